Source: an optimization exercise on an open RTL-to-GDS flow (aim: small area, a short achievable clock period and few clock cycles per item). Production flows keep margins and buffers that such runs may drop.
RTL that was checked went through simulation tests only; none was proved equivalent to the original.
Runs are listed by start time; runs that overlapped did not see each other's results, and the first one shown may already differ from the original design.
The series may have gaps, and a smaller design here may also do less where the tests do not look.
Only the layout flow was run in runs 2 and 4; the RTL was not checked for function there.
Power figures rest on the tool's default switching activity, not on a simulated workload.

===== design/flow/design.v =====
module fullAdder (a,b,c_in,s,c_out);
  input a;
  input b;
  input c_in;
  output s;
  output c_out;
  assign s=a^b^c_in;
  assign c_out=(a & b)|(c_in & (a^b));
endmodule  
module carrySaveAdder (addendA,addendB,addendC,sum,carry);
  parameter width = 32;
  input [width-1:0] addendA;
  input [width-1:0] addendB;
  input [width-1:0] addendC;
  output [width-1:0] sum;
  output [width-1:0] carry;
  genvar i;
  generate
    for (i=0; i < width; i++) begin
      fullAdder fx(.a(addendA[i]),.b(addendB[i]),.c_in(addendC[i]),.s(sum[i]),.c_out(carry[i]));
    end
  endgenerate
endmodule  
module adder (add1,add0,carry_in,sum);
 parameter parallelism=32;
 input unsigned [parallelism-1:0] add1;
 input unsigned [parallelism-1:0] add0;
 input carry_in;
 output unsigned [parallelism-1:0] sum;
 logic unsigned [parallelism-1:0] temp_sum;
 assign sum = temp_sum;
 always_comb begin
   if (carry_in) begin
     temp_sum=add1+add0+1;
   end else begin
     temp_sum=add1+add0;
   end
 end
endmodule  
module comparator (inA,inB,isEqual);
  parameter width = 32;
  input [width-1:0] inA;
  input [width-1:0] inB;
  output isEqual;
  assign isEqual = (inA==inB) ? 1'b1 : 1'b0;
endmodule  
module mux2to1 (inA,inB,sel,out);
  parameter width = 32;
  input [width-1:0] inA;
  input [width-1:0] inB;
  input sel;
  output [width-1:0] out;
  logic [width-1:0] temp;
  assign out = (temp);
  always_comb begin
    if (sel) begin
      temp=inB;
    end else begin
      temp=inA;
    end
  end
endmodule  
module mux4to1 (inA,inB,inC,inD,sel,out);
  parameter width = 32;
  input [width-1:0] inA;
  input [width-1:0] inB;
  input [width-1:0] inC;
  input [width-1:0] inD;
  input [1:0] sel;
  output [width-1:0] out;
  logic [width-1:0] temp;
  assign out = (temp);
  always_comb begin
    if (sel==2'b00) begin
      temp=inA;
    end else if (sel==2'b01) begin
      temp=inB;
    end else if (sel==2'b10) begin
      temp=inC;
    end else begin
      temp=inD;
    end
  end
endmodule  
module register (parallelIn,parallelOut,clk,rst_n,clear,sample_en);
  parameter width = 32;
  input [width-1:0] parallelIn;      
  output [width-1:0] parallelOut;    
  input clk;
  input rst_n;                       
  input clear;                       
  input sample_en;                   
  logic [width-1:0] temp;
  assign parallelOut = temp;
  always_ff @ (posedge clk, negedge rst_n) begin
    if (~rst_n) begin
      temp<={width{1'b0}};
    end else begin
      if (clear) begin
        temp<={width{1'b0}};
      end else begin
        if (sample_en) begin
          temp<=parallelIn;
        end else begin
          temp<=temp;
        end
      end
    end
  end
endmodule  
module shiftRegister (parallelIn,parallelOut,clk,rst_n,clear,sample_en,shiftLeft,shiftRight,newBit);
  parameter width = 32;
  input [width-1:0] parallelIn;      
  output [width-1:0] parallelOut;    
  input clk;
  input rst_n;                       
  input clear;                       
  input sample_en;                   
  input shiftLeft;                   
  input shiftRight;                  
  input newBit;                      
  logic [width-1:0] temp;
  assign parallelOut = temp;
  always_ff @ (posedge clk, negedge rst_n) begin
    if (~rst_n) begin
      temp<={width{1'b0}};
    end else begin
      if (clear) begin
        temp<={width{1'b0}};
      end else begin
        if      (sample_en) begin
          temp<=parallelIn;
        end else if (shiftLeft) begin
          temp<={temp[width-2:0],newBit};
        end else if (shiftRight) begin
          temp<={newBit,temp[width-1:1]};
        end else begin
          temp<=temp;
        end
      end
    end
  end
endmodule  
module syncCounter (clk,rst_n,clear,parallelLoad,threashold,upDown_n,load_en,cnt_en,terminalCount,parallelOutput);
  parameter WIDTH=16;
  input clk;                             
  input rst_n;                           
  input clear;                           
  input [WIDTH-1:0] parallelLoad;        
  input [WIDTH-1:0] threashold;          
  input upDown_n;                        
  input load_en;                         
  input cnt_en;                          
  output terminalCount;                  
  output [WIDTH-1:0] parallelOutput;     
  logic unsigned [WIDTH-1:0] counter;
  logic tc;
  assign parallelOutput = counter;
  assign terminalCount  = tc;
  always_ff @(posedge clk, negedge rst_n) begin
    if (~rst_n) begin
      counter<={WIDTH{1'b0}};
    end else begin
      if (clear) begin
        counter<={WIDTH{1'b0}};
      end else begin
        if (load_en) begin
          counter<=parallelLoad;
        end else begin
          if (cnt_en) begin
            if (upDown_n) begin
              counter<=counter+1;
            end else begin
              counter<=counter-1;
            end
          end
        end
      end
    end
  end
  always_comb begin
    if (threashold==counter) begin
      tc=1'b1;
    end else begin
      tc=1'b0;
    end
  end
endmodule
module kernelLogic (data,notData,saveReminder,opCode,sumMSBs,carryMSBs,multDecisionBits,SignSel,Non0,outData,d_MSB);
  parameter parallelism=32;
  parameter csaBits=5;
  input [parallelism:0] data;
  input [parallelism:0] notData;
  input saveReminder;
  input [2:0] opCode;
  input [csaBits-1:0] sumMSBs;
  input [csaBits-1:0] carryMSBs;
  input [1:0] multDecisionBits;
  input d_MSB;
  output SignSel;
  output Non0;
  output [parallelism:0] outData;
  logic [1:0] divisionControl;
  logic signD;
  logic unsigned [csaBits-1:0] tempU;
  logic signed [csaBits-1:0] temp;
  always_comb begin
    tempU=($unsigned(sumMSBs))+($unsigned(carryMSBs));
    temp=($signed(tempU));
    if (temp<-2) begin
      divisionControl=2'b00;
    end else if (temp>=0) begin
      divisionControl=2'b01;
    end else begin
      divisionControl=2'b11;
    end
  end
  always_comb begin
    if(opCode[0]) begin                  
      signD=0;
    end else begin
      signD=d_MSB;
    end
  end
  logic SS,N0;
  logic signed [parallelism:0] oData;
  assign SignSel=SS;
  assign Non0=N0;
  assign outData=oData;
  always_comb begin
    if (saveReminder) begin               
      SS=1'b0;
      N0=1'b0;
      oData={parallelism{1'b0}};
    end else begin
      if (opCode[2]==1'b1) begin         
        if (!signD) begin     
          case (divisionControl)
            2'b00: begin
              oData=data;
              SS=1'b1;
              N0=1'b1;
            end
            2'b01: begin
              oData=notData;
              SS=1'b0;
              N0=1'b1;
            end
            default: begin
              oData={parallelism{1'b0}};
              SS=1'b0;
              N0=1'b0;
            end
          endcase
        end else begin                 
          case (divisionControl)
            2'b00: begin
              oData=notData;
              SS=1'b1;
              N0=1'b1;
            end
            2'b01: begin
              oData=data;
              SS=1'b0;
              N0=1'b1;
            end
            default: begin
              oData={parallelism{1'b0}};
              SS=1'b0;
              N0=1'b0;
            end
          endcase
        end
      end else begin                     
        SS=1'b0;
        N0=1'b0;
        case (multDecisionBits)
          2'b10: oData=notData;  
          2'b01: oData=data;  
          default: oData={parallelism{1'b0}};
        endcase
      end
    end
  end
endmodule 
module MultDivUnitDP (clk,rst_n,opCode,lOp,rOp,result,res_ready,div_by_zero,div_overflow,lOp_en,divisor_lShift,notLOp_en,saveReminder,sumMux_sel,carryMux_sel,sum_en,carry_en,leftAddMux_sel,rightAddMux_sel,QCorrectBitMux_sel,rightAddMode,lRes_en,rRes_en,reminder_rShift,counterMux_sel,thrMux_sel,count_upDown,count_load,count_en,counterReg_en,prevReg_en,tc,signS,magnitudeD,csa_clear);
  parameter parallelism=32;
  input clk;
  input rst_n;
  input [2:0] opCode;
  input [parallelism-1:0] lOp;
  input [parallelism-1:0] rOp;
  output [parallelism-1:0] result;
  output res_ready;
  output div_by_zero;
  output div_overflow;
  input lOp_en;
  input divisor_lShift;
  input notLOp_en;
  input saveReminder;
  input [1:0] sumMux_sel;
  input carryMux_sel;
  input sum_en;
  input carry_en;
  input [1:0] leftAddMux_sel;
  input [1:0] rightAddMux_sel;
  input QCorrectBitMux_sel;
  input rightAddMode;
  input lRes_en;
  input rRes_en;
  input reminder_rShift;
  input counterMux_sel;
  input thrMux_sel;
  input count_upDown;
  input count_load;
  input count_en;
  input counterReg_en;
  input prevReg_en;
  input csa_clear;
  output tc;
  output signS;
  output [1:0] magnitudeD;
  logic usignedL,usignedR;
  logic [parallelism:0] signCorrection_to_lOpReg;
  logic [parallelism:0] signCorrection_to_rOpReg;
  logic [parallelism:0] lOp_to_kernelLogic;
  logic [parallelism+2:0] sumHMux_to_sumHReg;
  logic [parallelism+1:0] sumLMux_to_sumLReg;
  logic [parallelism+2:0] carryHMux_to_carryHReg;
  logic [parallelism:0] notLOp_to_kernelLogic;
  logic [parallelism:0] leftAdder_to_outReg;
  logic [parallelism:0] firstPP;
  logic [parallelism+2:0] sumH;
  logic [parallelism+1:0] sumL;
  logic [parallelism+2:0] carryH;
  logic [parallelism-1:0] carryL;
  logic [parallelism-1:0] quotientCorrectBit;
  logic SignSel;
  logic Non0;
  logic newNQ;
  logic newQ;
  logic [parallelism:0] kl_to_csa;
  logic [parallelism+1:0] csaSum_to_outReg;
  logic [parallelism+1:0] csaCarry_to_outReg;
  logic [parallelism:0] leftOpleftAdd;
  logic [parallelism:0] rightOpleftAdd;
  logic [parallelism-1:0] leftOprightAdd;
  logic [parallelism-1:0] rightOprightAdd;
  logic [parallelism:0] sum_to_outAdders;
  logic [parallelism:0] carry_to_outAdders;
  logic [parallelism-1:0] rightAdder_to_outReg;
  logic [parallelism-1:0] rResOutReg;
  logic [parallelism+1:0] lResOutReg;
  logic [parallelism-1:0] res;
  logic [5:0] counterMux_to_counter;
  logic [5:0] thrMux_to_thr;
  logic [5:0] counterOut_to_counterReg;
  logic [5:0] counterRegOut;
  logic [2:0] prevOpCode;
  logic [parallelism-1:0] prevLOp;
  logic [parallelism-1:0] prevROp;
  logic lEquality;
  logic rEquality;
  logic opEquality;
  logic divZero;
  logic min;
  logic maxPos;
  always_comb begin
    case (opCode)
      3'b010:begin
        usignedL=1;
        usignedR=0;
      end
      3'b011:begin
        usignedL=1;
        usignedR=1;
      end
      3'b101:begin
        usignedL=1;
        usignedR=1;
      end
      3'b111:begin
        usignedL=1;
        usignedR=1;
      end
      default: begin
        usignedL=0;
        usignedR=0;
      end
    endcase
  end
  assign signCorrection_to_lOpReg = (usignedL) ? {1'b0,lOp[parallelism-1:0]} : {lOp[parallelism-1],lOp[parallelism-1:0]};
  assign signCorrection_to_rOpReg = (usignedR) ? {1'b0,rOp[parallelism-1:0]} : {rOp[parallelism-1],rOp[parallelism-1:0]};
  shiftRegister #(parallelism+1) lOpRegister (  .parallelIn(signCorrection_to_lOpReg),
                                                .parallelOut(lOp_to_kernelLogic),
                                                .clk(clk),
                                                .rst_n(rst_n),
                                                .clear(csa_clear),
                                                .sample_en(lOp_en),
                                                .shiftLeft(divisor_lShift),
                                                .shiftRight(1'b0),
                                                .newBit(1'b0));
  assign magnitudeD = lOp_to_kernelLogic[parallelism-1:parallelism-2];
  register #(parallelism+1) notLOpRegister (  .parallelIn(leftAdder_to_outReg),
                                              .parallelOut(notLOp_to_kernelLogic),
                                              .clk(clk),
                                              .rst_n(rst_n),
                                              .clear(csa_clear),
                                              .sample_en(notLOp_en));
  kernelLogic #(.parallelism(parallelism)) KL ( .data(lOp_to_kernelLogic),
                                                .notData(notLOp_to_kernelLogic),
                                                .saveReminder(saveReminder),
                                                .opCode(opCode),
                                                .sumMSBs(sumH[parallelism+2:parallelism-2]),  
                                                .carryMSBs(carryH[parallelism+2:parallelism-2]),
                                                .multDecisionBits(sumL[1:0]),
                                                .SignSel(SignSel),
                                                .Non0(Non0),
                                                .outData(kl_to_csa),
                                                .d_MSB(signCorrection_to_lOpReg[parallelism]));
  assign firstPP = (signCorrection_to_rOpReg[0]) ? leftAdder_to_outReg : {parallelism+1{1'b0}};
  mux4to1 #(parallelism+3) sumHMux ( .inA({signCorrection_to_rOpReg[parallelism],signCorrection_to_rOpReg[parallelism],signCorrection_to_rOpReg}),  
                                    .inB({csaSum_to_outReg[parallelism+1:0],1'b0}),
                                    .inC({{2{csaSum_to_outReg[parallelism+1]}},csaSum_to_outReg[parallelism+1:1]}),
                                    .inD({{3{firstPP[parallelism]}},firstPP[parallelism:1]}),
                                    .out(sumHMux_to_sumHReg),
                                    .sel(sumMux_sel));
  register #(parallelism+3) sumHReg (  .parallelIn(sumHMux_to_sumHReg),
                                    .parallelOut(sumH),
                                    .clk(clk),
                                    .rst_n(rst_n),
                                    .clear(csa_clear),
                                    .sample_en(sum_en));
  assign newQ = (Non0 & ~SignSel);
  mux4to1 #(parallelism+2) sumLMux ( .inA({parallelism+2{1'b0}}),
                                    .inB({sumL[parallelism:0],newQ}),
                                    .inC({csaSum_to_outReg[0],sumL[parallelism+1:1]}),
                                    .inD({firstPP[0],signCorrection_to_rOpReg}),
                                    .out(sumLMux_to_sumLReg),
                                    .sel(sumMux_sel));
  register #(parallelism+2) sumLReg (  .parallelIn(sumLMux_to_sumLReg),
                                  .parallelOut(sumL),
                                  .clk(clk),
                                  .rst_n(rst_n),
                                  .clear(csa_clear),
                                  .sample_en(sum_en));
  mux2to1 #(parallelism+3) carryHMux ( .inA({csaCarry_to_outReg[parallelism:0],2'b0}),
                                    .inB({{2{csaCarry_to_outReg[parallelism+1]}},csaCarry_to_outReg[parallelism:0]}),
                                    .out(carryHMux_to_carryHReg),
                                    .sel(carryMux_sel));
  register #(parallelism+3) carryHReg (  .parallelIn(carryHMux_to_carryHReg),
                                    .parallelOut(carryH),
                                    .clk(clk),
                                    .rst_n(rst_n),
                                    .clear(csa_clear),
                                    .sample_en(carry_en));
  assign newNQ = (Non0 & SignSel);
  register #(parallelism) carryLReg (  .parallelIn({carryL[parallelism-2:0],newNQ}),
                                  .parallelOut(carryL),
                                  .clk(clk),
                                  .rst_n(rst_n),
                                  .clear(csa_clear),
                                  .sample_en(carry_en));
  carrySaveAdder #(parallelism+2) csa ( .addendA({kl_to_csa[parallelism],kl_to_csa[parallelism:0]}),
                                      .addendB(sumH[parallelism+1:0]),
                                      .addendC(carryH[parallelism+1:0]),
                                      .sum(csaSum_to_outReg),
                                      .carry(csaCarry_to_outReg));
  assign sum_to_outAdders = (saveReminder) ? {sumH[parallelism+1:1]} : {1'b0,sumH[parallelism-2:0],sumL[parallelism+1]};
  assign carry_to_outAdders = (saveReminder) ? {carryH[parallelism+1:1]} : {1'b0,carryH[parallelism-2:0],1'b0};
  mux4to1 #(parallelism+1) leftOpleftAdd_mux (  .inA(sum_to_outAdders),
                                              .inB(~lOp_to_kernelLogic),
                                              .inC(lOp_to_kernelLogic),
                                              .inD(notLOp_to_kernelLogic),
                                              .out(leftOpleftAdd),
                                              .sel(leftAddMux_sel));
  mux4to1 #(parallelism+1) rightOpleftAdd_mux (  .inA(carry_to_outAdders),
                                              .inB({{parallelism{1'b0}},1'b1}),
                                              .inC(lResOutReg[parallelism+1:1]),
                                              .inD(lResOutReg[parallelism+1:1]),
                                              .out(rightOpleftAdd),
                                              .sel(leftAddMux_sel));
  mux4to1 #(parallelism) leftOprightAdd_mux (  .inA(sumL[parallelism-1:0]),
                                              .inB(rResOutReg),
                                              .inC(~rResOutReg),
                                              .inD(sumL[parallelism:1]),
                                              .sel(rightAddMux_sel),
                                              .out(leftOprightAdd));
  mux2to1 #(parallelism) QCorrectBit_mux (    .inA({{parallelism-1{1'b0}},1'b1}),
                                              .inB({{parallelism{1'b1}}}),
                                              .out(quotientCorrectBit),
                                              .sel(QCorrectBitMux_sel));
  mux4to1 #(parallelism) rightOprightAdd_mux (  .inA(~carryL[parallelism-1:0]),
                                              .inB(quotientCorrectBit),
                                              .inC({parallelism{1'b0}}),
                                              .inD({parallelism{1'b0}}),
                                              .sel(rightAddMux_sel),
                                              .out(rightOprightAdd));
  adder #(parallelism+1) leftAdder (  .add1(leftOpleftAdd),
                                    .add0(rightOpleftAdd),
                                    .carry_in(1'b0),
                                    .sum(leftAdder_to_outReg));
  adder #(parallelism) rightAdder (  .add1(leftOprightAdd),
                                    .add0(rightOprightAdd),
                                    .carry_in(rightAddMode),
                                    .sum(rightAdder_to_outReg));
  shiftRegister #(parallelism+2) remProdHRegister (  .parallelIn({leftAdder_to_outReg,1'b0}),
                                                    .parallelOut(lResOutReg),
                                                    .clk(clk),
                                                    .rst_n(rst_n),
                                                    .clear(1'b0),
                                                    .sample_en(lRes_en),
                                                    .shiftLeft(1'b0),
                                                    .shiftRight(reminder_rShift),
                                                    .newBit(lResOutReg[parallelism+1]));
  assign signS = (lResOutReg[parallelism+1]);
  register #(parallelism) quoProdLReg (  .parallelIn(rightAdder_to_outReg),
                                        .parallelOut(rResOutReg),
                                        .clk(clk),
                                        .rst_n(rst_n),
                                        .clear(1'b0),
                                        .sample_en(rRes_en));
  assign result = res;
  always_comb begin
    case (opCode)
      3'b000: res=rResOutReg;
      3'b001: res=lResOutReg[parallelism:1];
      3'b010: res=lResOutReg[parallelism:1];
      3'b011: res=lResOutReg[parallelism:1];
      3'b100: res=rResOutReg;
      3'b101: res=rResOutReg;
      3'b110: res=lResOutReg[parallelism-1:0];
      3'b111: res=lResOutReg[parallelism-1:0];
      default: res={parallelism{1'b0}};
    endcase
  end
  mux2to1 #(6) counterMux (  .inA(6'b000001),
                              .inB(counterRegOut),  
                              .out(counterMux_to_counter),
                              .sel(counterMux_sel));
  mux2to1 #(6) threasholdMux (  .inA(6'b000001),
                              .inB(6'b011111),  
                              .out(thrMux_to_thr),
                              .sel(thrMux_sel));
  syncCounter #(6) counter ( .clk(clk),
                            .rst_n(rst_n),
                            .clear(csa_clear),
                            .parallelLoad(counterMux_to_counter),
                            .threashold(thrMux_to_thr),
                            .upDown_n(count_upDown),
                            .load_en(count_load),
                            .cnt_en(count_en),
                            .terminalCount(tc),
                            .parallelOutput(counterOut_to_counterReg));
  register #(6) counterReg (  .parallelIn(counterOut_to_counterReg),
                              .parallelOut(counterRegOut),
                              .clk(clk),
                              .rst_n(rst_n),
                              .clear(csa_clear),
                              .sample_en(counterReg_en));
  register #(parallelism) prevLopReg (  .parallelIn(lOp),
                                        .parallelOut(prevLOp),
                                        .clk(clk),
                                        .rst_n(rst_n),
                                        .clear(1'b0),
                                        .sample_en(prevReg_en));
  register #(parallelism) prevRopReg (  .parallelIn(rOp),
                                        .parallelOut(prevROp),
                                        .clk(clk),
                                        .rst_n(rst_n),
                                        .clear(1'b0),
                                        .sample_en(prevReg_en));
  register #(3) prevOpReg (  .parallelIn(opCode),
                              .parallelOut(prevOpCode),
                              .clk(clk),
                              .rst_n(rst_n),
                              .clear(1'b0),
                              .sample_en(prevReg_en));
  comparator #(parallelism) left_comparator ( .inA(lOp),
                                            .inB(prevLOp),
                                            .isEqual(lEquality));
  comparator #(parallelism) right_comparator ( .inA(rOp),
                                            .inB(prevROp),
                                            .isEqual(rEquality));
  always_comb begin
    if ((((prevOpCode==3'b001) || (prevOpCode==3'b010) || (prevOpCode==3'b011)) && (opCode==3'b000)) || (((opCode==3'b100) || (opCode==3'b110)) && ((prevOpCode==3'b100) || (prevOpCode==3'b110))) || (((opCode==3'b101) || (opCode==3'b111)) && ((prevOpCode==3'b101) || (prevOpCode==3'b111))) || (opCode==prevOpCode)) begin
      opEquality=1'b1;
    end else begin
      opEquality=1'b0;
    end
  end
  assign res_ready = (lEquality & rEquality & opEquality);
  comparator #(parallelism) zero_comparator ( .inA(lOp),
                                            .inB({parallelism{1'b0}}),
                                            .isEqual(divZero));
  assign div_by_zero = (divZero & opCode[2]);
  comparator #(parallelism) min_comparator ( .inA(lOp),
                                            .inB({parallelism{1'b1}}),
                                            .isEqual(min));
  comparator #(parallelism) maxPos_comparator ( .inA(rOp),
                                            .inB({1'b0,{parallelism-1{1'b1}}}),
                                            .isEqual(maxPos));
  assign div_overflow = (min & maxPos & opCode[2]);
endmodule
module MultDivUnit (clk,rst_n,opCode,lOp,rOp,result,done,valid,divByZero,divOverflow);
  parameter parallelism=32;
  input clk;
  input rst_n;
  input [2:0] opCode;
  input valid;
  input [parallelism-1:0] lOp; 
  input [parallelism-1:0] rOp; 
  output [parallelism-1:0] result;
  output done;
  output divByZero;
  output divOverflow;
  logic res_ready;
  logic div_by_zero;
  logic div_overflow;
  logic lOp_en;
  logic divisor_lShift;
  logic notLOp_en;
  logic saveReminder;
  logic [1:0] sumMux_sel;
  logic carryMux_sel;
  logic sum_en;
  logic carry_en;
  logic [1:0] leftAddMux_sel;
  logic [1:0] rightAddMux_sel;
  logic QCorrectBitMux_sel;
  logic rightAddMode;
  logic lRes_en;
  logic rRes_en;
  logic reminder_rShift;
  logic counterMux_sel;
  logic thrMux_sel;
  logic count_upDown;
  logic count_load;
  logic count_en;
  logic counterReg_en;
  logic prevReg_en;
  logic csa_clear;
  logic d_o_n_e; 
  logic d_i_v_B_y_Z_e_r_o; 
  logic d_i_v_O_v_e_r_f_l_o_w; 
  logic tc;
  logic signS;
  logic [1:0] magnitudeD;
  logic signD;
  logic signZ;
  logic divisorReady;
  logic load1;
  logic sDiv;
  logic negRes;
  logic [2:0] opCode_eff;
  logic [parallelism-1:0] lOp_eff;
  logic [parallelism-1:0] rOp_eff;
  logic [parallelism-1:0] result_dp;
  logic div_overflow_dp;
  enum bit [4:0]{   idle            =5'b00000,
                    divByZeroState  =5'b00001,
                    divOverflowState=5'b00010,
                    loadData        =5'b00011,
                    divisorLShift   =5'b00100,
                    saveIterLoop    =5'b00101,
                    divKernelStep   =5'b00110,
                    computeQ        =5'b00111,
                    waitSignals     =5'b01000,
                    correctDown     =5'b01001,
                    correctUp       =5'b01010,
                    qInv            =5'b01011,
                    remCorrection   =5'b01100,
                    save_muliplicand=5'b01101,
                    save_mulitplier =5'b01110,
                    multKernelStep  =5'b01111,
                    save_product    =5'b10000,
                    opDone          =5'b10001} present_state, next_state;
  assign sDiv=opCode[2] & ~opCode[0];
  assign opCode_eff={opCode[2:1],opCode[0] | opCode[2]};
  assign lOp_eff=(sDiv & lOp[parallelism-1]) ? -lOp : lOp;
  assign rOp_eff=(sDiv & rOp[parallelism-1]) ? -rOp : rOp;
  assign negRes=sDiv & (opCode[1] ? rOp[parallelism-1] : (rOp[parallelism-1] ^ lOp[parallelism-1]));
  assign result=negRes ? -result_dp : result_dp;
  assign div_overflow=sDiv & (&lOp) & (rOp=={1'b1,{parallelism-1{1'b0}}});
  assign done=d_o_n_e;
  assign divByZero=d_i_v_B_y_Z_e_r_o;
  assign divOverflow=d_i_v_O_v_e_r_f_l_o_w;
  MultDivUnitDP #(parallelism) DP (.*,
                                   .opCode(opCode_eff),
                                   .lOp(lOp_eff),
                                   .rOp(rOp_eff),
                                   .result(result_dp),
                                   .div_overflow(div_overflow_dp));
  always_comb begin
    if (opCode_eff[0]) begin
      signZ=1'b0;
      signD=1'b0;
    end else begin
      signZ=rOp_eff[parallelism-1];
      signD=lOp_eff[parallelism-1];
    end
  end
  always_comb begin
    if (lOp_eff[parallelism-1] & opCode_eff[0]) begin
      load1=1'b1;
    end else begin
      load1=1'b0;
    end
  end
  always_comb begin
    if (magnitudeD[0] ^ magnitudeD[1]) begin
      divisorReady=1'b1;
    end else begin
      divisorReady=1'b0;
    end
  end
  always_ff @ (posedge clk) begin
    if (~rst_n)
      present_state<=idle; 
    else
      present_state<=next_state;
  end
  always_comb begin
    case (present_state)
      idle: if (valid) begin
              if (div_overflow) begin
                next_state=divOverflowState;
              end else if (res_ready) begin
                next_state=opDone;
              end else if (div_by_zero) begin
                next_state=divByZeroState;
              end else if (opCode[2]==1'b0) begin
                next_state=save_muliplicand;
              end else begin
                next_state=loadData;
              end
            end else begin
              next_state=idle;
            end
      divByZeroState: next_state=idle;
      divOverflowState: next_state=idle;
      loadData: if (load1) begin
                  next_state=saveIterLoop;
                end else begin
                  next_state=divisorLShift;
                end
      divisorLShift:  if (divisorReady) begin
                        next_state=saveIterLoop;
                      end else begin
                        next_state=divisorLShift;
                      end
      saveIterLoop: next_state=divKernelStep;
      divKernelStep:  if (tc) begin
                        next_state=computeQ;
                      end else begin
                        next_state=divKernelStep;
                      end
      computeQ: if (signD) begin
                  next_state=qInv;
                end else begin
                  next_state=waitSignals;
                end
      waitSignals:  if (signS ^ signZ) begin
                      if (signS ^ signD) begin
                        next_state=correctDown;
                      end else begin
                        next_state=correctUp;
                      end
                    end else begin
                      next_state=remCorrection;
                    end
      qInv: if (signS ^ signZ) begin
              if (signS ^ signD) begin
                next_state=correctDown;
              end else begin
                next_state=correctUp;
              end
            end else begin
              next_state=remCorrection;
            end
      correctDown: next_state=remCorrection;
      correctUp:  next_state=remCorrection;
      remCorrection: if (tc) begin
                        next_state=opDone;
                      end else begin
                        next_state=remCorrection;
                      end
      save_muliplicand: next_state=save_mulitplier;
      save_mulitplier:  next_state=multKernelStep;
      multKernelStep: if (tc) begin
                        next_state=save_product;
                      end else begin
                        next_state=multKernelStep;
                      end
      save_product: next_state=opDone;
      opDone: next_state=idle;
      default: next_state=idle;
    endcase
  end
  always_comb begin
    case (present_state)
      idle: begin
        lOp_en=1'b0;
        divisor_lShift=1'b0;
        notLOp_en=1'b0;
        saveReminder=1'b0;
        sumMux_sel=2'b0;
        carryMux_sel=1'b0;
        sum_en=1'b0;
        carry_en=1'b0;
        leftAddMux_sel=2'b0;
        rightAddMux_sel=2'b0;
        QCorrectBitMux_sel=1'b0;
        rightAddMode=1'b0;
        lRes_en=1'b0;
        rRes_en=1'b0;
        reminder_rShift=1'b0;
        counterMux_sel=1'b0;
        thrMux_sel=1'b0;
        count_upDown=1'b0;
        count_load=1'b0;
        count_en=1'b0;
        counterReg_en=1'b0;
        prevReg_en=1'b0;
        csa_clear=1'b1;
        d_o_n_e=1'b0;
        d_i_v_B_y_Z_e_r_o=1'b0;
        d_i_v_O_v_e_r_f_l_o_w=1'b0;
      end
      divByZeroState: begin
        lOp_en=1'b0;
        divisor_lShift=1'b0;
        notLOp_en=1'b0;
        saveReminder=1'b0;
        sumMux_sel=2'b0;
        carryMux_sel=1'b0;
        sum_en=1'b0;
        carry_en=1'b0;
        leftAddMux_sel=2'b0;
        rightAddMux_sel=2'b0;
        QCorrectBitMux_sel=1'b0;
        rightAddMode=1'b0;
        lRes_en=1'b0;
        rRes_en=1'b0;
        reminder_rShift=1'b0;
        counterMux_sel=1'b0;
        thrMux_sel=1'b0;
        count_upDown=1'b0;
        count_load=1'b0;
        count_en=1'b0;
        counterReg_en=1'b0;
        prevReg_en=1'b0;
        csa_clear=1'b0;
        d_o_n_e=1'b1;
        d_i_v_B_y_Z_e_r_o=1'b1;
        d_i_v_O_v_e_r_f_l_o_w=1'b0;
      end
      divOverflowState: begin
        lOp_en=1'b0;
        divisor_lShift=1'b0;
        notLOp_en=1'b0;
        saveReminder=1'b0;
        sumMux_sel=2'b0;
        carryMux_sel=1'b0;
        sum_en=1'b0;
        carry_en=1'b0;
        leftAddMux_sel=2'b0;
        rightAddMux_sel=2'b0;
        QCorrectBitMux_sel=1'b0;
        rightAddMode=1'b0;
        lRes_en=1'b0;
        rRes_en=1'b0;
        reminder_rShift=1'b0;
        counterMux_sel=1'b0;
        thrMux_sel=1'b0;
        count_upDown=1'b0;
        count_load=1'b0;
        count_en=1'b0;
        counterReg_en=1'b0;
        prevReg_en=1'b0;
        csa_clear=1'b0;
        d_o_n_e=1'b1;
        d_i_v_B_y_Z_e_r_o=1'b0;
        d_i_v_O_v_e_r_f_l_o_w=1'b1;
      end
      loadData: begin
        lOp_en=1'b1;
        divisor_lShift=1'b0;
        notLOp_en=1'b0;
        saveReminder=1'b0;
        sumMux_sel=2'b00;
        carryMux_sel=1'b0;
        sum_en=1'b1;
        carry_en=1'b0;
        leftAddMux_sel=2'b0;
        rightAddMux_sel=2'b0;
        QCorrectBitMux_sel=1'b0;
        rightAddMode=1'b0;
        lRes_en=1'b0;
        rRes_en=1'b0;
        reminder_rShift=1'b0;
        counterMux_sel=1'b0;
        thrMux_sel=1'b0;
        count_upDown=1'b0;
        count_load=1'b1;
        count_en=1'b0;
        counterReg_en=1'b0;
        prevReg_en=1'b1;
        csa_clear=1'b0;
        d_o_n_e=1'b0;
        d_i_v_B_y_Z_e_r_o=1'b0;
        d_i_v_O_v_e_r_f_l_o_w=1'b0;
      end
      divisorLShift: begin
        lOp_en=1'b0;
        divisor_lShift=1'b1;
        notLOp_en=1'b0;
        saveReminder=1'b0;
        sumMux_sel=2'b0;
        carryMux_sel=1'b0;
        sum_en=1'b0;
        carry_en=1'b0;
        leftAddMux_sel=2'b0;
        rightAddMux_sel=2'b0;
        QCorrectBitMux_sel=1'b0;
        rightAddMode=1'b0;
        lRes_en=1'b0;
        rRes_en=1'b0;
        reminder_rShift=1'b0;
        counterMux_sel=1'b0;
        thrMux_sel=1'b0;
        count_upDown=1'b1;
        count_load=1'b0;
        count_en=1'b1;
        counterReg_en=1'b0;
        prevReg_en=1'b0;
        csa_clear=1'b0;
        d_o_n_e=1'b0;
        d_i_v_B_y_Z_e_r_o=1'b0;
        d_i_v_O_v_e_r_f_l_o_w=1'b0;
      end
      saveIterLoop: begin
        lOp_en=1'b0;
        divisor_lShift=1'b0;
        notLOp_en=1'b1;
        saveReminder=1'b0;
        sumMux_sel=2'b0;
        carryMux_sel=1'b0;
        sum_en=1'b0;
        carry_en=1'b0;
        leftAddMux_sel=2'b01;
        rightAddMux_sel=2'b0;
        QCorrectBitMux_sel=1'b0;
        rightAddMode=1'b0;
        lRes_en=1'b0;
        rRes_en=1'b0;
        reminder_rShift=1'b0;
        counterMux_sel=1'b0;
        thrMux_sel=1'b0;
        count_upDown=1'b0;
        count_load=1'b0;
        count_en=1'b0;
        counterReg_en=1'b1;
        prevReg_en=1'b0;
        csa_clear=1'b0;
        d_o_n_e=1'b0;
        d_i_v_B_y_Z_e_r_o=1'b0;
        d_i_v_O_v_e_r_f_l_o_w=1'b0;
      end
      divKernelStep: begin
        lOp_en=1'b0;
        divisor_lShift=1'b0;
        notLOp_en=1'b0;
        saveReminder=1'b0;
        sumMux_sel=2'b01;
        carryMux_sel=1'b0;
        sum_en=1'b1;
        carry_en=1'b1;
        leftAddMux_sel=2'b0;
        rightAddMux_sel=2'b0;
        QCorrectBitMux_sel=1'b0;
        rightAddMode=1'b0;
        lRes_en=1'b0;
        rRes_en=1'b0;
        reminder_rShift=1'b0;
        counterMux_sel=1'b0;
        thrMux_sel=1'b0;
        count_upDown=1'b0;
        count_load=1'b0;
        count_en=1'b1;
        counterReg_en=1'b0;
        prevReg_en=1'b0;
        csa_clear=1'b0;
        d_o_n_e=1'b0;
        d_i_v_B_y_Z_e_r_o=1'b0;
        d_i_v_O_v_e_r_f_l_o_w=1'b0;
      end
      computeQ: begin
        lOp_en=1'b0;
        divisor_lShift=1'b0;
        notLOp_en=1'b0;
        saveReminder=1'b1;
        sumMux_sel=2'b0;
        carryMux_sel=1'b0;
        sum_en=1'b0;
        carry_en=1'b0;
        leftAddMux_sel=2'b0;
        rightAddMux_sel=2'b0;
        QCorrectBitMux_sel=1'b0;
        rightAddMode=1'b1;
        lRes_en=1'b1;
        rRes_en=1'b1;
        reminder_rShift=1'b0;
        counterMux_sel=1'b1;
        thrMux_sel=1'b0;
        count_upDown=1'b0;
        count_load=1'b1;
        count_en=1'b0;
        counterReg_en=1'b0;
        prevReg_en=1'b0;
        csa_clear=1'b0;
        d_o_n_e=1'b0;
        d_i_v_B_y_Z_e_r_o=1'b0;
        d_i_v_O_v_e_r_f_l_o_w=1'b0;
      end
      waitSignals: begin
        lOp_en=1'b0;
        divisor_lShift=1'b0;
        notLOp_en=1'b0;
        saveReminder=1'b0;
        sumMux_sel=2'b0;
        carryMux_sel=1'b0;
        sum_en=1'b0;
        carry_en=1'b0;
        leftAddMux_sel=2'b0;
        rightAddMux_sel=2'b0;
        QCorrectBitMux_sel=1'b0;
        rightAddMode=1'b0;
        lRes_en=1'b0;
        rRes_en=1'b0;
        reminder_rShift=1'b0;
        counterMux_sel=1'b0;
        thrMux_sel=1'b0;
        count_upDown=1'b0;
        count_load=1'b0;
        count_en=1'b0;
        counterReg_en=1'b0;
        prevReg_en=1'b0;
        csa_clear=1'b0;
        d_o_n_e=1'b0;
        d_i_v_B_y_Z_e_r_o=1'b0;
        d_i_v_O_v_e_r_f_l_o_w=1'b0;
      end
      correctDown: begin
        lOp_en=1'b0;
        divisor_lShift=1'b0;
        notLOp_en=1'b0;
        saveReminder=1'b0;
        sumMux_sel=2'b0;
        carryMux_sel=1'b0;
        sum_en=1'b0;
        carry_en=1'b0;
        leftAddMux_sel=2'b10;
        rightAddMux_sel=2'b01;
        QCorrectBitMux_sel=1'b1;
        rightAddMode=1'b0;
        lRes_en=1'b1;
        rRes_en=1'b1;
        reminder_rShift=1'b0;
        counterMux_sel=1'b0;
        thrMux_sel=1'b0;
        count_upDown=1'b0;
        count_load=1'b0;
        count_en=1'b0;
        counterReg_en=1'b0;
        prevReg_en=1'b0;
        csa_clear=1'b0;
        d_o_n_e=1'b0;
        d_i_v_B_y_Z_e_r_o=1'b0;
        d_i_v_O_v_e_r_f_l_o_w=1'b0;
      end
      correctUp: begin
        lOp_en=1'b0;
        divisor_lShift=1'b0;
        notLOp_en=1'b0;
        saveReminder=1'b0;
        sumMux_sel=2'b0;
        carryMux_sel=1'b0;
        sum_en=1'b0;
        carry_en=1'b0;
        leftAddMux_sel=2'b11;
        rightAddMux_sel=2'b01;
        QCorrectBitMux_sel=1'b0;
        rightAddMode=1'b0;
        lRes_en=1'b1;
        rRes_en=1'b1;
        reminder_rShift=1'b0;
        counterMux_sel=1'b0;
        thrMux_sel=1'b0;
        count_upDown=1'b0;
        count_load=1'b0;
        count_en=1'b0;
        counterReg_en=1'b0;
        prevReg_en=1'b0;
        csa_clear=1'b0;
        d_o_n_e=1'b0;
        d_i_v_B_y_Z_e_r_o=1'b0;
        d_i_v_O_v_e_r_f_l_o_w=1'b0;
      end
      qInv: begin
        lOp_en=1'b0;
        divisor_lShift=1'b0;
        notLOp_en=1'b0;
        saveReminder=1'b0;
        sumMux_sel=2'b0;
        carryMux_sel=1'b0;
        sum_en=1'b0;
        carry_en=1'b0;
        leftAddMux_sel=2'b0;
        rightAddMux_sel=2'b10;
        QCorrectBitMux_sel=1'b0;
        rightAddMode=1'b1;
        lRes_en=1'b0;
        rRes_en=1'b1;
        reminder_rShift=1'b0;
        counterMux_sel=1'b0;
        thrMux_sel=1'b0;
        count_upDown=1'b0;
        count_load=1'b0;
        count_en=1'b0;
        counterReg_en=1'b0;
        prevReg_en=1'b0;
        csa_clear=1'b0;
        d_o_n_e=1'b0;
        d_i_v_B_y_Z_e_r_o=1'b0;
        d_i_v_O_v_e_r_f_l_o_w=1'b0;
      end
      remCorrection: begin
        lOp_en=1'b0;
        divisor_lShift=1'b0;
        notLOp_en=1'b0;
        saveReminder=1'b0;
        sumMux_sel=2'b0;
        carryMux_sel=1'b0;
        sum_en=1'b0;
        carry_en=1'b0;
        leftAddMux_sel=2'b0;
        rightAddMux_sel=2'b0;
        QCorrectBitMux_sel=1'b0;
        rightAddMode=1'b0;
        lRes_en=1'b0;
        rRes_en=1'b0;
        reminder_rShift=1'b1;
        counterMux_sel=1'b0;
        thrMux_sel=1'b0;
        count_upDown=1'b0;
        count_load=1'b0;
        count_en=1'b1;
        counterReg_en=1'b0;
        prevReg_en=1'b0;
        csa_clear=1'b0;
        d_o_n_e=1'b0;
        d_i_v_B_y_Z_e_r_o=1'b0;
        d_i_v_O_v_e_r_f_l_o_w=1'b0;
      end
      save_muliplicand: begin
        lOp_en=1'b1;
        divisor_lShift=1'b0;
        notLOp_en=1'b0;
        saveReminder=1'b0;
        sumMux_sel=2'b0;
        carryMux_sel=1'b1;
        sum_en=1'b0;
        carry_en=1'b0;
        leftAddMux_sel=2'b0;
        rightAddMux_sel=2'b0;
        QCorrectBitMux_sel=1'b0;
        rightAddMode=1'b0;
        lRes_en=1'b0;
        rRes_en=1'b0;
        reminder_rShift=1'b0;
        counterMux_sel=1'b0;
        thrMux_sel=1'b0;
        count_upDown=1'b0;
        count_load=1'b0;
        count_en=1'b0;
        counterReg_en=1'b0;
        prevReg_en=1'b1;
        csa_clear=1'b0;
        d_o_n_e=1'b0;
        d_i_v_B_y_Z_e_r_o=1'b0;
        d_i_v_O_v_e_r_f_l_o_w=1'b0;
      end
      save_mulitplier: begin
        lOp_en=1'b0;
        divisor_lShift=1'b0;
        notLOp_en=1'b1;
        saveReminder=1'b0;
        sumMux_sel=2'b11;
        carryMux_sel=1'b1;
        sum_en=1'b1;
        carry_en=1'b0;
        leftAddMux_sel=2'b01;
        rightAddMux_sel=2'b0;
        QCorrectBitMux_sel=1'b0;
        rightAddMode=1'b0;
        lRes_en=1'b0;
        rRes_en=1'b0;
        reminder_rShift=1'b0;
        counterMux_sel=1'b0;
        thrMux_sel=1'b0;
        count_upDown=1'b0;
        count_load=1'b0;
        count_en=1'b0;
        counterReg_en=1'b0;
        prevReg_en=1'b0;
        csa_clear=1'b0;
        d_o_n_e=1'b0;
        d_i_v_B_y_Z_e_r_o=1'b0;
        d_i_v_O_v_e_r_f_l_o_w=1'b0;
      end
      multKernelStep: begin
        lOp_en=1'b0;
        divisor_lShift=1'b0;
        notLOp_en=1'b0;
        saveReminder=1'b0;
        sumMux_sel=2'b10;
        carryMux_sel=1'b1;
        sum_en=1'b1;
        carry_en=1'b1;
        leftAddMux_sel=2'b0;
        rightAddMux_sel=2'b0;
        QCorrectBitMux_sel=1'b0;
        rightAddMode=1'b0;
        lRes_en=1'b0;
        rRes_en=1'b0;
        reminder_rShift=1'b0;
        counterMux_sel=1'b0;
        thrMux_sel=1'b1;
        count_upDown=1'b1;
        count_load=1'b0;
        count_en=1'b1;
        counterReg_en=1'b0;
        prevReg_en=1'b0;
        csa_clear=1'b0;
        d_o_n_e=1'b0;
        d_i_v_B_y_Z_e_r_o=1'b0;
        d_i_v_O_v_e_r_f_l_o_w=1'b0;
      end
      save_product: begin
        lOp_en=1'b0;
        divisor_lShift=1'b0;
        notLOp_en=1'b0;
        saveReminder=1'b0;
        sumMux_sel=2'b0;
        carryMux_sel=1'b1;
        sum_en=1'b0;
        carry_en=1'b0;
        leftAddMux_sel=2'b0;
        rightAddMux_sel=2'b11;
        QCorrectBitMux_sel=1'b0;
        rightAddMode=1'b0;
        lRes_en=1'b1;
        rRes_en=1'b1;
        reminder_rShift=1'b0;
        counterMux_sel=1'b0;
        thrMux_sel=1'b0;
        count_upDown=1'b0;
        count_load=1'b0;
        count_en=1'b0;
        counterReg_en=1'b0;
        prevReg_en=1'b0;
        csa_clear=1'b0;
        d_o_n_e=1'b0;
        d_i_v_B_y_Z_e_r_o=1'b0;
        d_i_v_O_v_e_r_f_l_o_w=1'b0;
      end
      opDone: begin
        lOp_en=1'b0;
        divisor_lShift=1'b0;
        notLOp_en=1'b0;
        saveReminder=1'b0;
        sumMux_sel=2'b0;
        carryMux_sel=1'b0;
        sum_en=1'b0;
        carry_en=1'b0;
        leftAddMux_sel=2'b0;
        rightAddMux_sel=2'b0;
        QCorrectBitMux_sel=1'b0;
        rightAddMode=1'b0;
        lRes_en=1'b0;
        rRes_en=1'b0;
        reminder_rShift=1'b0;
        counterMux_sel=1'b0;
        thrMux_sel=1'b0;
        count_upDown=1'b0;
        count_load=1'b0;
        count_en=1'b0;
        counterReg_en=1'b0;
        prevReg_en=1'b0;
        csa_clear=1'b0;
        d_o_n_e=1'b1;
        d_i_v_B_y_Z_e_r_o=1'b0;
        d_i_v_O_v_e_r_f_l_o_w=1'b0;
      end
      default: begin
        lOp_en=1'b0;
        divisor_lShift=1'b0;
        notLOp_en=1'b0;
        saveReminder=1'b0;
        sumMux_sel=2'b0;
        carryMux_sel=1'b0;
        sum_en=1'b0;
        carry_en=1'b0;
        leftAddMux_sel=2'b0;
        rightAddMux_sel=2'b0;
        QCorrectBitMux_sel=1'b0;
        rightAddMode=1'b0;
        lRes_en=1'b0;
        rRes_en=1'b0;
        reminder_rShift=1'b0;
        counterMux_sel=1'b0;
        thrMux_sel=1'b0;
        count_upDown=1'b0;
        count_load=1'b0;
        count_en=1'b0;
        counterReg_en=1'b0;
        prevReg_en=1'b0;
        csa_clear=1'b0;
        d_o_n_e=1'b0;
        d_i_v_B_y_Z_e_r_o=1'b0;
        d_i_v_O_v_e_r_f_l_o_w=1'b0;
      end
    endcase
  end
endmodule

===== design/flow/run.sh =====
#!/bin/bash
# synth_recipe.tcl (not shown) runs the flow's synth.tcl, then flattens the netlist and writes it again
# the make line also repeats each setting of config.mk as NAME=value (left out here)
make -C /OpenROAD-flow-scripts/flow DESIGN_CONFIG=/design/flow/config.mk WORK_HOME=/design/flow/orfs CLKGATE_MAP_FILE= SYNTH_SCRIPT=/design/flow/synth_recipe.tcl finish

===== design/flow/config.mk =====
export PLATFORM = sky130hd
export DESIGN_NAME = MultDivUnit
export DESIGN_NICKNAME = MultDivUnit
export VERILOG_FILES = /design/flow/design.v
export SDC_FILE = /design/flow/constraint.sdc
export NUM_CORES = 4
export LEC_CHECK = 0
export CAP_MARGIN = 20
export CORE_MARGIN = 2
export CORE_UTILIZATION = 40
export SLEW_MARGIN = 20

===== design/flow/constraint.sdc =====
create_clock -name core_clock -period 9.5 [get_ports {clk}]
set_input_delay 1.9000 -clock core_clock [delete_from_list [all_inputs] [get_ports {clk}]]
set_output_delay 1.9000 -clock core_clock [all_outputs]
set_load 0.01 [all_outputs]

==> impl_metrics.ini, run 1 <==
[synthesis]
ys_types = 94
post_synth_inst_count = 3960
synth_edf_count = 0
synth-main-ff-cell = dfrtp_1
syn_nets = 4154
async_reset_ff_frac = 0.916
synthesis.area_sq_mm = 0.0320
ys_ff_latch = 379
yosysSeqAreaShare = 0.291
avgSynthCellArea_sq_um = 8.09
ys_warn_count = 21

[timing]
finalSetupViolCount = 0
period_share = 0.888
fmax_mhz = 119
fin_skew_ps = 26.0
setup_tns_ps = 0
hold_ws_ps = 523
tightestPinTransition_ps = 1180
period_minus_slack_ps = 8430
setup_ws_ps = 1070
slew_violations = 0
relSlewSlack = 0.203
finalHoldViolations = 0
rsz0062_at_grt = no

[setup_path]
path_delay_family = buffers and inverters
critical-path-slowest-cell = clkdlybuf4s50_1
cp.arrival_ps = 6530
critPathKind = input port to output pin
cp-start-kind = input port
cp.required_ps = 7600
worst_path_most_repeated_cell = nand2b_1
rr_worst_depth = 16
r2r_start = DP.leftOprightAdd_mux.sel[0]$_DFF_P_
path_buf_inv = 4
slowest_delay_ps = 680
worstPathMaxFanout = 33
r2r_end = DP.quoProdLReg.temp[31]$_DFFE_PN0P_
cp-end-kind = output pin
regToRegSetupSlack_ps = 2860
path_cells = clkdlybuf4s50_1, nand2b_1, buf_4, nand2b_1, buf_4, o221ai_1, nand3_1, nor3b_1, and3_1, nand2b_1, o21ai_0, o21ai_0, xor2_1, clkdlybuf4s50_1

[hold_path]
hp-class = flip-flop to flip-flop
min_path_cells = 2
hold_end = DP.counterReg.temp[4]$_DFFE_PN0P_
worstHoldStart = DP.counterReg.temp[4]$_DFFE_PN0P_

[final_layout]
nets = 4036
layout_commonest_cell = nor2_1
drive_gt1_frac = 0.0562
final_cell_mix = nor2_1 (472), dfrtp_1 (347), a21oi_1 (339)
synthToLayoutAreaGrowth_pct = 10.1

[global_route]
grt_overflow = 0
grt_pass1_vias = 29008
grt_first_pass_wirelength_um = 184000
grt_max_degree = 150
antenna_found_initial = 1
grt_usage = 0.288

[placed_design]
gp_congestion = 0.990
dp_hpwl_um = 87300
dp_slack_ps = 1170
numPortBuffers = 104

[power_and_ir_drop]
internal_power_uw = 4340
combPwrFrac = 0.440
p_switching_uw = 3450
clockPowerShare = 0.245
cellPowerDensity_mw_per_mm2 = 221
ir_drop_mv = 0.134
leakagePower_uw = 0.0136
p_sw_frac = 0.443
power_frac_seq = 0.316

[clock_tree]
cts-htree-levels = 2
post_cts_buffers = 0
cts-root-buf = clkbuf_16
cts_sinks = 379
cts_tree = built
clk_pin_slew_ps = 60
insertion_delay_ps = 610
cts_resized = 0
cts_buffers = 48
hold_buffers = 0
cts.path.max_buffers = 3

[floorplan]
die_w_um = 287
initial_core_util = 0.405
rows = 103
die_h_um = 287
coreArea_sq_mm = 0.0791
ioPinCount = 105
die-area_sq_mm = 0.0824

[route]
routed-via-count = 30952
antenna_left = 0
drtIter0Drc = 3292
vias_per_cell = 6.28
routedWlPerCell_um = 24.4
remaining_drc_errors = 0
first_pass_iters = 7
routed_wl_um = 121000

[outcome]
status = timing/DRC/antenna clean

[job]
cap_violations = 0
==> synthesized netlist by cell type (19+ instances only) <==
| cell type | n | area, sq um |
|---|---|---|
| nand3_1 | 63 | 315 |
| o22ai_1 | 19 | 119 |
| buf_1 | 43 | 161 |
| or3_1 | 19 | 119 |
| clkbuf_1 | 266 | 998 |
| and2_1 | 22 | 138 |
| and3_1 | 28 | 175 |
| mux2i_1 | 277 | 2770 |
| a21oi_1 | 339 | 1700 |
| dfrtp_1 | 347 | 8680 |
| nand4_1 | 37 | 231 |
| a211oi_1 | 194 | 1460 |
| nand2b_1 | 29 | 181 |
| o22a_1 | 34 | 298 |
| nor2b_1 | 91 | 569 |
| xor2_1 | 89 | 780 |
| nor3_1 | 62 | 310 |
| xnor2_1 | 136 | 1190 |
| ha_1 | 86 | 1080 |
| nor2_1 | 472 | 1770 |
| nor4_1 | 35 | 219 |
| o211ai_1 | 20 | 150 |
| dfxtp_1 | 32 | 641 |
| a221o_1 | 36 | 360 |
| fa_1 | 38 | 761 |
| a21o_1 | 41 | 308 |
| a22oi_1 | 102 | 766 |
| o21ai_0 | 258 | 1290 |
| inv_1 | 96 | 360 |
| a31oi_1 | 38 | 238 |
| nand2_1 | 306 | 1150 |
| o221ai_1 | 63 | 552 |
==> registers in the layout (all words and copies together) (netlist names), 3 cells and up <==
signal / count
DP.carryHReg.temp: 35
DP.sumHReg.temp: 35
DP.notLOpRegister.temp: 33
DP.carryLReg.temp: 32
DP.counterReg.temp: 6
DP.lOpRegister.temp: 33
DP.quoProdLReg.temp: 32
DP.prevOpReg.temp: 3
present_state: 5
DP.sumLReg.temp: 34
DP.counter.counter: 6
DP.prevLopReg.temp: 32
DP.prevRopReg.temp: 32
DP.remProdHRegister.temp: 34
==> worst max-delay path by stage <==
stage            endpoint  cells past startpoint      start  slack, ps
6_report       result[31]                     14  opCode[0]       1070
5_1_grt        result[31]                     14  opCode[0]        880
4_1_cts        result[31]                     14  opCode[0]       1170
3_5_place_dp   result[31]                     14  opCode[0]       1170
3_3_place_gp   result[31]                     14  opCode[0]       1220
2_1_floorplan  result[30]                     15  opCode[2]       2450
==> stage by stage <==
step,util,std cells,instance area [sq um],total power (uW)
floorplan,-,3960,32000,4670
global placement,0.425,4841,33600,5790
detailed placement,0.425,4841,33600,5810
CTS,0.445,4929,35200,7730
global route,0.446,4930,35300,8240
finish,0.446,4931,35300,7790
==> area by class of cell <==
class | instances | area (sq um)
well taps | 1050 | 1310
multi-input cells | 3159 | 21100
clock buffers | 65 | 1360
diodes | 1 | 2.50
clock inverters | 23 | 250
repair buffers | 157 | 1480
flip-flops and latches | 379 | 9360
fillers | 7953 | 43900
inverters | 97 | 364
==> power groups by stage <==
stage                     clock network (uW)  registers (uW)  logic, uW
after floorplan                            0            2160       2510
after global placement                     0            2480       3310
after detailed placement                   0            2470       3340
after CTS                               1930            2450       3360
after global routing                    2000            2500       3740
final                                   1910            2460       3420
==> per-layer routing <==
layer,vias to the layer above,global-route usage,share of wire
li1,14280,-,-
met1,15072,0.403,0.44
met2,1328,0.436,0.44
met3,272,0.0487,0.080
met4,0,0.122,0.046
met5,-,0,0
==> worst min-delay path, delay by kind of cell, from the launching register on <==
| family | cells | cell delay (ps) |
|---|---|---|
| flip-flops | 1 | 340 |
| AND/OR/NAND/NOR | 1 | 80 |
| multiplexers | 1 | 70 |
==> kinds of logic (layout without fill, tap and decap cells) <==
family,Yosys count,after routing,synth area share
multiplexers,288,288,0.0904
XOR/XNOR,229,229,0.0641
adder cells (fa/ha/maj),124,124,0.0573
buffers and inverters,422,342,0.0508
AND/OR/NAND/NOR,1244,1244,0.184
AO/OA/AOI/OAI,1274,1274,0.263
flip-flops,379,379,0.291
other,0,1,0
Testbench counts, summed over its fixed seeds: cycles 80,647, ops 3,200.
==> run 2, diff against run 1 <==
==> design/flow/design.v (replaced) <==
module MultDivUnit (clk,rst_n,opCode,lOp,rOp,result,done,valid,divByZero,divOverflow);
  input clk;
  input rst_n;
  input [2:0] opCode;
  input valid;
  input [31:0] lOp; 
  input [31:0] rOp; 
  output [31:0] result;
  output done;
  output divByZero;
  output divOverflow;
  localparam W = 35;
  localparam [2:0] S_IDLE   = 3'd0,
                   S_MUL    = 3'd1,
                   S_MFIX   = 3'd2,
                   S_DPREP  = 3'd3,
                   S_DSHIFT = 3'd4,
                   S_DITER  = 3'd5,
                   S_DFIX   = 3'd6,
                   S_DONE   = 3'd7;
  logic [2:0]   state;
  logic [2:0]   op;
  logic [5:0]   cnt;
  logic [W-1:0] X;      
  logic [32:0]  PH;     
  logic [31:0]  PL;     
  logic         bprev;  
  logic         negA;   
  logic         negB;   
  logic         dz;
  logic         ovf;
  logic         resPH;  
  function automatic [5:0] bitlen32(input [31:0] v);
    integer i;
    bitlen32 = 6'd0;
    for (i = 0; i < 32; i = i + 1)
      if (v[i]) bitlen32 = i + 1;
  endfunction
  wire in_signedA = (opCode == 3'b001) | (opCode == 3'b010) | (opCode == 3'b100) | (opCode == 3'b110);
  wire in_signedB = (opCode == 3'b001) | (opCode == 3'b100) | (opCode == 3'b110);
  wire in_dz  = opCode[2] & (lOp == 32'd0);
  wire in_ovf = opCode[2] & ~opCode[0] & (rOp == 32'h80000000) & (&lOp);
  logic         enA, invA, selX, sel2X, selPL, invB, cin;
  logic [W-1:0] opA, mag, sum;
  always_comb begin
    enA = 1'b1; invA = 1'b0; selX = 1'b0; sel2X = 1'b0; selPL = 1'b0; invB = 1'b0; cin = 1'b0;
    case (state)
      S_MUL: begin
        selX  = PL[0] ^ bprev;
        sel2X = (PL[1] & ~PL[0] & ~bprev) | (~PL[1] & PL[0] & bprev);
        invB  = PL[1] & ~(PL[0] & bprev);
        cin   = invB;
      end
      S_MFIX: begin
        selX = 1'b1;
      end
      S_DPREP: begin
        invA = negA; cin = negA;
      end
      S_DITER: begin
        selX = 1'b1; invB = ~X[W-1]; cin = ~X[W-1];
      end
      S_DFIX: begin
        if (op[1]) begin  
          invA = 1'b1; cin = 1'b1;
        end else begin    
          enA = 1'b0; selPL = 1'b1; invB = 1'b1; cin = 1'b1;
        end
      end
      default: ;
    endcase
  end
  assign opA = ({{(W-33){PH[32]}}, PH} & {W{enA}}) ^ {W{invA}};
  assign mag = ({W{selX}} & X) | ({W{sel2X}} & {X[W-2:0], 1'b0}) | ({W{selPL}} & {{(W-32){1'b0}}, PL});
  assign sum = opA + (mag ^ {W{invB}}) + {{(W-1){1'b0}}, cin};
  wire [5:0] nA = bitlen32(PH[31:0] ^ {32{PH[32]}}) + {5'd0, PH[32]};
  wire [5:0] nB = bitlen32(X[31:0] ^ {32{X[W-1]}});
  wire [6:0] dd = {1'b0, nA} - {1'b0, nB};
  wire       qbit = ~sum[W-1];
  always_ff @(posedge clk or negedge rst_n) begin
    if (~rst_n) state <= S_IDLE;
    else begin
      case (state)
        S_IDLE:   if (valid) state <= (in_dz | in_ovf) ? S_DONE : (opCode[2] ? S_DPREP : S_MUL);
        S_MUL:    if (cnt == 6'd0) state <= (op[1] & negB) ? S_MFIX : S_DONE;
        S_MFIX:   state <= S_DONE;
        S_DPREP:  state <= dd[6] ? S_DONE : S_DSHIFT;
        S_DSHIFT: state <= S_DITER;
        S_DITER:  if (cnt == 6'd0) state <= ((op[1] ? negA : (negA ^ negB)) & ~op[0]) ? S_DFIX : S_DONE;
        S_DFIX:   state <= S_DONE;
        default:  state <= S_IDLE;
      endcase
    end
  end
  always_ff @(posedge clk) begin
    case (state)
      S_IDLE: if (valid) begin
        op    <= opCode;
        dz    <= in_dz;
        ovf   <= in_ovf;
        resPH <= 1'b0;
        bprev <= 1'b0;
        cnt   <= 6'd15;
        if (opCode[2]) begin
          X    <= {{(W-32){in_signedB & lOp[31]}}, lOp};
          PH   <= {in_signedA & rOp[31], rOp};
          PL   <= 32'd0;
          negA <= in_signedA & rOp[31];
          negB <= in_signedB & lOp[31];
        end else begin
          X    <= {{(W-32){in_signedA & rOp[31]}}, rOp};
          PH   <= 33'd0;
          PL   <= lOp;
          negB <= lOp[31];
        end
      end
      S_MUL: begin
        PH    <= sum[W-1:2];
        PL    <= {sum[1:0], PL[31:2]};
        bprev <= PL[1];
        cnt   <= cnt - 6'd1;
      end
      S_MFIX: PH <= sum[32:0];
      S_DPREP: begin
        if (~dd[6]) begin
          PH  <= sum[32:0];
          cnt <= dd[5:0];
        end
      end
      S_DSHIFT: X <= X << cnt;
      S_DITER: begin
        if (qbit) PH <= sum[32:0];
        PL  <= {PL[30:0], qbit};
        X   <= {X[W-1], X[W-1:1]};
        cnt <= cnt - 6'd1;
      end
      S_DFIX: begin
        PH    <= sum[32:0];
        resPH <= 1'b1;
      end
      default: ;
    endcase
  end
  wire selLow = (op == 3'b000) | ((op[2:1] == 2'b10) & ~resPH);
  assign result      = selLow ? PL : PH[31:0];
  assign done        = (state == S_DONE);
  assign divByZero   = dz;
  assign divOverflow = ovf;
endmodule
==> impl_metrics.ini, run 2 <==
[floorplan]
ioPinCount = 105
coreArea_sq_mm = 0.0325
rows = 66
die_w_um = 186
initial_core_util = 0.407
die_h_um = 186
die-area_sq_mm = 0.0346

[setup_path]
path_cells = buf_4, inv_2, or2_1, inv_2, nand2_2, nand2_2, buf_4, xnor2_1, ha_1, nor2b_1, o31a_1, o21ai_1, a21oi_2, o31ai_1, a21oi_1, o21ai_1, a31oi_1, a221oi_4, buf_4
slowest_delay_ps = 620
cp-start-kind = flip-flop
critical-path-slowest-cell = nand2_2
worstPathMaxFanout = 45
path_buf_inv = 5
r2r_start = state[2]$_DFFE_PN0P_
cp-end-kind = flip-flop
cp.arrival_ps = 6760
critPathKind = flip-flop to flip-flop
crit_start = state[2]$_DFFE_PN0P_
cp.required_ps = 9570
worst_path_most_repeated_cell = buf_4
path_delay_family = compound AO/OA/AOI/OAI gates

[synthesis]
ys_ff_latch = 118
ys_types = 88
async_reset_ff_frac = 0.0254
synth_top_area_frac = 0.261
synthesis.area_sq_mm = 0.0132
synth-main-ff-cell = edfxtp_1
avgSynthCellArea_sq_um = 8.45
synth_edf_count = 115
syn_nets = 1683
yosysTopAreaCell = edfxtp_1
synthTopCellsByArea = edfxtp_1 (26%), mux2i_1 (7.3%), xnor2_1 (6.0%)
post_synth_inst_count = 1567
yosysSeqAreaShare = 0.266
yosysMostFrequentCell = nand2_1
synth_common_cells = nand2_1 (196), nor2_1 (126), edfxtp_1 (115), mux2i_1 (96), xnor2_1 (90)
ys_warn_count = 1

[outcome]
status = timing/DRC/antenna clean

[clock_tree]
cts.path.max_buffers = 2
clk_pin_slew_ps = 60
hold_buffers = 0
cts-root-buf = clkbuf_16
cts_sinks = 118
cts_buffers = 17
cts_resized = 0
cts-htree-levels = 4
cts_tree = built
insertion_delay_ps = 430
post_cts_buffers = 0

[route]
routed_wl_um = 52400
routedWlPerCell_um = 25.7
maxUsedRoutingLayer = met4
antenna_left = 0
drtIter0Drc = 1893
first_pass_iters = 10
route.met3.wl_um = 5010
remaining_drc_errors = 0
wl_met2_um = 23100
vias_per_cell = 6.53
wl_met1_um = 22400
routed-via-count = 13301

[placed_design]
gp_congestion = 0.947
dp_hpwl_um = 39000
numPortBuffers = 104

[timing]
period_minus_slack_ps = 6690
slew_violations = 0
finalHoldViolations = 0
tightestPinTransition_ps = 1150
period_share = 0.704
fin_skew_ps = 10.6
rsz0062_at_grt = no
setup_tns_ps = 0
relSlewSlack = 0.232
fmax_mhz = 150
finalSetupViolCount = 0

[final_layout]
drive_gt1_frac = 0.114
largest_register_ffs = 35
synthToLayoutAreaGrowth_pct = 14.0
top_register = X
antenna_cells = 0
final_cell_mix = nand2_1 (195), nor2_1 (122), edfxtp_1 (115)
nFillCells = 3180
layout_commonest_cell = nand2_1
multi_input_area_sq_mm = 0.00908
nets = 1697
seq_area_sq_mm = 0.00353
largestRegisters = X x35, PH x33, PL x32

[global_route]
antenna_found_initial = 0
grt_max_degree = 73
grt_usage = 0.301
grt_pass1_vias = 12245
grt_first_pass_wirelength_um = 77300
grt_overflow = 0

[hold_path]
worstHoldStart = negB$_DFFE_PP_
hp-class = flip-flop to flip-flop

[job]
cap_violations = 0
## run 2: cell count changes after synthesis, sizes merged, moves of 115 or more
cell / change
a211oi: -175
a21oi: -259
clkbuf: -175
edfxtp: +115
mux2i: -181
nor2: -345
o21ai: -195
dfrtp: -344
## run 2: final cells by class
class / count / share of cell area
inverter: 39 / 0.00970
tap: 442 / 0.0366
multi-input combinational: 1276 / 0.601
clock buffer: 19 / 0.0287
clock inverter: 13 / 0.00887
timing repair buffer: 129 / 0.0810
sequential: 118 / 0.234
## run 2: final timing paths
| check | endpoint | slack (ps) | cells past startpoint |
|---|---|---|---|
| setup / recovery | PH[26]$_DFFE_PP_ | 2810 | 19 |
| hold / removal | state[2]$_DFFE_PN0P_ | 730 | 3 |
| setup reg to reg | PH[26]$_DFFE_PP_ | 2810 | 19 |
| hold reg to reg | state[2]$_DFFE_PN0P_ | 730 | 3 |
| max in group asynchronous | state[2]$_DFFE_PN0P_ | 7700 | 1 |
| min in group asynchronous | state[2]$_DFFE_PN0P_ | 1650 | 1 |
## run 2: cells by family (layout without fill, tap and decap cells)
logic type / count (synthesis) / count (layout) / share of synthesized area
AOI/OAI and AO/OA: 424 / 424 / 0.235
muxes: 157 / 157 / 0.139
xor gates and xnor gates: 108 / 108 / 0.0714
and+or+nand+nor: 541 / 541 / 0.191
buffers and inverters: 173 / 200 / 0.0520
DFF: 118 / 118 / 0.266
adders and majority gates: 46 / 46 / 0.0452
## run 2: metrics by stage
stage,hold slack (ps),area [sq um],utilization,instances,worst slack (ps)
6_report,727,15100,0.464,2036,2810
5_1_grt,761,15100,0.464,2036,2470
4_1_cts,716,15100,0.464,2036,2960
3_5_place_dp,708,14500,0.447,2004,2990
3_3_place_gp,713,14500,0.447,2004,3090
2_1_floorplan,586,13200,-,1567,2690
## run 2: tightest hold or removal path, delay by kind of cell, from the launching register on
kind           cells  cell delay [ps]
flip-flops         1              380
AO/OA/AOI/OAI      3              300
## run 2: per-layer routing
metal,vias up,GRT usage
li1,5977,-
met1,6402,0.423
met2,814,0.467
met3,108,0.0524
met4,0,0.103
met5,-,0
Power of run 2 is left out: the tool's default activity adds up to more than one toggle a clock period on the data nets, which glitch-free logic cannot reach.
==> run 3, diff against run 2 <==
==> design/flow/design.v (replaced) <==
module MultDivUnit (clk,rst_n,opCode,lOp,rOp,result,done,valid,divByZero,divOverflow);
  input clk;
  input rst_n;
  input [2:0] opCode;
  input valid;
  input [31:0] lOp; 
  input [31:0] rOp; 
  output [31:0] result;
  output done;
  output divByZero;
  output divOverflow;
  localparam W = 34;
  localparam AW = 37;
  logic sIDLE, sMUL, sMFIX, sDPREP, sDNORM, sDITER, sDCORR, sDFIX, sDONE;
  logic [2:0]   op;
  logic [5:0]   cnt;
  logic [W-1:0] X;      
  logic [W-1:0] PH;     
  logic [31:0]  PL;     
  logic         negA;   
  logic         negB;   
  logic         mfix;   
  logic         dz;
  logic         ovf;
  logic         oselPL, oselPH;
  logic [31:0]  prevA;     
  logic         lastDone;  
  logic [1:0]   lastKind;  
  logic [1:0]   pk;        
  logic         remFinal;  
  logic         plFinal;   
  localparam [1:0] K_NONE = 2'd0, K_MUL = 2'd1, K_DIVS = 2'd2, K_DIVU = 2'd3;
  localparam [1:0] P_SU = 2'd0, P_SS = 2'd1, P_UU = 2'd2;
  logic         c_enA, c_invA, c_selX, c_sel2X, c_selPL, c_invB, c_cin;
  logic         c_selX1, c_sel2X1, c_neg1;  
  function automatic [2:0] booth(input hi, input mid, input lo);
    booth = {mid ^ lo, (hi & ~mid & ~lo) | (~hi & mid & lo), hi & ~(mid & lo)};
  endfunction
  function automatic [32:0] below_msb(input [32:0] v);
    integer i;
    below_msb[32] = v[32];
    for (i = 31; i >= 0; i = i - 1)
      below_msb[i] = below_msb[i+1] | v[i];
  endfunction
  wire [2:0] bd_in0 = booth(rOp[1], rOp[0], 1'b0);
  wire [2:0] bd_in1 = booth(rOp[3], rOp[2], rOp[1]);
  wire [2:0] bd_pl0 = booth(PL[5], PL[4], PL[3]);
  wire [2:0] bd_pl1 = booth(PL[7], PL[6], PL[5]);
  wire in_signedA = (opCode == 3'b001) | (opCode == 3'b010) | (opCode == 3'b100) | (opCode == 3'b110);
  wire in_signedB = (opCode == 3'b001) | (opCode == 3'b100) | (opCode == 3'b110);
  wire in_dz  = opCode[2] & (lOp == 32'd0);
  wire in_ovf = opCode[2] & ~opCode[0] & (rOp == 32'h80000000) & (&lOp);
  wire in_negA = in_signedA & rOp[31];
  wire in_negB = in_signedB & lOp[31];
  wire sameOps = lastDone & (rOp == prevA) & (lOp == X[31:0]);
  wire in_fixDiv = ~opCode[0] & (in_negA ^ in_negB);
  wire in_fixRem = ~opCode[0] & in_negA;
  wire mulOk = ~opCode[2] & (lastKind == K_MUL) &
               ((opCode == 3'b000) | ((opCode == 3'b001) & (pk == P_SS)) |
                ((opCode == 3'b010) & (pk == P_SU)) | ((opCode == 3'b011) & ((pk == P_UU) | (pk == P_SU))));
  wire divOk = opCode[2] & (lastKind == (opCode[0] ? K_DIVU : K_DIVS));
  wire reuse = sameOps & (mulOk | divOk);
  wire ruMFIX  = ~opCode[2] & (opCode[1:0] == 2'b11) & (pk == P_SU) & rOp[31];
  wire ruDCORR = opCode[2] & opCode[1] & ~remFinal & PH[W-1];
  wire ruDFIX  = opCode[2] & (opCode[1] ? (~remFinal & ~PH[W-1] & in_fixRem) : (~plFinal & in_fixDiv));
  wire [AW-1:0] Xe  = {{(AW-W){X[W-1]}}, X};
  wire [AW-1:0] opA = ({{(AW-W){PH[W-1]}}, PH} & {AW{c_enA}}) ^ {AW{c_invA}};
  wire [AW-1:0] mag = ({AW{c_selX}} & Xe) | ({AW{c_sel2X}} & {Xe[AW-2:0], 1'b0}) | ({AW{c_selPL}} & {{(AW-32){1'b0}}, PL});
  wire [AW-1:0] mag1 = ({AW{c_selX1}} & Xe) | ({AW{c_sel2X1}} & {Xe[AW-2:0], 1'b0});
  wire [AW-1:0] t1 = mag ^ {AW{c_invB}};
  wire [AW-1:0] t2 = {mag1[AW-3:0], 2'b00} ^ {AW{c_neg1}};
  wire [AW-1:0] cs_s = opA ^ t1 ^ t2;
  wire [AW-1:0] cs_c = {(opA[AW-2:0] & t1[AW-2:0]) | (opA[AW-2:0] & t2[AW-2:0]) | (t1[AW-2:0] & t2[AW-2:0]), c_neg1};
  wire [AW-1:0] sumf = cs_s + cs_c + {{(AW-1){1'b0}}, c_cin};
  wire [W-1:0]  sum = sumf[W-1:0];
  wire [32:0] Xm  = X[32:0] ^ {33{X[W-1]}};
  wire [32:0] Am  = PH[32:0] ^ {33{PH[W-1]}};
  wire [32:0] MA  = below_msb(Am);
  wire [32:0] MAp = PH[W-1] ? {MA[31:0], 1'b1} : MA;
  wire        qz  = |(Xm & ~MAp);                       
  wire        ok4 = ~|Xm[32:29] & ~|({Xm[28:0], 4'b0} & ~MA);         
  wire        ok1 = ~Xm[32] & ~|({Xm[31:0], 1'b0} & ~MA);
  wire        dIter = sDITER | (sDNORM & ~ok1);         
  wire cntz    = (cnt == 6'd0);
  wire isRem   = op[1];
  wire needFix = ~op[0] & (isRem ? negA : (negA ^ negB));
  logic nIDLE, nMUL, nMFIX, nDPREP, nDNORM, nDITER, nDCORR, nDFIX, nDONE;
  always_comb begin
    nIDLE = 1'b0; nMUL = 1'b0; nMFIX = 1'b0; nDPREP = 1'b0; nDNORM = 1'b0;
    nDITER = 1'b0; nDCORR = 1'b0; nDFIX = 1'b0; nDONE = 1'b0;
    if (sIDLE) begin
      if (valid) begin
        if (reuse) begin
          if (ruMFIX) nMFIX = 1'b1;
          else if (ruDCORR) nDCORR = 1'b1;
          else if (ruDFIX) nDFIX = 1'b1;
          else nDONE = 1'b1;
        end
        else if (opCode[2]) nDPREP = 1'b1; else nMUL = 1'b1;
      end else nIDLE = 1'b1;
    end
    if (sMUL) begin
      if (cntz) begin
        if (mfix) nMFIX = 1'b1; else nDONE = 1'b1;
      end else nMUL = 1'b1;
    end
    if (sMFIX) nDONE = 1'b1;
    if (sDPREP) begin
      if (dz | ovf | qz) nDONE = 1'b1; else nDNORM = 1'b1;
    end
    if (sDNORM & ok1) nDNORM = 1'b1;
    if (dIter) begin
      if (cntz) begin
        if (isRem & sum[W-1]) nDCORR = 1'b1;
        else if (needFix) nDFIX = 1'b1;
        else nDONE = 1'b1;
      end else nDITER = 1'b1;
    end
    if (sDCORR) begin
      if (needFix) nDFIX = 1'b1; else nDONE = 1'b1;
    end
    if (sDFIX) nDONE = 1'b1;
    if (sDONE) nIDLE = 1'b1;
  end
  always_ff @(posedge clk or negedge rst_n) begin
    if (~rst_n) begin
      sIDLE <= 1'b1; sMUL <= 1'b0; sMFIX <= 1'b0; sDPREP <= 1'b0; sDNORM <= 1'b0;
      sDITER <= 1'b0; sDCORR <= 1'b0; sDFIX <= 1'b0; sDONE <= 1'b0;
      lastDone <= 1'b0;
    end else begin
      lastDone <= sDONE;
      sIDLE <= nIDLE; sMUL <= nMUL; sMFIX <= nMFIX; sDPREP <= nDPREP; sDNORM <= nDNORM;
      sDITER <= nDITER; sDCORR <= nDCORR; sDFIX <= nDFIX; sDONE <= nDONE;
    end
  end
  always_ff @(posedge clk) begin
    c_enA <= 1'b1; c_invA <= 1'b0; c_selX <= 1'b0; c_sel2X <= 1'b0; c_selPL <= 1'b0;
    c_invB <= 1'b0; c_cin <= 1'b0;
    c_selX1 <= 1'b0; c_sel2X1 <= 1'b0; c_neg1 <= 1'b0;
    if (sIDLE) begin
      if (reuse) begin
        if (ruMFIX | ruDCORR) begin
          c_selX <= 1'b1; c_invB <= ruDCORR & in_negB; c_cin <= ruDCORR & in_negB;
        end else if (opCode[1]) begin  
          c_invA <= 1'b1; c_cin <= 1'b1;
        end else begin                 
          c_enA <= 1'b0; c_selPL <= 1'b1; c_invB <= 1'b1; c_cin <= 1'b1;
        end
      end else if (opCode[2]) begin
        c_cin  <= in_negA;
        c_invA <= in_negA;
      end else begin
        {c_selX, c_sel2X, c_invB} <= bd_in0;
        c_cin <= bd_in0[0];
        {c_selX1, c_sel2X1, c_neg1} <= bd_in1;
      end
    end
    if (sMUL) begin
      if (cntz) c_selX <= 1'b1;  
      else begin
        {c_selX, c_sel2X, c_invB} <= bd_pl0;
        c_cin <= bd_pl0[0];
        {c_selX1, c_sel2X1, c_neg1} <= bd_pl1;
      end
    end
    if (sDPREP | (sDNORM & ok1)) begin
      c_selX <= 1'b1; c_invB <= ~X[W-1]; c_cin <= ~X[W-1];
    end
    if (dIter | sDCORR) begin
      if (nDITER) begin
        c_selX <= 1'b1;
        c_invB <= X[W-1] ^ ~sum[W-1];
        c_cin  <= X[W-1] ^ ~sum[W-1];
      end else if (nDCORR) begin
        c_selX <= 1'b1; c_invB <= X[W-1]; c_cin <= X[W-1];
      end else begin  
        if (isRem) begin
          c_invA <= 1'b1; c_cin <= 1'b1;
        end else begin
          c_enA <= 1'b0; c_selPL <= 1'b1; c_invB <= 1'b1; c_cin <= 1'b1;
        end
      end
    end
  end
  always_ff @(posedge clk) begin
    if (sIDLE) begin
      op   <= opCode;
      dz   <= in_dz;
      ovf  <= in_ovf;
      cnt  <= opCode[2] ? 6'd0 : 6'd7;
      negA <= in_negA;
      negB <= in_negB;
      mfix <= (opCode == 3'b011) & rOp[31];
      oselPL <= (opCode == 3'b000) | (opCode[2:1] == 2'b10);
      oselPH <= ~((opCode == 3'b000) | (opCode[2:1] == 2'b10));
      X  <= {{(W-32){in_signedB & lOp[31]}}, lOp};
      if (~reuse) begin
        PH <= {{(W-32){in_negA & opCode[2]}}, rOp & {32{opCode[2]}}};
        PL <= rOp;
        lastKind <= opCode[2] ? (opCode[0] ? K_DIVU : K_DIVS) : K_MUL;
        pk       <= (opCode == 3'b001) ? P_SS : ((opCode == 3'b011) ? P_UU : P_SU);
        remFinal <= 1'b0;
        plFinal  <= 1'b0;
      end
    end
    if (sMFIX) pk <= P_UU;
    if (sDONE & op[2]) begin
      if (op[1]) remFinal <= 1'b1;
      else plFinal <= 1'b1;
    end
    if (sMUL) begin
      PH  <= {sumf[AW-1], sumf[AW-1:4]};
      PL  <= {sumf[3:0], PL[31:4]};
      cnt <= cnt - 6'd1;
    end
    if (sMFIX | sDCORR | (sDFIX & isRem)) PH <= sum;
    if (sDFIX & ~isRem) PL <= sum[31:0];
    if (sDPREP) begin
      PH <= sum;
      if (qz) begin  
        oselPL   <= isRem;
        oselPH   <= 1'b0;
        lastKind <= K_NONE;
      end
      if (dz | ovf) lastKind <= K_NONE;
    end
    if (sDNORM) begin
      if (ok4) begin
        X   <= {X[W-5:0], 4'b0};
        cnt <= cnt + 6'd4;
      end else if (ok1) begin
        X   <= {X[W-2:0], 1'b0};
        cnt <= cnt + 6'd1;
      end
    end
    if (dIter) begin
      PH  <= sum;
      PL  <= {PL[30:0] & {31{~sDNORM}}, ~sum[W-1]};  
      if (~cntz) X <= {X[W-1], X[W-1:1]};
      cnt <= cnt - 6'd1;
    end
  end
  always_ff @(posedge clk) prevA <= rOp;
  assign result      = ({32{oselPL}} & PL) | ({32{oselPH}} & PH[31:0]);
  assign done        = sDONE;
  assign divByZero   = dz;
  assign divOverflow = ovf;
endmodule
--- a/design/flow/config.mk
+++ b/design/flow/config.mk
@@ -9,3 +9,4 @@
 export CORE_MARGIN = 2
-export CORE_UTILIZATION = 40
+export CORE_UTILIZATION = 60
+export SETUP_SLACK_MARGIN = 5
 export SLEW_MARGIN = 20
==> impl_metrics.ini, run 3 <==
[outcome]
status = timing/DRC/antenna clean

[setup_path]
worstPathMaxFanout = 4
path_cells = clkdlybuf4s50_1, xnor2_1, nand4_1, nor4_2, and4_1, nand4b_1, buf_4, buf_4, or3_1, a31o_1, a221oi_2
r2r_end = c_cin$_DFF_P_
regToRegSetupSlack_ps = 4940
rr_worst_depth = 17
r2r_start = c_selPL$_DFF_P_
critical-path-slowest-cell = clkdlybuf4s50_1
path_buf_inv = 3
cp-start-kind = input port
critPathKind = input port to flip-flop
slowest_delay_ps = 560
cp.required_ps = 9860
cp.arrival_ps = 5050
cp-end-kind = flip-flop
path_delay_family = simple AND/OR/NAND/NOR gates
worst_path_most_repeated_cell = buf_4

[floorplan]
die_h_um = 174
die-area_sq_mm = 0.0302
rows = 62
ioPinCount = 105
coreArea_sq_mm = 0.0285
initial_core_util = 0.605
die_w_um = 174

[timing]
slew_violations = 0
tightestPinTransition_ps = 1060
fmax_mhz = 213
period_minus_slack_ps = 4690
fin_skew_ps = 27.0
rsz0062_at_grt = yes
finalSetupViolCount = 0
setup_tns_ps = 0
setup_ws_ps = 4810
hold_ws_ps = 473
period_share = 0.493
finalHoldViolations = 0
relSlewSlack = 0.296

[clock_tree]
cts_buffers = 17
cts_sinks = 174
cts_tree = built
clk_pin_slew_ps = 80
cts-root-buf = clkbuf_16
cts.path.max_buffers = 2
cts-htree-levels = 4
insertion_delay_ps = 460
hold_buffers = 0

[synthesis]
avgSynthCellArea_sq_um = 7.98
yosys.area_share.simple = 0.171
synth_edf_count = 77
muxShareOfSynthArea = 0.0407
post_synth_inst_count = 2164
yosysTopAreaCell = edfxtp_1
yosysSeqAreaShare = 0.249
synth_fa_ha_area_frac = 0.0748
synth-main-ff-cell = dfxtp_1
synth-compound-area-share = 0.262
async_reset_ff_frac = 0.0575
synth-xor-area-share = 0.122
syn_nets = 2315
synthTopCellsByArea = edfxtp_1 (13%), dfxtp_1 (10%), xor2_1 (7.9%)
yosysMostFrequentCell = nand2_1
ys_types = 98
synth_top_area_frac = 0.134
ys_warn_count = 1
synth_top_family_by_area = compound AO/OA/AOI/OAI gates
synth_common_cells = nand2_1 (198), xor2_1 (156), a21oi_1 (151), nor2_1 (147), inv_1 (136)
synthesis.area_sq_mm = 0.0173
ys_ff_latch = 174

[global_route]
antenna_found_initial = 1
grt_pass1_vias = 16629
grt_usage = 0.431
grt_overflow = 0
grt_max_degree = 74
grt_first_pass_wirelength_um = 100000

[hold_path]
worstHoldStart = sDONE$_DFF_PN0_
min_path_cells = 0
hold_end = lastDone$_DFF_PN0_
hp-class = flip-flop to flip-flop

[route]
remaining_drc_errors = 0
routed_wl_um = 67200
drtIter0Drc = 3393
routedWlPerCell_um = 26.2
routed-via-count = 18091
first_pass_iters = 9
antenna_left = 0
vias_per_cell = 7.05

[final_layout]
layout_commonest_cell = nand2_1
largestRegisters = PH x34, X x34
synthToLayoutAreaGrowth_pct = 14.6
nets = 2319
final_cell_mix = nand2_1 (196), xor2_1 (155), nor2_1 (143)
final_cells = 2567
drive_gt1_frac = 0.108

[job]
cap_violations = 0

[placed_design]
numPortBuffers = 104
gp_congestion = 1.06
place_inst = 2498
dp_hpwl_um = 47300
dp_slack_ps = 3420
==> run 3: cell count changes after synthesis, moves of 30 or more <==
cell,previous run,this run
a21oi_1,78,151
a22o_1,2,35
a22oi_1,15,52
a31o_2,30,0
clkbuf_1,89,132
dfxtp_1,0,87
edfxtp_1,115,77
fa_1,3,37
inv_1,36,136
mux2_2,44,2
o21ai_0,56,126
o221ai_1,46,5
xor2_1,18,156
==> run 3: metal layers <==
layer | up-vias | global-route usage | part of all wire
met1 | 8566 | 0.601 | 0.39
met5 | - | 0 | 0
met2 | 1443 | 0.631 | 0.42
met3 | 225 | 0.120 | 0.15
met4 | 0 | 0.171 | 0.041
li1 | 7857 | - | -
==> run 3: layout make-up <==
cell class / instances / area, sq um
multi-input combinational: 1661 / 12100
inverter: 138 / 523
fill: 2396 / 8760
clock inverter: 15 / 193
antenna: 2 / 5.00
tap: 384 / 480
sequential: 174 / 4340
clock buffer: 17 / 425
timing repair buffer: 176 / 1750
==> run 3: cell families after synthesis <==
| group | after synthesis |
|---|---|
| compound gates | 652 |
| simple gates | 617 |
| buf+inv | 330 |
| xor+xnor | 240 |
| flops | 174 |
| fa+ha+maj | 81 |
| mux | 70 |
==> run 3: through the flow <==
stage               cell area (sq um)   util
finish                          19800  0.693
floorplan                       17300      -
global route                    19800  0.693
detailed placement              18200  0.639
global placement                18200  0.639
CTS                             19400  0.679
==> run 3: how the worst max path moves through the flow <==
stage	startpoint	to	cells after the start
after floorplan	c_invB$_DFF_P_	PL[26]$_DFFE_PP_	16
after global placement	rOp[22]	PL[3]$_DFFE_PP_	8
after detailed placement	rOp[0]	PL[21]$_DFFE_PP_	8
after CTS	c_selPL$_DFF_P_	sDFIX$_DFF_PN0_	17
after global routing	lOp[30]	c_invB$_DFF_P_	11
final	lOp[30]	c_invB$_DFF_P_	11
==> run 3: what timing repair did <==
action                                  CTS  global route
setup buffers                            27             6
pin swaps                                26            43
cloned                                    2             0
gates resized for setup                  68            86
endpoints found under the setup margin  175           134
Testbench counts for the RTL of run 3, summed over its fixed seeds: cycles 25,188, ops 3,200.
Power of run 3 is left out for the same reason.
==> run 4, diff against run 3 <==
--- a/design/flow/design.v
+++ b/design/flow/design.v
@@ -13,3 +13,3 @@
   localparam AW = 37;
-  logic sIDLE, sMUL, sMFIX, sDPREP, sDNORM, sDITER, sDCORR, sDFIX, sDONE;
+  logic sIDLE, sMUL, sMFIX, sDNORM, sDITER, sDCORR, sDFIX, sDONE;
   logic [2:0]   op;
@@ -35,2 +35,3 @@
   logic         c_selX1, c_sel2X1, c_neg1;  
+  logic         c_one;   
   function automatic [2:0] booth(input hi, input mid, input lo);
@@ -54,2 +55,8 @@
   wire in_negB = in_signedB & lOp[31];
+  wire [32:0] in_Am   = {1'b0, rOp ^ {32{in_negA}}};
+  wire [32:0] in_Xm   = {1'b0, lOp ^ {32{in_negB}}};
+  wire [32:0] in_MA   = below_msb(in_Am);
+  wire [32:0] in_MAp  = in_negA ? {in_MA[31:0], 1'b1} : in_MA;
+  wire        in_qz   = |(in_Xm & ~in_MAp);
+  wire        in_dshort = in_dz | in_ovf | in_qz;    
   wire sameOps = lastDone & (rOp == prevA) & (lOp == X[31:0]);
@@ -72,3 +79,3 @@
   wire [AW-1:0] cs_s = opA ^ t1 ^ t2;
-  wire [AW-1:0] cs_c = {(opA[AW-2:0] & t1[AW-2:0]) | (opA[AW-2:0] & t2[AW-2:0]) | (t1[AW-2:0] & t2[AW-2:0]), c_neg1};
+  wire [AW-1:0] cs_c = {(opA[AW-2:0] & t1[AW-2:0]) | (opA[AW-2:0] & t2[AW-2:0]) | (t1[AW-2:0] & t2[AW-2:0]), c_neg1 | c_one};
   wire [AW-1:0] sumf = cs_s + cs_c + {{(AW-1){1'b0}}, c_cin};
@@ -76,6 +83,4 @@
   wire [32:0] Xm  = X[32:0] ^ {33{X[W-1]}};
-  wire [32:0] Am  = PH[32:0] ^ {33{PH[W-1]}};
-  wire [32:0] MA  = below_msb(Am);
-  wire [32:0] MAp = PH[W-1] ? {MA[31:0], 1'b1} : MA;
-  wire        qz  = |(Xm & ~MAp);                       
+  wire [32:0] MA0 = below_msb(PH[32:0]);
+  wire [32:0] MA  = negA ? {MA0[31:0], 1'b1} : MA0;
   wire        ok4 = ~|Xm[32:29] & ~|({Xm[28:0], 4'b0} & ~MA);         
@@ -86,5 +91,5 @@
   wire needFix = ~op[0] & (isRem ? negA : (negA ^ negB));
-  logic nIDLE, nMUL, nMFIX, nDPREP, nDNORM, nDITER, nDCORR, nDFIX, nDONE;
+  logic nIDLE, nMUL, nMFIX, nDNORM, nDITER, nDCORR, nDFIX, nDONE;
   always_comb begin
-    nIDLE = 1'b0; nMUL = 1'b0; nMFIX = 1'b0; nDPREP = 1'b0; nDNORM = 1'b0;
+    nIDLE = 1'b0; nMUL = 1'b0; nMFIX = 1'b0; nDNORM = 1'b0;
     nDITER = 1'b0; nDCORR = 1'b0; nDFIX = 1'b0; nDONE = 1'b0;
@@ -98,3 +103,5 @@
         end
-        else if (opCode[2]) nDPREP = 1'b1; else nMUL = 1'b1;
+        else if (opCode[2]) begin
+          if (in_dshort) nDONE = 1'b1; else nDNORM = 1'b1;
+        end else nMUL = 1'b1;
       end else nIDLE = 1'b1;
@@ -107,5 +114,2 @@
     if (sMFIX) nDONE = 1'b1;
-    if (sDPREP) begin
-      if (dz | ovf | qz) nDONE = 1'b1; else nDNORM = 1'b1;
-    end
     if (sDNORM & ok1) nDNORM = 1'b1;
@@ -126,3 +130,3 @@
     if (~rst_n) begin
-      sIDLE <= 1'b1; sMUL <= 1'b0; sMFIX <= 1'b0; sDPREP <= 1'b0; sDNORM <= 1'b0;
+      sIDLE <= 1'b1; sMUL <= 1'b0; sMFIX <= 1'b0; sDNORM <= 1'b0;
       sDITER <= 1'b0; sDCORR <= 1'b0; sDFIX <= 1'b0; sDONE <= 1'b0;
@@ -131,3 +135,3 @@
       lastDone <= sDONE;
-      sIDLE <= nIDLE; sMUL <= nMUL; sMFIX <= nMFIX; sDPREP <= nDPREP; sDNORM <= nDNORM;
+      sIDLE <= nIDLE; sMUL <= nMUL; sMFIX <= nMFIX; sDNORM <= nDNORM;
       sDITER <= nDITER; sDCORR <= nDCORR; sDFIX <= nDFIX; sDONE <= nDONE;
@@ -138,3 +142,3 @@
     c_invB <= 1'b0; c_cin <= 1'b0;
-    c_selX1 <= 1'b0; c_sel2X1 <= 1'b0; c_neg1 <= 1'b0;
+    c_selX1 <= 1'b0; c_sel2X1 <= 1'b0; c_neg1 <= 1'b0; c_one <= 1'b0;
     if (sIDLE) begin
@@ -149,4 +153,3 @@
       end else if (opCode[2]) begin
-        c_cin  <= in_negA;
-        c_invA <= in_negA;
+        c_selX <= 1'b1; c_invB <= ~in_negB; c_cin <= ~in_negB; c_one <= in_negA;
       end else begin
@@ -165,4 +168,4 @@
     end
-    if (sDPREP | (sDNORM & ok1)) begin
-      c_selX <= 1'b1; c_invB <= ~X[W-1]; c_cin <= ~X[W-1];
+    if (sDNORM & ok1) begin
+      c_selX <= 1'b1; c_invB <= ~X[W-1]; c_cin <= ~X[W-1]; c_one <= negA;
     end
@@ -197,5 +200,9 @@
       if (~reuse) begin
-        PH <= {{(W-32){in_negA & opCode[2]}}, rOp & {32{opCode[2]}}};
+        PH <= {{(W-32){1'b0}}, (rOp ^ {32{in_negA}}) & {32{opCode[2]}}};  
         PL <= rOp;
-        lastKind <= opCode[2] ? (opCode[0] ? K_DIVU : K_DIVS) : K_MUL;
+        lastKind <= opCode[2] ? (in_dshort ? K_NONE : (opCode[0] ? K_DIVU : K_DIVS)) : K_MUL;
+        if (opCode[2] & in_qz) begin  
+          oselPL <= opCode[1];
+          oselPH <= 1'b0;
+        end
         pk       <= (opCode == 3'b001) ? P_SS : ((opCode == 3'b011) ? P_UU : P_SU);
@@ -217,11 +224,2 @@
     if (sDFIX & ~isRem) PL <= sum[31:0];
-    if (sDPREP) begin
-      PH <= sum;
-      if (qz) begin  
-        oselPL   <= isRem;
-        oselPH   <= 1'b0;
-        lastKind <= K_NONE;
-      end
-      if (dz | ovf) lastKind <= K_NONE;
-    end
     if (sDNORM) begin
==> impl_metrics.ini, run 4 <==
[clock_tree]
clk_pin_slew_ps = 70
cts_buffers = 17
insertion_delay_ps = 450
hold_buffers = 0
cts.path.max_buffers = 2
cts-htree-levels = 4
cts_tree = built
cts-root-buf = clkbuf_16
cts_sinks = 174

[floorplan]
initial_core_util = 0.611
die_w_um = 175
die_h_um = 175
coreArea_sq_mm = 0.0287
die-area_sq_mm = 0.0306
ioPinCount = 105
rows = 62

[setup_path]
path_buf_inv = 2
slowest_delay_ps = 550
worstPathMaxFanout = 18
cp.required_ps = 9840
path_delay_family = compound AO/OA/AOI/OAI gates
cp.arrival_ps = 4970
cp-end-kind = flip-flop
regToRegSetupSlack_ps = 4870
critPathKind = flip-flop to flip-flop
path_cells = buf_12, a222oi_1, xor2_1, fa_1, inv_1, ha_4, and3_4, and2_4, nand4_1, o211a_4, o21ai_4, o211ai_4, xnor2_4, a41oi_4, a211o_1, a22o_1
critical-path-slowest-cell = fa_1
cp-start-kind = flip-flop

[global_route]
use_met1 = 0.631
grt_first_pass_wirelength_um = 110000
antenna_found_initial = 1
top_usage_layer = met2
use_met2 = 0.696
grt_pass1_vias = 17678
grt_max_degree = 63
grt_usage = 0.475
gr-usage-met3 = 0.129
grt_overflow = 0

[synthesis]
ys_warn_count = 1
synth-xor-area-share = 0.124
syn_nets = 2316
avgSynthCellArea_sq_um = 8.10
synthesis.area_sq_mm = 0.0175
yosysTopAreaCell = edfxtp_1
synth_common_cells = nand2_1 (208), clkbuf_1 (158), xor2_1 (142), inv_1 (134), a21oi_1 (118)
ys_ff_latch = 174
synth_edf_count = 81
yosysMostFrequentCell = nand2_1
async_reset_ff_frac = 0.0517
yosysSeqAreaShare = 0.248
synth_top_area_frac = 0.139
synthTopCellsByArea = edfxtp_1 (14%), dfxtp_1 (9.6%), xor2_1 (7.1%)
yosys.area_share.simple = 0.157
synth_top_family_by_area = compound AO/OA/AOI/OAI gates
synth_fa_ha_area_frac = 0.0741
synth-main-ff-cell = dfxtp_1
post_synth_inst_count = 2165
synth-compound-area-share = 0.279
muxShareOfSynthArea = 0.0384
ys_types = 94

[final_layout]
largestRegisters = PH x34, X x34
drive_gt1_frac = 0.146
synthToLayoutAreaGrowth_pct = 17.9
nFillCells = 2261
layout_commonest_cell = nand2_1
final_cell_mix = nand2_1 (204), xor2_1 (139), inv_1 (129)
nets = 2330

[timing]
fin_skew_ps = 13.7
period_share = 0.488
fmax_mhz = 216
rsz0062_at_grt = yes
setup_tns_ps = 0
tightestPinTransition_ps = 1060
period_minus_slack_ps = 4630
finalHoldViolations = 0
slew_violations = 0
relSlewSlack = 0.293
finalSetupViolCount = 0

[route]
drtIter0Drc = 3571
vias_per_cell = 7.43
remaining_drc_errors = 0
routed_wl_um = 75900
routed-via-count = 19156
first_pass_iters = 7
antenna_left = 0
routedWlPerCell_um = 29.5

[job]
cap_violations = 0

[hold_path]
hp-class = flip-flop to flip-flop

[placed_design]
dp_hpwl_um = 49900
gp_congestion = 1.03
numPortBuffers = 104

[outcome]
status = timing/DRC/antenna clean
run 4: cell count changes after synthesis, sizes merged, moves of 15 or more:
cell,previous run,this run
a21oi,154,118
a22o,35,73
a31oi,36,21
clkbuf,132,159
nor2,147,97
nor3,57,38
o22ai,13,44
xnor2,84,103
run 4: timing repair:
item                       CTS  global route
buffers inserted            28            22
gates resized for setup    181           148
pin swaps                   45            60
setup endpoints to repair  167           137
cloned                       7             5
run 4: path summary, 6_finish.rpt:
check	startpoint	depth (start not counted)	to
min reg2reg	sDONE$_DFF_PN0_	0	lastDone$_DFF_PN0_
max	c_selX$_DFF_P_	16	c_cin$_DFF_P_
max in group asynchronous	rst_n	1	sIDLE$_DFF_PN1_
min in group asynchronous	rst_n	1	sDITER$_DFF_PN0_
min	sDONE$_DFF_PN0_	0	lastDone$_DFF_PN0_
max reg2reg	c_selX$_DFF_P_	16	c_cin$_DFF_P_
run 4: through the flow:
step	utilization	instance area [sq um]	setup WS, ps	hold WS (ps)	cells
final	0.720	20700	4870	471	2577
after global routing	0.720	20700	4720	484	2576
after CTS	0.698	20000	4940	468	2549
after detailed placement	0.647	18600	2730	446	2482
after global placement	0.646	18600	2840	442	2481
after floorplan	-	17600	5010	426	2165
run 4: area by class of cell:
class / instances / area [sq um] / share of cell area
clock inverters: 11 / 141 / 0.00684
inverters: 137 / 547 / 0.0265
clock buffers: 21 / 483 / 0.0234
repair inverters: 3 / 23.8 / 0.00115
diodes: 1 / 2.50 / 0.000121
well taps: 384 / 480 / 0.0233
multi-input cells: 1646 / 12600 / 0.609
repair buffers: 200 / 2030 / 0.0980
flip-flops and latches: 174 / 4380 / 0.212
run 4: kinds of logic (layout without fill, tap and decap cells):
kind of cell               count (synthesis)  in the layout
AOI/OAI and AO/OA                        689            689
and+or+nand+nor                          560            563
buffers and inverters                    348            372
xor gates and xnor gates                 246            246
DFF                                      174            174
adders and majority gates                 81             81
muxes                                     67             67
other                                      0              1
run 4: metal layers:
| layer | part of all wire | wire length (um) |
|---|---|---|
| met1 | 0.36 | 27700 |
| met2 | 0.41 | 31400 |
| met3 | 0.15 | 11200 |
| met4 | 0.074 | 5610 |
| met5 | 0 | 0 |
Power of run 4 is left out for the same reason.
==> run 5, diff against run 4 <==
--- a/design/flow/design.v
+++ b/design/flow/design.v
@@ -38,2 +38,21 @@
     booth = {mid ^ lo, (hi & ~mid & ~lo) | (~hi & mid & lo), hi & ~(mid & lo)};
+  endfunction
+  function automatic [AW-1:0] addf(input [AW-1:0] x, input [AW-1:0] y, input ci);
+    logic [AW:0] g, p, gn, pn;
+    integer i, l;
+    g[0] = ci; p[0] = 1'b0;
+    for (i = 0; i < AW; i = i + 1) begin
+      g[i+1] = x[i] & y[i];
+      p[i+1] = x[i] ^ y[i];
+    end
+    for (l = 0; (1 << l) <= AW; l = l + 1) begin
+      gn = g; pn = p;
+      for (i = 0; i <= AW; i = i + 1)
+        if ((i >> l) & 1) begin
+          gn[i] = g[i] | (p[i] & g[((i >> l) << l) - 1]);
+          pn[i] = p[i] & p[((i >> l) << l) - 1];
+        end
+      g = gn; p = pn;
+    end
+    for (i = 0; i < AW; i = i + 1) addf[i] = x[i] ^ y[i] ^ g[i];
   endfunction
@@ -80,3 +99,3 @@
   wire [AW-1:0] cs_c = {(opA[AW-2:0] & t1[AW-2:0]) | (opA[AW-2:0] & t2[AW-2:0]) | (t1[AW-2:0] & t2[AW-2:0]), c_neg1 | c_one};
-  wire [AW-1:0] sumf = cs_s + cs_c + {{(AW-1){1'b0}}, c_cin};
+  wire [AW-1:0] sumf = addf(cs_s, cs_c, c_cin);
   wire [W-1:0]  sum = sumf[W-1:0];
==> impl_metrics.ini, run 5 <==
[route]
routed_wl_um = 75900
routed-via-count = 19385
first_pass_iters = 10
remaining_drc_errors = 0
drtIter0Drc = 3380
routedWlPerCell_um = 29.5
vias_per_cell = 7.53
antenna_left = 0

[setup_path]
cp-start-kind = input port
worst_path_most_repeated_cell = o31ai_1
cp.required_ps = 9690
critical-path-slowest-cell = a311o_1
slowest_delay_ps = 420
path_cells = clkdlybuf4s15_2, buf_12, and3b_1, buf_4, nor2_4, clkinvlp_4, o31ai_1, o221ai_1, a311o_1, a211oi_2, o31ai_4, a21boi_2, o31ai_1
worstPathMaxFanout = 14
critPathKind = input port to flip-flop
cp-end-kind = flip-flop
cp.arrival_ps = 4770

[synthesis]
synthTopCellsByArea = edfxtp_1 (14%), dfxtp_1 (9.5%), xor2_1 (7.1%)
yosysTopAreaCell = edfxtp_1
ys_types = 101
synthesis.area_sq_mm = 0.0178
async_reset_ff_frac = 0.0517
synth_common_cells = nand2_1 (201), clkbuf_1 (159), xor2_1 (144), inv_1 (141), nor2_1 (119)
yosysSeqAreaShare = 0.245
ys_ff_latch = 174
synth-main-ff-cell = dfxtp_1
yosysMostFrequentCell = nand2_1
synth_edf_count = 81
synth_top_area_frac = 0.137
post_synth_inst_count = 2188
avgSynthCellArea_sq_um = 8.11
ys_warn_count = 1
syn_nets = 2343

[clock_tree]
cts_tree = built
clk_pin_slew_ps = 80
cts-htree-levels = 4
hold_buffers = 0
cts-root-buf = clkbuf_16
cts.path.max_buffers = 2
insertion_delay_ps = 470
cts_sinks = 174
cts_buffers = 17

[timing]
relSlewSlack = 0.254
tightestPinTransition_ps = 1120
finalHoldViolations = 0
period_share = 0.482
rsz0062_at_grt = yes
slew_violations = 0
period_minus_slack_ps = 4580
finalSetupViolCount = 0
fmax_mhz = 218
fin_skew_ps = 20.6
setup_tns_ps = 0

[floorplan]
ioPinCount = 105
coreArea_sq_mm = 0.0289
die_h_um = 176
die-area_sq_mm = 0.0310
initial_core_util = 0.614
die_w_um = 176
rows = 62

[final_layout]
synthToLayoutAreaGrowth_pct = 16.2
layout_commonest_cell = nand2_1
final_cell_mix = nand2_1 (199), xor2_1 (142), inv_1 (131)
antenna_cells = 0
nets = 2332
largestRegisters = PH x34, X x34
drive_gt1_frac = 0.134

[outcome]
status = timing/DRC/antenna clean

[global_route]
antenna_found_initial = 0
grt_usage = 0.480
grt_overflow = 0
grt_pass1_vias = 18045
grt_max_degree = 67
grt_first_pass_wirelength_um = 112000

[placed_design]
dp_hpwl_um = 52400
gp_congestion = 1.04
numPortBuffers = 104

[hold_path]
hp-class = flip-flop to flip-flop

[job]
cap_violations = 0
[run 5: cell types whose count changed after synthesis, moves of 18 or more]
cell       before  now
o22ai_1        44   20
a21oi_1       118   98
o21ai_1        33    4
o21ai_0        96  116
a221oi_1       15   33
a2111oi_0       7   25
nor2_1         95  119
or4_1           4   33
mux2i_1        65   43
a22o_1         73   38
[run 5: critical path, delay by kind of cell]
| kind | cells | cell delay [ps] |
|---|---|---|
| AO/OA/AOI/OAI | 7 | 1680 |
| buffers and inverters | 4 | 850 |
| AND/OR/NAND/NOR | 2 | 320 |
[run 5: area by class of cell]
type,instances,area (sq um)
Clock buffer,18,450
Clock inverter,14,153
Fill cell,2255,8300
Inverter,143,572
Multi-Input combinational cell,1655,12700
Sequential cell,174,4370
Tap cell,384,480
Timing Repair Buffer,186,1880
[run 5: cell families (layout without fill, tap and decap cells)]
group | after synthesis | in the layout | synth area share
AO/OA/AOI/OAI | 655 | 655 | 0.273
XOR/XNOR | 238 | 238 | 0.117
adder cells (fa/ha/maj) | 85 | 85 | 0.0777
buffers and inverters | 361 | 361 | 0.0811
flip-flops | 174 | 174 | 0.245
multiplexers | 47 | 47 | 0.0268
AND/OR/NAND/NOR | 628 | 630 | 0.179
[run 5: per-stage QoR]
stage	instance area (sq um)	util	setup slack, ps	instances	hold WS, ps
finish	20600	0.713	4920	2574	479
detailed placement	18700	0.647	3050	2494	468
CTS	20000	0.691	4990	2556	481
global placement	18700	0.647	3240	2494	483
floorplan	17800	-	5010	2188	426
global route	20600	0.713	4860	2574	512
[run 5: path summary, 6_finish.rpt]
check                                start                to  slack (ps)  cells past startpoint
setup / recovery                 opCode[2]  oselPL$_DFFE_PP_        4920                     13
min in group asynchronous            rst_n  sDITER$_DFF_PN0_        1740                      1
hold reg to reg            plFinal$_DFF_P_   plFinal$_DFF_P_         480                      2
max in group asynchronous            rst_n    sMUL$_DFF_PN0_        7410                      1
hold / removal             plFinal$_DFF_P_   plFinal$_DFF_P_         480                      2
setup reg to reg            c_selX$_DFF_P_  PH[28]$_DFFE_PP_        5040                     16
[run 5: repair_timing]
item / CTS / global route
pin swaps: 26 / 41
gates cloned: 4 / 1
endpoints found under the setup margin: 132 / 151
hold endpoints to repair: 0 / 0
buffers inserted: 26 / 16
resized for setup: 174 / 111
[run 5: per-layer routing]
layer,share of wire,track usage
met5,0,0
met2,0.42,0.709
met4,0.082,0.302
met1,0.36,0.621
met3,0.14,0.136
Testbench counts for the RTL of run 5, summed over its fixed seeds: cycles 24,081, ops 3,200.
Power of run 5 is left out for the same reason.
==> run 6, diff against run 5 <==
--- a/design/flow/design.v
+++ b/design/flow/design.v
@@ -104,3 +104,3 @@
   wire [32:0] MA  = negA ? {MA0[31:0], 1'b1} : MA0;
-  wire        ok4 = ~|Xm[32:29] & ~|({Xm[28:0], 4'b0} & ~MA);         
+  wire        ok5 = ~|Xm[32:28] & ~|({Xm[27:0], 5'b0} & ~MA);         
   wire        ok1 = ~Xm[32] & ~|({Xm[31:0], 1'b0} & ~MA);
@@ -244,5 +244,5 @@
     if (sDNORM) begin
-      if (ok4) begin
-        X   <= {X[W-5:0], 4'b0};
-        cnt <= cnt + 6'd4;
+      if (ok5) begin
+        X   <= {X[W-6:0], 5'b0};
+        cnt <= cnt + 6'd5;
       end else if (ok1) begin
==> impl_metrics.ini, run 6 <==
[global_route]
antenna_found_initial = 1
grt_usage = 0.460
grt_overflow = 0
use_met1 = 0.592
grt_max_degree = 80
gr-usage-met3 = 0.100
top_usage_layer = met2
use_met2 = 0.722
grt_first_pass_wirelength_um = 107000
grt_pass1_vias = 17076

[route]
drtIter0Drc = 3317
vias_per_cell = 7.28
routed-via-count = 18529
routedWlPerCell_um = 28.6
antenna_left = 0
routed_wl_um = 72800
first_pass_iters = 10
remaining_drc_errors = 0

[timing]
fin_skew_ps = 17.6
rsz0062_at_grt = yes
period_minus_slack_ps = 4600
finalSetupViolCount = 0
period_share = 0.484
tightestPinTransition_ps = 1140
slew_violations = 0
fmax_mhz = 217
relSlewSlack = 0.236
setup_tns_ps = 0
finalHoldViolations = 0

[final_layout]
drive_gt1_frac = 0.130
antenna_cells = 0
layout_commonest_cell = nand2_1
nets = 2301
synthToLayoutAreaGrowth_pct = 15.0
post-route-util = 0.701
nFillCells = 2319
final_cell_mix = nand2_1 (211), xor2_1 (132), inv_1 (123)
largestRegisters = PH x34, X x34

[synthesis]
synth_edf_count = 79
avgSynthCellArea_sq_um = 8.16
yosysMostFrequentCell = nand2_1
post_synth_inst_count = 2145
synth_common_cells = nand2_1 (214), xor2_1 (138), clkbuf_1 (134), inv_1 (129), nor2_1 (112)
synth-main-ff-cell = dfxtp_1
ys_types = 102
async_reset_ff_frac = 0.0517
yosysSeqAreaShare = 0.247
ys_ff_latch = 174
synthesis.area_sq_mm = 0.0175
synth_top_area_frac = 0.136
synthTopCellsByArea = edfxtp_1 (14%), dfxtp_1 (9.8%), xor2_1 (6.9%)
syn_nets = 2298
yosysTopAreaCell = edfxtp_1
ys_warn_count = 1

[placed_design]
dp_hpwl_um = 50100
numPortBuffers = 104
gp_congestion = 1.03

[clock_tree]
clk_pin_slew_ps = 90
cts_sinks = 174
cts_buffers = 17
cts.path.max_buffers = 2
hold_buffers = 0
cts_tree = built
insertion_delay_ps = 460
cts-htree-levels = 4
cts-root-buf = clkbuf_16

[floorplan]
initial_core_util = 0.610
die-area_sq_mm = 0.0305
ioPinCount = 105
rows = 62
die_w_um = 175
die_h_um = 175
coreArea_sq_mm = 0.0287

[outcome]
status = timing/DRC/antenna clean

[hold_path]
min_path_cells = 0
hp-class = flip-flop to flip-flop

[setup_path]
rr_worst_depth = 17
worstPathMaxFanout = 8
cp.arrival_ps = 4930
cp-end-kind = flip-flop
cp-start-kind = input port
cp.required_ps = 9830
critPathKind = input port to flip-flop

[job]
cap_violations = 0
-- run 6: cell types whose count changed after synthesis, sizes merged, moves of 10 or more --
cell	previous run	this run
o31ai	15	37
xnor2	94	104
o2111a	11	1
nor2b	14	34
inv	143	132
buf	58	73
a221oi	36	18
nand2	202	216
clkbuf	160	138
o22ai	20	40
a2111oi	29	12
o21ai	121	105
a211oi	39	65
or4	33	4
-- run 6: per-stage QoR --
stage / setup WS, ps / cell area, sq um / hold slack [ps] / instances
after CTS: 4920 / 19500 / 489 / 2516
after global placement: 2880 / 18300 / 469 / 2453
final: 4900 / 20100 / 492 / 2545
after global routing: 4730 / 20100 / 516 / 2545
after detailed placement: 2790 / 18300 / 460 / 2453
after floorplan: 4990 / 17500 / 426 / 2145
-- run 6: final timing paths --
check / start / endpoint / slack (ps)
worst min-delay path: sDONE$_DFF_PN0_ / lastDone$_DFF_PN0_ / 490
min in group asynchronous: rst_n / sDITER$_DFF_PN0_ / 1730
worst max register to register: c_selX$_DFF_P_ / PH[33]$_DFFE_PP_ / 4930
worst max-delay path: rOp[16] / c_invB$_DFF_P_ / 4900
worst min register to register: sDONE$_DFF_PN0_ / lastDone$_DFF_PN0_ / 490
max in group asynchronous: rst_n / sIDLE$_DFF_PN1_ / 7450
-- run 6: timing repair --
item / CTS / global route
buffers inserted: 27 / 26
resized for setup: 122 / 96
pin swaps: 19 / 33
setup endpoints to repair: 147 / 91
cloned: 4 / 2
-- run 6: routing by layer --
| layer | share of wire | up-vias |
|---|---|---|
| met5 | 0 | - |
| met1 | 0.36 | 8653 |
| met2 | 0.44 | 1642 |
| met3 | 0.13 | 385 |
| met4 | 0.071 | 0 |
| li1 | - | 7849 |
-- run 6: cell families after synthesis --
| logic type | Yosys count | share of synthesized area |
|---|---|---|
| compound gates | 653 | 0.268 |
| simple gates | 600 | 0.171 |
| buf+inv | 346 | 0.0874 |
| xor+xnor | 242 | 0.121 |
| flops | 174 | 0.247 |
| fa+ha+maj | 85 | 0.0786 |
| mux | 45 | 0.0263 |
-- run 6: layout make-up --
class                           instances  area (sq um)  share of cell area
Clock buffer                           17           425              0.0211
Timing Repair inverter                  1          7.51            0.000373
Timing Repair Buffer                  190          1800              0.0893
Multi-Input combinational cell       1629         12300               0.613
Tap cell                              384           480              0.0239
Inverter                              135           523              0.0260
Clock inverter                         15           218              0.0108
Sequential cell                       174          4350               0.216
-- run 6: worst max-delay path: stages --
cell and delay (ps):
dlygate4sd2_1 430, nand2b_1 160, o2111ai_1 200, nor4_2 360, nand4_1 140, a2111oi_1 330, and4_4 350, mux2_2 350
a311o_1 350, a22oi_1 190, a32oi_2 170
Testbench counts for the RTL of run 6, summed over its fixed seeds: cycles 24,022, ops 3,200.
Power of run 6 is left out for the same reason.
==> run 7, diff against run 6 <==
==> design/flow/flow/run.sh (new file) <==
#!/bin/bash
set -euo pipefail
bash standard.sh synth > synth_make.log 2>&1
sed 's/"\${@:-finish}"/SETUP_SLACK_MARGIN=5.2 "\${@:-finish}"/' standard.sh > standard_margin.sh
grep -q "SETUP_SLACK_MARGIN=5.2" standard_margin.sh
bash standard_margin.sh > layout_make.log 2>&1
==> design/flow/standard.sh (new file) <==
#!/bin/bash
# synth_recipe.tcl (not shown) runs the flow's synth.tcl, then flattens the netlist and writes it again
# the make line also repeats each setting of config.mk as NAME=value (left out here)
make -C /OpenROAD-flow-scripts/flow DESIGN_CONFIG=/design/flow/config.mk WORK_HOME=/design/flow/orfs CLKGATE_MAP_FILE= SYNTH_SCRIPT=/design/flow/synth_recipe.tcl "${@:-finish}"
removed: design/flow/run.sh
==> impl_metrics.ini, run 7 <==
[outcome]
status = timing/DRC/antenna clean

[clock_tree]
cts_sinks = 174
cts-htree-levels = 4
hold_buffers = 0
clk_pin_slew_ps = 90
cts-root-buf = clkbuf_16
insertion_delay_ps = 480
cts_tree = built
cts.path.max_buffers = 2
cts_buffers = 17

[placed_design]
gp_congestion = 1.01
numPortBuffers = 104
dp_hpwl_um = 49500

[global_route]
grt_max_degree = 73
grt_overflow = 0
grt_first_pass_wirelength_um = 110000
grt_pass1_vias = 17656
antenna_found_initial = 1
grt_usage = 0.473

[setup_path]
cp.arrival_ps = 5000
critPathKind = flip-flop to flip-flop
regToRegSetupSlack_ps = 4880
slowest_delay_ps = 510
critical-path-slowest-cell = fa_1
worst_path_most_repeated_cell = xor2_1
cp-start-kind = flip-flop
cp.required_ps = 9880
rr_worst_depth = 18
worstPathMaxFanout = 9
r2r_start = c_selX$_DFF_P_
r2r_end = c_invB$_DFF_P_
path_cells = bufbuf_16, a222oi_1, xor2_1, fa_1, inv_1, ha_4, nand4_1, nor3_4, a311oi_4, a21oi_4, o21ai_4, a31oi_4, xor2_1, buf_6, buf_4, xnor2_1, nand2_1, a32oi_2
cp-end-kind = flip-flop

[route]
vias_per_cell = 7.36
routed_wl_um = 74900
remaining_drc_errors = 0
routedWlPerCell_um = 29.0
routed-via-count = 19028
first_pass_iters = 12
antenna_left = 0
drtIter0Drc = 3252

[timing]
relSlewSlack = 0.142
period_share = 0.487
rsz0062_at_grt = yes
fin_skew_ps = 22.5
setup_tns_ps = 0
finalHoldViolations = 0
tightestPinTransition_ps = 1270
slew_violations = 0
fmax_mhz = 216
finalSetupViolCount = 0
period_minus_slack_ps = 4620

[synthesis]
post_synth_inst_count = 2145
synth-main-ff-cell = dfxtp_1
yosysTopAreaCell = edfxtp_1
ys_ff_latch = 174
synth_edf_count = 79
synthesis.area_sq_mm = 0.0175
ys_types = 102
synth_top_area_frac = 0.136
ys_warn_count = 1
yosysSeqAreaShare = 0.247
synthTopCellsByArea = edfxtp_1 (14%), dfxtp_1 (9.8%), xor2_1 (6.9%)
avgSynthCellArea_sq_um = 8.16
synth_common_cells = nand2_1 (214), xor2_1 (138), clkbuf_1 (134), inv_1 (129), nor2_1 (112)
async_reset_ff_frac = 0.0517
yosysMostFrequentCell = nand2_1
syn_nets = 2298

[floorplan]
initial_core_util = 0.610
die_h_um = 175
rows = 62
die_w_um = 175
coreArea_sq_mm = 0.0287
die-area_sq_mm = 0.0305
ioPinCount = 105

[final_layout]
final_cell_mix = nand2_1 (209), xor2_1 (132), inv_1 (116)
drive_gt1_frac = 0.171
layout_commonest_cell = nand2_1
largestRegisters = PH x34, X x34
nFillCells = 2199
nets = 2341
synthToLayoutAreaGrowth_pct = 19.3

[hold_path]
hp-class = flip-flop to flip-flop
min_path_cells = 0
hold_end = lastDone$_DFF_PN0_
worstHoldStart = sDONE$_DFF_PN0_

[job]
cap_violations = 0
## run 7: cell types whose count changed in the layout (fill, tap and decap cells not counted), sizes merged, moves of 3 or more
| cell | change |
|---|---|
| buf | +40 |
| clkinv | -3 |
| dlymetal6s2s | -4 |
| bufbuf | +3 |
| dlygate4sd2 | +9 |
| clkdlybuf4s50 | -7 |
## run 7: worst max-delay path: cells and delay by family (launching register included)
kind                       cells  cell delay [ps]
and+or+nand+nor                3              590
xor gates and xnor gates       3              450
DFF                            1              410
adders and majority gates      2              800
AOI/OAI and AO/OA              6             1510
buffers and inverters          4              730
## run 7: per-layer routing
metal | GRT usage | wire length, um
met2 | 0.724 | 31900
met3 | 0.121 | 10200
met5 | 0 | 82
met1 | 0.600 | 26400
met4 | 0.291 | 6320
## run 7: cell families (layout without fill, tap and decap cells)
kind of cell,after synthesis,count (layout),share of synthesized area
adders and majority gates,85,85,0.0786
DFF,174,174,0.247
buffers and inverters,346,399,0.0874
xor gates and xnor gates,242,242,0.121
AOI/OAI and AO/OA,653,653,0.268
other,0,1,0
muxes,45,45,0.0263
and+or+nand+nor,600,603,0.171
## run 7: timing repair
action                                  CTS  global route
cloned                                    9             0
buffers inserted                         43            46
endpoints found under the setup margin  191           166
resized for setup                       226           105
pin swaps                                69            57
## run 7: layout make-up
cell class / instances / area (sq um) / area share
sequential: 174 / 4340 / 0.208
tap: 384 / 480 / 0.0230
clock inverter: 14 / 146 / 0.00701
multi-input combinational: 1628 / 12700 / 0.608
timing repair inverter: 2 / 16.3 / 0.000779
timing repair buffer: 230 / 2220 / 0.106
antenna: 1 / 2.50 / 0.000120
inverter: 135 / 548 / 0.0262
clock buffer: 18 / 429 / 0.0206
## run 7: through the flow
| stage | hold WS, ps | cell area (sq um) | utilization | std cells | setup slack (ps) |
|---|---|---|---|---|---|
| 4_1_cts | 482 | 20100 | 0.700 | 2538 | 5090 |
| 5_1_grt | 508 | 20900 | 0.727 | 2585 | 4820 |
| 3_5_place_dp | 465 | 18300 | 0.638 | 2454 | 2620 |
| 3_3_place_gp | 467 | 18300 | 0.638 | 2454 | 2900 |
| 2_1_floorplan | 426 | 17600 | - | 2145 | 5030 |
| 6_report | 486 | 20900 | 0.728 | 2586 | 4880 |
## run 7: worst max-delay path by stage
stage | from | end | slack (ps) | cells past startpoint
after global routing | c_selX$_DFF_P_ | c_invB$_DFF_P_ | 4820 | 16
final | c_selX$_DFF_P_ | c_invB$_DFF_P_ | 4880 | 18
after global placement | opCode[1] | lastKind[0]$_SDFFCE_PN1P_ | 2900 | 12
after floorplan | opCode[0] | oselPL$_DFFE_PP_ | 5030 | 12
after detailed placement | opCode[1] | lastKind[0]$_SDFFCE_PN1P_ | 2620 | 12
after CTS | c_selX$_DFF_P_ | PL[22]$_DFFE_PP_ | 5090 | 15
Power of run 7 is left out for the same reason.
==> run 8, diff against run 7 <==
==> design/flow/flow/run.sh (replaced) <==
#!/bin/bash
set -euo pipefail
bash standard.sh synth > synth_make.log 2>&1
sed 's/"\${@:-finish}"/SETUP_SLACK_MARGIN=5.3 "\${@:-finish}"/' standard.sh > standard_margin.sh
grep -q "SETUP_SLACK_MARGIN=5.3" standard_margin.sh
bash standard_margin.sh > layout_make.log 2>&1
==> impl_metrics.ini, run 8 <==
[synthesis]
synth_common_cells = nand2_1 (214), xor2_1 (138), clkbuf_1 (134), inv_1 (129), nor2_1 (112)
post_synth_inst_count = 2145
async_reset_ff_frac = 0.0517
ys_warn_count = 1
synth-xor-area-share = 0.121
synthesis.area_sq_mm = 0.0175
yosysSeqAreaShare = 0.247
synth_top_family_by_area = compound AO/OA/AOI/OAI gates
synth-compound-area-share = 0.268
synth_fa_ha_area_frac = 0.0786
synthTopCellsByArea = edfxtp_1 (14%), dfxtp_1 (9.8%), xor2_1 (6.9%)
ys_types = 102
synth_top_area_frac = 0.136
synth_edf_count = 79
yosysMostFrequentCell = nand2_1
ys_ff_latch = 174
synth-main-ff-cell = dfxtp_1
yosys.area_share.simple = 0.171
muxShareOfSynthArea = 0.0263
avgSynthCellArea_sq_um = 8.16
yosysTopAreaCell = edfxtp_1
syn_nets = 2298

[global_route]
grt_first_pass_wirelength_um = 113000
grt_pass1_vias = 18104
grt_overflow = 0
grt_max_degree = 75
grt_usage = 0.487
antenna_found_initial = 1

[placed_design]
numPortBuffers = 104
place_inst = 2451
dp_hpwl_um = 50700
gp_congestion = 0.998

[setup_path]
cp-start-kind = flip-flop
cp.required_ps = 9690
worst_path_most_repeated_cell = buf_6
path_cells = buf_6, buf_16, a222oi_1, xnor2_1, fa_1, ha_1, nand3b_1, nand3_4, a311oi_4, buf_4, a21oi_4, buf_6, o21bai_4, a21boi_2, o21a_1, o311a_4, a22oi_2, o21ai_1
cp-end-kind = flip-flop
critical-path-slowest-cell = fa_1
cp.depth = 18
rr_worst_depth = 18
r2r_start = c_selX$_DFF_P_
worstPathMaxFanout = 7
r2r_end = PH[26]$_DFFE_PP_
path_buf_inv = 4
regToRegSetupSlack_ps = 4800
critPathKind = flip-flop to flip-flop
path_delay_family = compound AO/OA/AOI/OAI gates
cp.arrival_ps = 4880
slowest_delay_ps = 500

[timing]
fmax_mhz = 213
fin_skew_ps = 20.7
relSlewSlack = 0.304
finalSetupViolCount = 0
tightestPinTransition_ps = 1040
slew_violations = 0
setup_tns_ps = 0
period_minus_slack_ps = 4700
period_share = 0.494
finalHoldViolations = 0
rsz0062_at_grt = yes

[final_layout]
drive_gt1_frac = 0.190
antenna_cells = 0
final_cell_mix = nand2_1 (206), xor2_1 (129), inv_1 (120)
layout_commonest_cell = nand2_1
largestRegisters = PH x34, X x34
final_cells = 2580
post-route-util = 0.739
nFillCells = 2064
nets = 2336
seq_area_sq_mm = 0.00435
synthToLayoutAreaGrowth_pct = 21.3
multi_input_area_sq_mm = 0.0130

[floorplan]
die_h_um = 175
die-area_sq_mm = 0.0305
die_w_um = 175
initial_core_util = 0.610
rows = 62
ioPinCount = 105
coreArea_sq_mm = 0.0287

[route]
drtIter0Drc = 4044
vias_per_cell = 7.52
remaining_drc_errors = 0
routed-via-count = 19411
first_pass_iters = 17
routed_wl_um = 77600
antenna_left = 0
routedWlPerCell_um = 30.1

[clock_tree]
hold_buffers = 0
insertion_delay_ps = 460
cts_buffers = 17
cts-root-buf = clkbuf_16
clk_pin_slew_ps = 80
cts-htree-levels = 4
cts.path.max_buffers = 2
cts_tree = built
cts_sinks = 174

[outcome]
status = timing/DRC/antenna clean

[hold_path]
hp-class = flip-flop to flip-flop
min_path_cells = 2
worstHoldStart = plFinal$_DFF_P_
hold_end = plFinal$_DFF_P_

[job]
cap_violations = 0
## run 8: worst register-to-register path, cell delays in order, from the launching register on
cell      delay (ps)
dfxtp_4          400
buf_6            140
buf_16           130
a222oi_1         470
xnor2_1          220
fa_1             500
ha_1             290
nand3b_1         180
nand3_4          150
a311oi_4         360
buf_4            190
a21oi_4           80
buf_6            140
o21bai_4         170
a21boi_2          90
o21a_1           250
o311a_4          420
a22oi_2          180
o21ai_1           80
## run 8: cell families after synthesis
family          after synthesis
compound gates              653
xor+xnor                    242
fa+ha+maj                    85
buf+inv                     346
flops                       174
mux                          45
simple gates                600
## run 8: through the flow
| step | area, sq um | hold slack [ps] | setup WS (ps) |
|---|---|---|---|
| 2_1_floorplan | 17600 | 426 | 5030 |
| 3_3_place_gp | 18300 | 462 | 2910 |
| 3_5_place_dp | 18300 | 449 | 2780 |
| 4_1_cts | 20200 | 467 | 5120 |
| 5_1_grt | 21200 | 487 | 4730 |
| 6_report | 21200 | 471 | 4800 |
## run 8: cell type report
class                   count  area share
clock buffers              17      0.0200
repair buffers            225       0.106
flip-flops and latches    174       0.205
multi-input cells        1628       0.613
well taps                 384      0.0226
repair inverters            2    0.000766
clock inverters            15     0.00784
inverters                 135      0.0253
## run 8: how the worst max path moves through the flow
stage              startpoint               end
2_1_floorplan       opCode[0]  oselPL$_DFFE_PP_
3_3_place_gp        opCode[1]  oselPL$_DFFE_PP_
3_5_place_dp        opCode[1]  oselPL$_DFFE_PP_
4_1_cts             opCode[2]  oselPL$_DFFE_PP_
5_1_grt        c_selX$_DFF_P_  PH[26]$_DFFE_PP_
6_report       c_selX$_DFF_P_  PH[26]$_DFFE_PP_
## run 8: metal layers
layer  vias to the layer above  wire length (um)  GRT usage
li1                       7920                 -          -
met1                      8996             26300      0.610
met2                      1869             32700      0.745
met3                       626             11100      0.124
met4                         0              7470      0.318
met5                         -                 0          0
## run 8: timing repair
action,in CTS,in global routing
endpoints found under the setup margin,187,171
buffers inserted,49,38
gates resized for setup,273,164
pin swaps,62,64
gates cloned,8,0
hold endpoints to repair,0,0
Power of run 8 is left out for the same reason.
==> run 9, diff against run 8 <==
==> design/flow/run.sh (new file) <==
#!/bin/bash
# synth_recipe.tcl (not shown) runs the flow's synth.tcl, then flattens the netlist and writes it again
# the make line also repeats each setting of config.mk as NAME=value (left out here)
make -C /OpenROAD-flow-scripts/flow DESIGN_CONFIG=/design/flow/config.mk WORK_HOME=/design/flow/orfs CLKGATE_MAP_FILE= SYNTH_SCRIPT=/design/flow/synth_recipe.tcl finish
--- a/design/flow/config.mk
+++ b/design/flow/config.mk
@@ -9,3 +9,3 @@
 export CORE_MARGIN = 2
-export CORE_UTILIZATION = 60
+export CORE_UTILIZATION = 50
 export SETUP_SLACK_MARGIN = 5
removed: design/flow/flow/run.sh
removed: design/flow/standard.sh
==> impl_metrics.ini, run 9 <==
[outcome]
status = timing/DRC/antenna clean

[synthesis]
synth_top_area_frac = 0.136
synth-main-ff-cell = dfxtp_1
async_reset_ff_frac = 0.0517
post_synth_inst_count = 2145
synth_edf_count = 79
synth_common_cells = nand2_1 (214), xor2_1 (138), clkbuf_1 (134), inv_1 (129), nor2_1 (112)
ys_warn_count = 1
yosysMostFrequentCell = nand2_1
yosysTopAreaCell = edfxtp_1
yosysSeqAreaShare = 0.247
synthTopCellsByArea = edfxtp_1 (14%), dfxtp_1 (9.8%), xor2_1 (6.9%)
avgSynthCellArea_sq_um = 8.16
ys_types = 102
syn_nets = 2298
ys_ff_latch = 174
synthesis.area_sq_mm = 0.0175

[timing]
setup_tns_ps = 0
period_minus_slack_ps = 4600
tightestPinTransition_ps = 1200
finalSetupViolCount = 0
fmax_mhz = 218
rsz0062_at_grt = yes
relSlewSlack = 0.198
fin_skew_ps = 23.4
slew_violations = 0
period_share = 0.484
finalHoldViolations = 0

[route]
routed_wl_um = 78200
routedWlPerCell_um = 29.6
remaining_drc_errors = 0
drtIter0Drc = 2588
route.met3.wl_um = 8570
maxUsedRoutingLayer = met4
antenna_left = 0
wl_met2_um = 34700
wl_met1_um = 29600
vias_per_cell = 6.97
first_pass_iters = 9
routed-via-count = 18388

[clock_tree]
cts_buffers = 17
clk_pin_slew_ps = 80
cts_tree = built
cts_sinks = 174
insertion_delay_ps = 470
cts-htree-levels = 4
cts-root-buf = clkbuf_16
cts.path.max_buffers = 2
hold_buffers = 0

[placed_design]
dp_hpwl_um = 53700
gp_congestion = 0.961
numPortBuffers = 104

[final_layout]
synthToLayoutAreaGrowth_pct = 17.1
layout_commonest_cell = nand2_1
drive_gt1_frac = 0.146
nFillCells = 3164
final_cell_mix = nand2_1 (211), xor2_1 (133), inv_1 (122)
largestRegisters = PH x34, X x34
nets = 2323

[floorplan]
initial_core_util = 0.507
die_w_um = 191
die_h_um = 191
die-area_sq_mm = 0.0365
rows = 68
coreArea_sq_mm = 0.0345
ioPinCount = 105

[setup_path]
r2r_end = c_invB$_DFF_P_
cp-end-kind = flip-flop
cp.arrival_ps = 4950
cp-start-kind = flip-flop
rr_worst_depth = 18
critPathKind = flip-flop to flip-flop
worstPathMaxFanout = 17
r2r_start = c_selX$_DFF_P_
regToRegSetupSlack_ps = 4900
cp.required_ps = 9850

[global_route]
antenna_found_initial = 1
grt_overflow = 0
grt_usage = 0.420
grt_max_degree = 80
grt_first_pass_wirelength_um = 113000
grt_pass1_vias = 17169

[hold_path]
hold_end = lastDone$_DFF_PN0_
worstHoldStart = sDONE$_DFF_PN0_
min_path_cells = 0
hp-class = flip-flop to flip-flop

[job]
cap_violations = 0
[run 9: worst max-delay path, stage by stage (launching register included)]
cell	delay [ps]
dfxtp_4	360
buf_12	150
a222oi_1	410
xor2_1	150
fa_1	530
inv_1	70
ha_4	290
nand4_1	190
nor3_4	320
a311oi_4	160
buf_4	180
a21oi_4	220
o21ai_4	120
a31oi_4	230
xor2_2	170
buf_6	210
o2111ai_4	150
a21o_1	260
a32oi_2	290
[run 9: worst max path at each step]
stage | slack, ps | from | end | depth (start not counted)
2_1_floorplan | 4990 | opCode[0] | oselPL$_DFFE_PP_ | 12
3_3_place_gp | 3140 | opCode[0] | oselPL$_DFFE_PP_ | 11
3_5_place_dp | 3100 | opCode[0] | lastKind[0]$_SDFFCE_PN1P_ | 12
4_1_cts | 5000 | lOp[16] | c_invB$_DFF_P_ | 9
5_1_grt | 4800 | c_selX$_DFF_P_ | PH[18]$_DFFE_PP_ | 17
6_report | 4900 | c_selX$_DFF_P_ | c_invB$_DFF_P_ | 18
[run 9: kinds of logic (layout without fill, tap and decap cells)]
kind of cell	after synthesis	in the layout	synth area share
AOI/OAI and AO/OA	653	653	0.268
DFF	174	174	0.247
adders and majority gates	85	85	0.0786
and+or+nand+nor	600	603	0.171
buffers and inverters	346	381	0.0874
xor gates and xnor gates	242	242	0.121
muxes	45	45	0.0263
other	0	1	0
[run 9: what timing repair did]
action                     4_1_cts  5_1_grt
pin swaps                       26       50
gates cloned                     7        2
setup buffers                   25       40
resized for setup              147      111
setup endpoints to repair      137       40
[run 9: per-stage QoR]
stage / instance area, sq um / hold slack [ps] / cells / setup slack, ps / utilization
2_1_floorplan: 17500 / 426 / 2145 / 4990 / -
3_3_place_gp: 18400 / 473 / 2532 / 3140 / 0.534
6_report: 20500 / 478 / 2639 / 4900 / 0.593
3_5_place_dp: 18400 / 446 / 2532 / 3100 / 0.534
4_1_cts: 19700 / 480 / 2596 / 5000 / 0.571
5_1_grt: 20500 / 495 / 2638 / 4800 / 0.593
[run 9: cell type report]
cell class	instances	area, sq um	area share
clock buffers	19	443	0.0216
flip-flops and latches	174	4350	0.212
diodes	1	2.50	0.000122
clock inverters	13	125	0.00610
well taps	455	569	0.0278
multi-input cells	1628	12400	0.605
inverters	135	532	0.0259
repair inverters	2	16.3	0.000794
repair buffers	212	2060	0.100
[run 9: metal layers]
layer	track usage	vias to the layer above
met1	0.540	8880
met2	0.660	1311
met3	0.0806	297
met5	0	-
li1	-	7900
met4	0.240	0
Power of run 9 is left out for the same reason.

==> static timing again, ports no longer ideal <==
The results above use ideal ports. As a check the final layouts listed here were re-extracted and re-timed, cells and wires unchanged.
Step 1 (the two cells are an assumption about what drives the block):
set clk [get_ports {clk}]
set_driving_cell -lib_cell sky130_fd_sc_hd__clkbuf_16 $clk
set_driving_cell -lib_cell sky130_fd_sc_hd__buf_2 [delete_from_list [all_inputs] $clk]
Step 2 adds t to the input delays and takes it off the output delays; t is the mean of the earliest and latest rising clock arrival at the registers after step 1. Input paths then give back, and output paths get back, about the clock's delay inside the block.
Slacks: no drivers / after step 1 / after step 2; pairs: no drivers / after step 1.
run | t (ns) | slack for setup (ns) | latest minus earliest clock arrival (ns) | slew at the worst register clock pin (ns)
run 1 | 0.665 | 1.066 / 1.045 / 1.045 | 0.026 / 0.026 | 0.07 / 0.07
run 2 | 0.475 | 2.812 / 2.812 / 2.812 | 0.011 / 0.011 | 0.06 / 0.06
run 3 | 0.493 | 4.813 / 4.841 / 4.348 | 0.027 / 0.027 | 0.09 / 0.09
run 4 | 0.497 | 4.866 / 4.866 / 4.466 | 0.014 / 0.014 | 0.08 / 0.08
run 5 | 0.510 | 4.918 / 4.950 / 4.440 | 0.021 / 0.021 | 0.09 / 0.09
run 6 | 0.509 | 4.898 / 4.927 / 4.424 | 0.018 / 0.018 | 0.09 / 0.09
run 7 | 0.518 | 4.877 / 4.877 / 4.495 | 0.022 / 0.023 | 0.09 / 0.09
run 8 | 0.504 | 4.804 / 4.804 / 4.690 | 0.021 / 0.022 | 0.09 / 0.09
run 9 | 0.514 | 4.903 / 4.903 / 4.427 | 0.024 / 0.023 | 0.09 / 0.09
After both steps every run listed still meets setup and hold. For run 5, which loses most, drivers alone change the setup slack by +0.032 ns; drivers and shift together by -0.478 ns.
